What follows belongs to an exercise in optimizing a design on an open flow for small area and a short achievable clock period; a production flow would make more cautious choices. The RTL was checked by simulation tests, not by an equivalence proof against the original design. Runs are listed by start time; runs that overlapped did not see each other's results, and the first one shown may already differ from the original design. The series may have gaps, and a smaller design here may also do less where the tests do not look. No activity file was given, so power comes from the tool's default toggle rates.

===== flow/config.mk =====
export PLATFORM = sky130hd
export DESIGN_NAME = PC
export DESIGN_NICKNAME = PC
export VERILOG_FILES = /design/flow/design.v
export SDC_FILE = /design/flow/constraint.sdc
export NUM_CORES = 4
export LEC_CHECK = 0
export CAP_MARGIN = 20
export CELL_PAD_IN_SITES_DETAIL_PLACEMENT = 1
export CELL_PAD_IN_SITES_GLOBAL_PLACEMENT = 2
export CORE_MARGIN = 2
export CORE_UTILIZATION = 25
export PLACE_DENSITY = 0.3
export SLEW_MARGIN = 20

===== flow/constraint.sdc =====
create_clock -name core_clock -period 7.0 [get_ports {clk}]
set_input_delay 1.4000 -clock core_clock [delete_from_list [all_inputs] [get_ports {clk}]]
set_output_delay 1.4000 -clock core_clock [all_outputs]
set_load 0.01 [all_outputs]

===== flow/design.v =====
module sign_extend(
	input logic [15:0] Imm,
	output logic [31:0] SignImm
	);
	assign SignImm = {{16{Imm[15]}},Imm};
endmodule
module MUX_RegDst(
	input logic RegDst,
	input logic [4:0] WriteReg,
	input logic [4:0] rt,
	output logic [4:0] RegDst_out
	);
	assign RegDst_out = RegDst ? WriteReg : rt;
endmodule
module MUX_ALUSrc(
	input logic ALUSrc,
	input logic [31:0] SignImm,
	input logic [31:0] RD2,
	output logic [31:0] ALUSrc_out
	);
	assign ALUSrc_out = ALUSrc ? SignImm : RD2;
endmodule
module MUX_MemtoReg(
	input logic MemtoReg,
	input logic [31:0] ALUResult,
	input logic [31:0] RD,  
	output logic [31:0] MemtoReg_out
	);
	assign MemtoReg_out = MemtoReg ? RD : ALUResult;
endmodule
module ALU(
	input logic [31:0] SrcA,
	input logic [31:0] SrcB,
	input logic [2:0] ALUControl,
	output logic [31:0] ALUResult
	);
	logic [31:0] sum, SrcBout;
	assign SrcBout = ALUControl[2] ? ~SrcB : SrcB;
	assign sum = SrcA + SrcBout + ALUControl[2];
	assign ALUResult = sum;
endmodule
module instruction_memory(
	input logic clk,
	input logic rst,
	input logic [31:0] instr_in,  
	output logic [31:0] RD  
);
	always@(posedge clk)
		begin
			if(rst)
				RD <= instr_in;
		end
endmodule
module register_file(
	input logic clk,
	input logic rst,
	input logic WE3,  
	input logic [4:0] A1,A2,A3,  
	input logic [31:0] WD3,  
	output logic [31:0] RD1,  
	output logic [31:0] RD2,  
	output logic [31:0] probe_rf
	);
	reg [31:0] rf[31:0];
	always@(posedge clk or negedge rst)
		begin
			if(!rst)
			begin
				for(int i=0; i<32; i++)
				begin
					rf[i] <= i;
				end
			end
			else
				begin
						if(WE3)
							rf[A3] <= WD3;
				end
		end
	always@(posedge clk)
		begin
			if(rst)
			begin
				RD1 <= rf[A1];
				RD2 <= rf[A2];
			end
		end
		assign probe_rf = rf[A3];
endmodule
module data_memory(
	input logic clk,
	input logic rst,
	input logic [31:0] A,  
	input logic [31:0] WD,  
	input logic WE,  
	output logic [31:0] RD,
	output logic [31:0] probe_dm
	);
	reg [31:0] mem[31:0];
	always@(posedge clk or negedge rst)
		begin
			if(!rst)
			begin
				for(int i=0; i<32; i++)
				begin
					mem[i] <= i;
				end
			end
			else
				begin
					if(WE)
						mem[A[4:0]] <= WD;
				end
		end
		assign RD = mem[A[4:0]];
		assign probe_dm = mem[A[4:0]];
endmodule
module PC(
	input logic clk,
	input logic rst,
	input logic [31:0] instruction,  
	input logic RegWrite, MemWrite,  
	output logic [31:0] probe_register_file,
	output logic [31:0] probe_data_memory
	);
	logic [31:0] instr;
	instruction_memory im(.clk(clk), .rst(rst), .instr_in(instruction), .RD(instr));
	logic [4:0] A1;
	assign A1 = instr[25:21];
	logic [4:0] A2;
	assign A2 = instr[20:16];
	logic [4:0] A3;
	assign A3 = instr[15:11];
	logic RegDst;
	assign RegDst = instr[31];
	logic ALUSrc;
	assign ALUSrc = instr[30];
	logic [2:0] ALUControl;
	assign ALUControl = instr[29:27];
	logic MemtoReg;
	assign MemtoReg = instr[26];
	logic [31:0] SrcB;
	logic [4:0] RegDst_out;
	logic [31:0] MemtoReg_out;
	logic [31:0] SrcA;
	logic [31:0] RD1;
	logic [31:0] RD2;
	logic [31:0] SignImm;
	logic [31:0] ALUResult;
	logic [31:0] ALUSrc_out;
	logic [31:0] RD;
	logic [31:0] WD3;
	sign_extend sign_mux(.Imm(instr[15:0]), .SignImm(SignImm));
	MUX_RegDst regmux (.RegDst(RegDst), .WriteReg(A3), .rt(A2), .RegDst_out(RegDst_out));
	register_file rf (.clk(clk), .rst(rst), .WE3(RegWrite), .A1(A1), .A2(A2), .A3(RegDst_out),
		.WD3(MemtoReg_out), .RD1(RD1), .RD2(RD2), .probe_rf(probe_register_file));
	MUX_ALUSrc alumux(.ALUSrc(ALUSrc), .SignImm(SignImm), .RD2(RD2), .ALUSrc_out(ALUSrc_out));
	ALU arithlu(.SrcA(RD1),.SrcB(ALUSrc_out), .ALUControl(ALUControl), .ALUResult(ALUResult));
	data_memory dm(.clk(clk), .rst(rst), .A(ALUResult), .WD(RD2), .WE(MemWrite),.RD(RD),.probe_dm(probe_data_memory));
	MUX_MemtoReg memmux(.MemtoReg(MemtoReg), .ALUResult(ALUResult), .RD(RD), .MemtoReg_out(MemtoReg_out));
endmodule

===== flow/run.sh =====
#!/bin/bash
# synth_recipe.tcl (not shown) runs the flow's synth.tcl, then flattens the netlist and writes it again
# the make line also repeats each setting of config.mk as NAME=value (left out here)
make -C /OpenROAD-flow-scripts/flow DESIGN_CONFIG=/design/flow/config.mk WORK_HOME=/design/flow/orfs CLKGATE_MAP_FILE= SYNTH_SCRIPT=/design/flow/synth_recipe.tcl finish

==> results of run 1 <==
[area by class of cell]
cell class | count | area (sq um)
Tap cell | 5497 | 6880
Inverter | 6 | 22.5
Clock buffer | 449 | 8780
Antenna cell | 52 | 130
Multi-Input combinational cell | 6625 | 48400
Sequential cell | 2142 | 54300
Fill cell | 45200 | 289000
Clock inverter | 65 | 825
Timing Repair Buffer | 702 | 7290
[worst max-delay path, delay by kind of cell (launching register included)]
kind                       cells  cell delay, ns
AOI/OAI and AO/OA              2            0.65
xor gates and xnor gates       1            0.23
adders and majority gates      1            0.27
buffers and inverters          7            1.66
DFF                            1            0.45
muxes                          3            0.83
and+or+nand+nor                3            0.45
[cell usage in the layout (no fill, tap or decap), types with 41 or more instances in the layout]
| master | instances |
|---|---|
| edfxtp_1 | 94 |
| o22ai_1 | 41 |
| buf_12 | 112 |
| clkbuf_8 | 56 |
| nor2_1 | 220 |
| o21ai_0 | 877 |
| xnor2_1 | 42 |
| a222oi_1 | 117 |
| nand3_1 | 167 |
| nor2_4 | 99 |
| nand4_1 | 216 |
| nor3_1 | 68 |
| mux2_2 | 1079 |
| a22oi_1 | 732 |
| o32a_1 | 51 |
| diode_2 | 52 |
| dfstp_2 | 160 |
| a22o_1 | 434 |
| clkbuf_16 | 310 |
| dfrtp_1 | 1888 |
| a221oi_1 | 461 |
| mux2i_1 | 46 |
| buf_4 | 464 |
| clkdlybuf4s50_1 | 77 |
| clkbuf_1 | 86 |
| nand2_1 | 1114 |
| a21oi_1 | 305 |
[power by group]
group,leakage [uW],switching [uW],internal [uW]
logic,0.0210,18800,10100
clock network,0.00471,6220,9230
registers,0.0272,5720,18100
total,0.0529,30700,37400
[what timing repair did]
item,4_1_cts,5_1_grt
cloned,6,3
setup buffers,31,8
hold buffers,0,0
pin swaps,47,27
resized for setup,122,33
endpoints found under the setup margin,40,18
[metal layers]
metal | part of all wire, % | GRT usage (%) | vias up
met4 | 5.3 | 16.5 | 32
met3 | 7.5 | 8.04 | 1843
met1 | 41 | 43.6 | 52100
met2 | 46 | 55.1 | 5860
met5 | 0.059 | 0.464 | -
li1 | - | - | 37200
[registers in the layout (all words and copies together), names as in the netlist]
register,flops
dm.mem,1024
im.RD,30
rf.RD1,32
rf.RD2,32
rf.rf,1024
[stage by stage]
step	TNS, ns	std cells	util, %	area, sq um
after floorplan	0	9739	-	104000
after global placement	0	14900	27.8	116000
after detailed placement	0	14900	27.8	116000
after CTS	-0.0699	15500	30.3	126000
after global routing	-0.00605	15500	30.4	127000
final	0	15500	30.5	127000
[logic make-up (layout without fill, tap and decap cells)]
group	count (synthesis)	in the layout
flip-flops	2142	2142
other	0	52
AO/OA/AOI/OAI	3271	3271
AND/OR/NAND/NOR	2122	2123
adder cells (fa/ha/maj)	32	32
multiplexers	1139	1139
XOR/XNOR	60	60
buffers and inverters	973	1222
[worst max-delay path by stage]
stage               startpoint                    end  slack [ns]
finish               im.RD[30]  probe_data_memory[31]        0.10
global route         im.RD[30]  probe_data_memory[22]      -0.003
CTS                  im.RD[30]  probe_data_memory[29]       -0.07
detailed placement   im.RD[30]  probe_data_memory[17]        0.22
global placement     im.RD[30]  probe_data_memory[21]        0.21
floorplan            im.RD[30]  probe_data_memory[27]        1.07
==> run_results.csv, run 1 <==
group,metric,value,unit
floorplanning,core_area,416000,sq um
floorplanning,dieArea,422000,sq um
yosys,synth.yosys.seq_area_share,52.1,%
yosys,syn-num-nets,9807,
setup_path,arrival,5.50,ns
sta,finalCriticalPeriod,6.90,ns
sta,drv_slew,0,
yosys,synth.mux.area_fraction,12.3,%
floorplanning,rows,237,
setup_path,endpoint_kind,"output port",
cells_and_area,layout-drive-gt1-share,25.9,%
placement,place_congestion,0.903,
yosys,synth_top_area_cell,"dfrtp_1",
power,finalPower,68200,uW
placement,portBuffers,97,
setup_path,reg2reg_depth,20,
setup_path,slowest_delay,0.49,ns
power,pwr_density_cell,538,nW/um^2
sta,skew,0.0413,ns
grt,grt_pass1_wl,978000,microns
cts,clk_latency,0.96,ns
job,maxCapViolations,0,
setup_path,critPathMostFrequentCell,"buf_4",
floorplanning,start_util,25.1,%
yosys,synth_compound_area_share,22.2,%
yosys,synthArstFlopShare,95.6,%
yosys,yosys.area_share.xor_xnor,0.529,%
grt,gr-total-overflow,0,
routing,via_count,97000,
sta,setup_viol,0,
grt,gr-usage-all-layers,34.4,%
cts,h-tree-depth,5,
power,power_leakage,0.0529,uW
cts,clockRootBuffer,"clkbuf_16",
setup_path,cpMaxStageDelayCell,"clkdlybuf4s50_1",
sta,finalWorstSetupSlack,0.102,ns
setup_path,timing.rr.start,"im.RD[30]",
sta,holdWs,0.289,ns
grt,grt_pass1_vias,96600,
placement,dp_slack,0.225,ns
hold_path,hold_class,"in -> async",
routing,route.detailed.drc,0,
yosys,ys_warn_count,5,
sta,worst_pin_slew,1.35,ns
setup_path,path_cells,"buf_6 -> mux2i_4 -> xnor2_2 -> ha_4 -> a21o_4 -> buf_4 -> or2_2 -> mux2i_2 -> buf_4 -> nor2_2 -> buf_4 -> mux2_2 -> a2111oi_4 -> buf_4 -> nand3_1 -> buf_4 -> clkdlybuf4s50_1",
yosys,syn-cell-area,104000,sq um
yosys,yosys.area.top_type_share,45.3,%
cts,cts.clk_slew.worst_paths,0.06,ns
placement,dp_hpwl,444000,microns
yosys,yosysUniqueCellTypes,82,
floorplanning,die_x,650,microns
setup_path,startpoint_type,"register",
cts,cts.sinks,2142,
sta,hold_viol_final,0,
yosys,yosysMostFrequentCell,"dfrtp_1",
cts,numCtsBuffers,287,
sta,relSlewSlack,10.1,%
routing,firstDrtPassIters,7,
cts,cts_buffer_depth,4,
setup_path,cp_data_required_time,5.60,ns
sta,fmax,145,MHz
cts,cts_tree,"yes",
cells_and_area,area_delta_synth_final,21.5,%
cells_and_area,nets,9832,
yosys,synth_edf_count,94,
setup_path,ff2ff_setup_slack,1.55,ns
sta,fin_crit_sh,98.5,%
floorplanning,ios,100,
status,status,"no timing/DRC/antenna violations",
yosys,synth.avg_cell_area,10.7,sq um
yosys,ys_ff_latch,2142,
yosys,synth-simple-area-share,8.94,%
yosys,synth_top_family_by_area,"compound AO/OA/AOI/OAI gates",
routing,routedWlPerCell,48.1,microns
routing,finalWirelength,747000,microns
yosys,synth_flop_cell,"dfrtp_1",
grt,antenna_found_initial,88,
yosys,synth_fa_ha_area_share,0.391,%
routing,vias_per_cell,6.24,
setup_path,crit_type,"reg -> out",
setup_path,cp_max_fo,12,
yosys,synthCells,9739,
routing,postRouteAntennaNets,0,
setup_path,crit-reg2reg-capture,"rf.rf[8][30]",
yosys,synth_common_cells,"dfrtp_1, nand2_1, mux2_2",
floorplanning,die_h,650,microns
grt,grt_max_degree,170,
power,ir_drop,323,uV
routing,first_iter_violations,12000,
yosys,synth_area_leaders,"dfrtp_1, mux2_2, a22oi_1, o21ai_0, nand2_1",
==> run 2: changes to the inputs <==
==> flow/design.v (replaced) <==
module sign_extend(
	input logic [15:0] Imm,
	output logic [31:0] SignImm
	);
	assign SignImm = {{16{Imm[15]}},Imm};
endmodule
module MUX_RegDst(
	input logic RegDst,
	input logic [4:0] WriteReg,
	input logic [4:0] rt,
	output logic [4:0] RegDst_out
	);
	assign RegDst_out = RegDst ? WriteReg : rt;
endmodule
module MUX_ALUSrc(
	input logic ALUSrc,
	input logic [31:0] SignImm,
	input logic [31:0] RD2,
	output logic [31:0] ALUSrc_out
	);
	assign ALUSrc_out = ALUSrc ? SignImm : RD2;
endmodule
module MUX_MemtoReg(
	input logic MemtoReg,
	input logic [31:0] ALUResult,
	input logic [31:0] RD,  
	output logic [31:0] MemtoReg_out
	);
	assign MemtoReg_out = MemtoReg ? RD : ALUResult;
endmodule
module ALU(
	input logic [31:0] SrcA,
	input logic [31:0] SrcB,
	input logic [2:0] ALUControl,
	output logic [31:0] ALUResult
	);
	logic [31:0] sum, SrcBout;
	assign SrcBout = ALUControl[2] ? ~SrcB : SrcB;
	assign sum = SrcA + SrcBout + ALUControl[2];
	assign ALUResult = sum;
endmodule
module register_file(
	input  logic        clk,
	input  logic        rst,
	input  logic        WE3,             
	input  logic [4:0]  A3,              
	input  logic [31:0] WD3,             
	input  logic [4:0]  A1, A2, A4,      
	output logic [31:0] RD1, RD2, RD4    
	);
	logic [1023:0] rf;
	logic [31:0] valid;
	logic [31:0] wen;    
	always_comb begin
		wen = '0;
		wen[A3] = WE3;
	end
	for (genvar i = 0; i < 32; i++) begin : word
		always @(posedge clk or negedge rst)
			if (!rst)
				valid[i] <= 1'b0;
			else if (wen[i])
				valid[i] <= 1'b1;
		always @(posedge clk)
			if (wen[i])
				rf[i*32 +: 32] <= WD3;
	end
	read_port rp1(.A(A1), .valid(valid), .mem(rf), .RD(RD1));
	read_port rp2(.A(A2), .valid(valid), .mem(rf), .RD(RD2));
	read_port rp4(.A(A4), .valid(valid), .mem(rf), .RD(RD4));
endmodule
module read_port(
	input  logic [4:0]  A,
	input  logic [31:0] valid,
	input  logic [1023:0] mem,
	output logic [31:0] RD
	);
	logic [31:0] sel;
	always_comb begin
		sel = '0;
		sel[A] = 1'b1;
		sel = sel & valid;
		RD = '0;
		for (int i = 0; i < 32; i++)
			RD = RD | ({32{sel[i]}} & mem[i*32 +: 32]);
		if (sel == '0)
			RD[4:0] = A;
	end
endmodule
module data_memory(
	input  logic        clk,
	input  logic        rst,
	input  logic        WE,              
	input  logic [4:0]  WA,              
	input  logic [31:0] WD,              
	input  logic [4:0]  RA,              
	output logic [31:0] RD               
	);
	logic [1023:0] mem;
	logic [31:0] valid;
	logic [31:0] wen;    
	always_comb begin
		wen = '0;
		wen[WA] = WE;
	end
	for (genvar i = 0; i < 32; i++) begin : word
		always @(posedge clk or negedge rst)
			if (!rst)
				valid[i] <= 1'b0;
			else if (wen[i])
				valid[i] <= 1'b1;
		always @(posedge clk)
			if (wen[i])
				mem[i*32 +: 32] <= WD;
	end
	read_port rp(.A(RA), .valid(valid), .mem(mem), .RD(RD));
endmodule
module PC(
	input logic clk,
	input logic rst,
	input logic [31:0] instruction,  
	input logic RegWrite, MemWrite,  
	output logic [31:0] probe_register_file,
	output logic [31:0] probe_data_memory
	);
	logic [4:0] nA1, nA2, nA3;
	logic [31:0] nImm;
	assign nA1 = instruction[25:21];
	assign nA2 = instruction[20:16];
	MUX_RegDst regmux(.RegDst(instruction[31]), .WriteReg(instruction[15:11]), .rt(nA2), .RegDst_out(nA3));
	sign_extend sign_ext(.Imm(instruction[15:0]), .SignImm(nImm));
	logic [31:0] X, Y, ALUr, OP2, prf, pdm;
	logic [4:0]  A3r;
	logic        MemtoRegr;
	logic [31:0] WD;
	MUX_MemtoReg memmux(.MemtoReg(MemtoRegr), .ALUResult(ALUr), .RD(pdm), .MemtoReg_out(WD));
	logic [31:0] nB, nALU;
	MUX_ALUSrc alumux(.ALUSrc(instruction[30]), .SignImm(nImm), .RD2(Y), .ALUSrc_out(nB));
	ALU arithlu(.SrcA(X), .SrcB(nB), .ALUControl(instruction[29:27]), .ALUResult(nALU));
	logic [31:0] rd1, rd2, rd3, rdm;
	register_file rf(.clk(clk), .rst(rst), .WE3(RegWrite), .A3(A3r), .WD3(WD),
		.A1(nA1), .A2(nA2), .A4(nA3), .RD1(rd1), .RD2(rd2), .RD4(rd3));
	data_memory dm(.clk(clk), .rst(rst), .WE(MemWrite), .WA(ALUr[4:0]), .WD(OP2),
		.RA(nALU[4:0]), .RD(rdm));
	always @(posedge clk) begin
		X         <= (RegWrite && A3r == nA1) ? WD : rd1;
		Y         <= (RegWrite && A3r == nA2) ? WD : rd2;
		prf       <= (RegWrite && A3r == nA3) ? WD : rd3;
		pdm       <= (MemWrite && ALUr[4:0] == nALU[4:0]) ? OP2 : rdm;
		ALUr      <= nALU;
		OP2       <= Y;
		A3r       <= nA3;
		MemtoRegr <= instruction[26];
	end
	assign probe_register_file = prf;
	assign probe_data_memory = pdm;
endmodule
==> run_results.csv, run 2 <==
group,metric,value,unit
floorplanning,die_h,626,microns
routing,firstDrtPassIters,9,
hold_path,hold_depth,0,
cells_and_area,final_cell_mix,"edfxtp_1, a22oi_1, buf_4, a221oi_1, a22o_1",
routing,first_iter_violations,10600,
placement,dp_slack,-0.257,ns
status,status,"no timing/DRC/antenna violations",
cts,cts.sinks,2310,
sta,fin_crit_sh,90.0,%
cells_and_area,layout-drive-gt1-share,18.0,%
yosys,syn-cell-area,96600,sq um
grt,grt_pass1_wl,789000,microns
floorplanning,start_util,25.1,%
yosys,synth_top_area_cell,"edfxtp_1",
cts,cts-hold-fix-buffers,0,
routing,vias_per_cell,6.09,
sta,finalWorstSetupSlack,0.697,ns
yosys,ys_ff_latch,2310,
sta,setup_viol,0,
setup_path,slowest_delay,0.66,ns
yosys,ys_warn_count,4,
hold_path,worstHoldStart,"Y[5]",
routing,postRouteAntennaNets,0,
yosys,yosysUniqueCellTypes,85,
placement,portBuffers,97,
cells_and_area,final_common_cell,"edfxtp_1",
cells_and_area,nets,7147,
setup_path,startpoint_type,"input pin",
hold_path,worstHoldEndpoint,"OP2[5]",
setup_path,crit_type,"in -> reg",
power,pwr_density_cell,422,nW/um^2
yosys,synthArstFlopShare,2.77,%
routing,via_count,75600,
setup_path,crit-reg2reg-capture,"pdm[1]",
floorplanning,core_area,385000,sq um
cts,cts_tree,"yes",
cells_and_area,fin_area,118000,sq um
setup_path,cp_max_fo,8,
cts,cts.clk_slew.worst_paths,0.06,ns
cts,h-tree-depth,5,
hold_path,hold_class,"reg -> reg",
sta,drv_slew,0,
yosys,synth.avg_cell_area,14.5,sq um
yosys,synth_common_cells,"edfxtp_1, a22oi_1, clkbuf_1",
cts,clk_latency,0.94,ns
floorplanning,ios,100,
placement,dp_hpwl,399000,microns
placement,place_congestion,0.893,
sta,holdWs,0.354,ns
routing,route.detailed.drc,0,
sta,fmax,159,MHz
floorplanning,die_x,626,microns
yosys,syn-num-nets,6752,
cells_and_area,top_regs,"dm.mem: 1024 flops, rf.rf: 1024 flops",
setup_path,timing.rr.start,"Y[0]",
floorplanning,rows,228,
routing,routedWlPerCell,48.9,microns
yosys,yosys.area.top_type_share,63.7,%
yosys,synth.yosys.seq_area_share,69.4,%
setup_path,ff2ff_setup_slack,1.26,ns
setup_path,reg2reg_depth,17,
sta,relSlewSlack,21.8,%
yosys,synthCells,6671,
setup_path,path_cells,"clkdlybuf4s50_1 -> mux2i_4 -> mux2i_1 -> fa_1 -> ha_1 -> xnor3_1 -> and3_1 -> a22oi_1 -> nor3_1 -> a31oi_1 -> nor2_1 -> nor4_1 -> buf_4 -> nand3_1 -> a2111oi_0 -> buf_4 -> nand3_1 -> o31a_1",
yosys,synth_edf_count,2048,
setup_path,cp_data_required_time,7.78,ns
sta,rsz0062_at_grt,"false",
yosys,synth_flop_cell,"edfxtp_1",
floorplanning,dieArea,391000,sq um
setup_path,arrival,7.08,ns
cells_and_area,area_delta_synth_final,22.3,%
routing,finalWirelength,606000,microns
grt,grt_max_degree,42,
grt,gr-total-overflow,0,
grt,gr-usage-all-layers,30.2,%
sta,finalCriticalPeriod,6.30,ns
power,power_leakage,0.0384,uW
yosys,synth_area_leaders,"edfxtp_1, a22oi_1, a221oi_1, dfxtp_1, a22o_1",
sta,skew,0.0452,ns
cts,numCtsBuffers,296,
cts,clockRootBuffer,"clkbuf_16",
power,ir_drop,205,uV
job,maxCapViolations,0,
cells_and_area,fin_util,30.7,%
cts,cts.repair.resized,0,
grt,grt_pass1_vias,76300,
sta,hold_viol_final,0,
sta,fin_tns_setup,0,ns
setup_path,cpMaxStageDelayCell,"a2111oi_0",
cts,post_cts_buffers,0,
grt,antenna_found_initial,52,
sta,worst_pin_slew,1.16,ns
placement,placed_area,108000,sq um
cts,cts_buffer_depth,4,
setup_path,cp-startpoint,"instruction[0]",
setup_path,endpoint_kind,"register",
yosys,yosysMostFrequentCell,"edfxtp_1",
==> run 2: layout make-up <==
| class | instances | area, sq um |
|---|---|---|
| tap | 5060 | 6330 |
| multi-input combinational | 3727 | 28300 |
| inverter | 70 | 263 |
| antenna | 32 | 80.1 |
| clock inverter | 153 | 1650 |
| clock buffer | 394 | 8220 |
| sequential | 2310 | 67100 |
| fill | 40000 | 267000 |
| timing repair buffer | 661 | 6260 |
==> run 2: worst max-delay path by stage <==
stage                   end  slack, ns  depth (start not counted)
floorplan            pdm[4]       0.90                         18
global placement    pdm[10]      -0.31                         18
detailed placement  pdm[10]      -0.26                         18
CTS                 pdm[10]       0.69                         18
global route         pdm[1]       0.41                         19
finish               pdm[1]       0.70                         18
==> run 2: report_power, final <==
part	switching, uW	internal (uW)	leakage (uW)	total (uW)
clock network	6480	9390	0.00482	15900
logic	10700	4510	0.0125	15200
registers	965	17800	0.0211	18800
total	18200	31700	0.0384	49900
==> run 2: cells by family after synthesis <==
group,count (synthesis),share of synthesized area [%]
buf+inv,634,2.50
flops,2310,69.4
fa+ha+maj,45,0.591
compound gates,2257,18.9
simple gates,1267,6.99
mux,56,0.614
xor+xnor,102,0.997
==> run 2: worst max-delay path: cells and delay by family <==
family / cells / cell delay (ns)
AOI/OAI and AO/OA: 4 / 1.46
xor gates and xnor gates: 1 / 0.49
buffers and inverters: 3 / 0.87
and+or+nand+nor: 6 / 1.46
muxes: 2 / 0.42
adders and majority gates: 2 / 0.95
==> run 2: metrics by stage <==
stage / total power [uW] / cells
2_1_floorplan: 25300 / 6671
3_3_place_gp: 34300 / 11800
3_5_place_dp: 34400 / 11800
4_1_cts: 50300 / 12400
5_1_grt: 51600 / 12400
6_report: 49900 / 12400
==> run 2: layer usage <==
layer / share of wire, % / global-route usage (%)
met1: 39 / 36.8
met2: 48 / 51.3
met3: 6.0 / 4.87
met4: 6.2 / 15.8
met5: 0.013 / 0
==> run 3: changes to the inputs <==
--- a/flow/design.v
+++ b/flow/design.v
@@ -36,6 +36,25 @@
 	);
-	logic [31:0] sum, SrcBout;
-	assign SrcBout = ALUControl[2] ? ~SrcB : SrcB;
-	assign sum = SrcA + SrcBout + ALUControl[2];
-	assign ALUResult = sum;
+	logic [31:0] b, p, g, c;
+	logic [31:0] G [0:5];
+	logic [31:0] P [0:5];
+	assign b = ALUControl[2] ? ~SrcB : SrcB;
+	assign p = SrcA ^ b;
+	assign g = (SrcA & b) | {31'd0, p[0] & ALUControl[2]};
+	always_comb begin
+		G[0] = g;
+		P[0] = p;
+		for (int l = 0; l < 5; l++) begin
+			for (int i = 0; i < 32; i++) begin
+				if (i >= (1 << l)) begin
+					G[l+1][i] = G[l][i] | (P[l][i] & G[l][i - (1 << l)]);
+					P[l+1][i] = P[l][i] & P[l][i - (1 << l)];
+				end else begin
+					G[l+1][i] = G[l][i];
+					P[l+1][i] = P[l][i];
+				end
+			end
+		end
+		c = {G[5][30:0], ALUControl[2]};
+	end
+	assign ALUResult = p ^ c;
 endmodule
@@ -47,4 +66,5 @@
 	input  logic [31:0] WD3,             
-	input  logic [4:0]  A1, A2, A4,      
-	output logic [31:0] RD1, RD2, RD4    
+	input  logic [31:0] S1, S2, S4,      
+	output logic [31:0] RD1, RD2, RD4,   
+	output logic        V1, V2, V4       
 	);
@@ -67,22 +87,20 @@
 	end
-	read_port rp1(.A(A1), .valid(valid), .mem(rf), .RD(RD1));
-	read_port rp2(.A(A2), .valid(valid), .mem(rf), .RD(RD2));
-	read_port rp4(.A(A4), .valid(valid), .mem(rf), .RD(RD4));
+	read_port rp1(.sel(S1), .valid(valid), .mem(rf), .RD(RD1), .V(V1));
+	read_port rp2(.sel(S2), .valid(valid), .mem(rf), .RD(RD2), .V(V2));
+	read_port rp4(.sel(S4), .valid(valid), .mem(rf), .RD(RD4), .V(V4));
 endmodule
 module read_port(
-	input  logic [4:0]  A,
-	input  logic [31:0] valid,
+	input  logic [31:0]   sel,
+	input  logic [31:0]   valid,
 	input  logic [1023:0] mem,
-	output logic [31:0] RD
-	);
-	logic [31:0] sel;
-	always_comb begin
-		sel = '0;
-		sel[A] = 1'b1;
-		sel = sel & valid;
+	output logic [31:0]   RD,
+	output logic          V
+	);
+	logic [31:0] g;
+	always_comb begin
+		g = sel & valid;
+		V = |g;
 		RD = '0;
 		for (int i = 0; i < 32; i++)
-			RD = RD | ({32{sel[i]}} & mem[i*32 +: 32]);
-		if (sel == '0)
-			RD[4:0] = A;
+			RD = RD | ({32{g[i]}} & mem[i*32 +: 32]);
 	end
@@ -95,4 +113,7 @@
 	input  logic [31:0] WD,              
-	input  logic [4:0]  RA,              
-	output logic [31:0] RD               
+	input  logic [3:0]  LO,              
+	input  logic [7:0]  HOT,             
+	output logic [31:0] RD,              
+	output logic        V,               
+	output logic        HIT              
 	);
@@ -115,3 +136,22 @@
 	end
-	read_port rp(.A(RA), .valid(valid), .mem(mem), .RD(RD));
+	logic [31:0] grp [0:7];
+	logic [7:0]  vgrp, wgrp, g;
+	always_comb begin
+		for (int k = 0; k < 8; k++) begin
+			grp[k] = '0;
+			vgrp[k] = 1'b0;
+			wgrp[k] = 1'b0;
+			for (int j = 0; j < 4; j++) begin
+				grp[k]  = grp[k] | ({32{LO[j]}} & mem[(4*k+j)*32 +: 32]);
+				vgrp[k] = vgrp[k] | (LO[j] & valid[4*k+j]);
+				wgrp[k] = wgrp[k] | (LO[j] & wen[4*k+j]);
+			end
+		end
+		g = HOT & vgrp;
+		V = |g;
+		HIT = |(HOT & wgrp);
+		RD = '0;
+		for (int k = 0; k < 8; k++)
+			RD = RD | ({32{g[k]}} & grp[k]);
+	end
 endmodule
@@ -139,12 +179,53 @@
 	ALU arithlu(.SrcA(X), .SrcB(nB), .ALUControl(instruction[29:27]), .ALUResult(nALU));
+	function automatic logic [31:0] dec32(input logic [4:0] a);
+		dec32 = '0;
+		dec32[a] = 1'b1;
+	endfunction
+	logic [31:0] s1, s2, s3;
+	assign s1 = dec32(nA1);
+	assign s2 = dec32(nA2);
+	assign s3 = dec32(instruction[15:11]);    
+	logic [4:0] nb;
+	logic [3:0] lohot;
+	logic       c2;
+	logic [7:0] hot0, hot;
+	assign nb = (instruction[30] ? instruction[4:0] : Y[4:0]) ^ {5{instruction[29]}};
+	always_comb begin
+		lohot = '0;
+		c2 = 1'b0;
+		for (int u = 0; u < 32; u++)
+			if ({X[1:0], nb[1:0], instruction[29]} == u[4:0]) begin
+				lohot[(u[4:3] + u[2:1] + u[0]) % 4] = 1'b1;
+				c2 = (u[4:3] + u[2:1] + u[0]) >= 4;
+			end
+		hot0 = '0;
+		for (int u = 0; u < 64; u++)
+			if ({X[4:2], nb[4:2]} == u[5:0])
+				hot0[(u[5:3] + u[2:0]) % 8] = 1'b1;
+	end
+	assign hot = c2 ? {hot0[6:0], hot0[7]} : hot0;
+	logic [4:0] nAddr;   
+	always_comb begin
+		nAddr = '0;
+		for (int k = 0; k < 8; k++)
+			if (hot[k]) nAddr[4:2] = nAddr[4:2] | k[2:0];
+		for (int j = 0; j < 4; j++)
+			if (lohot[j]) nAddr[1:0] = nAddr[1:0] | j[1:0];
+	end
 	logic [31:0] rd1, rd2, rd3, rdm;
+	logic        v1, v2, v3, vm, hitm;
 	register_file rf(.clk(clk), .rst(rst), .WE3(RegWrite), .A3(A3r), .WD3(WD),
-		.A1(nA1), .A2(nA2), .A4(nA3), .RD1(rd1), .RD2(rd2), .RD4(rd3));
+		.S1(s1), .S2(s2), .S4(s3), .RD1(rd1), .RD2(rd2), .RD4(rd3), .V1(v1), .V2(v2), .V4(v3));
 	data_memory dm(.clk(clk), .rst(rst), .WE(MemWrite), .WA(ALUr[4:0]), .WD(OP2),
-		.RA(nALU[4:0]), .RD(rdm));
+		.LO(lohot), .HOT(hot), .RD(rdm), .V(vm), .HIT(hitm));
+	function automatic logic [31:0] word(input logic [31:0] d, input logic v, input logic [4:0] a);
+		word = {d[31:5], d[4:0] | (a & {5{~v}})};
+	endfunction
+	logic [31:0] nY;
+	assign nY = (RegWrite && A3r == nA2) ? WD : word(rd2, v2, nA2);
 	always @(posedge clk) begin
-		X         <= (RegWrite && A3r == nA1) ? WD : rd1;
-		Y         <= (RegWrite && A3r == nA2) ? WD : rd2;
-		prf       <= (RegWrite && A3r == nA3) ? WD : rd3;
-		pdm       <= (MemWrite && ALUr[4:0] == nALU[4:0]) ? OP2 : rdm;
+		X         <= (RegWrite && A3r == nA1) ? WD : word(rd1, v1, nA1);
+		Y         <= nY;
+		prf       <= instruction[31] ? ((RegWrite && A3r == instruction[15:11]) ? WD : word(rd3, v3, instruction[15:11])) : nY;
+		pdm       <= hitm ? OP2 : word(rdm, vm, nAddr);
 		ALUr      <= nALU;
--- a/flow/config.mk
+++ b/flow/config.mk
@@ -11,4 +11,7 @@
 export CORE_MARGIN = 2
-export CORE_UTILIZATION = 25
-export PLACE_DENSITY = 0.3
+export CORE_UTILIZATION = 30
+export CTS_CLUSTER_DIAMETER = 60
+export CTS_CLUSTER_SIZE = 20
+export PLACE_DENSITY = 0.4
+export SETUP_SLACK_MARGIN = 2.6
 export SLEW_MARGIN = 20
==> run_results.csv, run 3 <==
group,metric,value,unit
status,status,"no timing/DRC/antenna violations",
floorplanning,ios,100,
sta,fin_tns_setup,0,ns
placement,dp_hpwl,365000,microns
yosys,synthArstFlopShare,2.77,%
sta,finalCriticalPeriod,4.49,ns
routing,wl_met1,224000,microns
yosys,ys_ff_latch,2310,
power,p_int,29000,uW
yosys,synth_common_cells,"edfxtp_1, a22oi_1, a221oi_1",
floorplanning,rows,210,
yosys,yosysUniqueCellTypes,93,
sta,drv_slew,0,
power,ir_drop,206,uV
routing,via_count,78200,
placement,portBuffers,97,
yosys,synth_area_leaders,"edfxtp_1, a22oi_1, a221oi_1, dfxtp_1, a22o_1",
routing,route.detailed.drc,0,
setup_path,cp_data_required_time,7.84,ns
cts,clk_latency,0.98,ns
cts,cts_buffer_depth,4,
grt,antenna_found_initial,55,
power,pwr_density_cell,376,nW/um^2
routing,vias_per_cell,6.57,
setup_path,startpoint_type,"input pin",
placement,placed_area,109000,sq um
cells_and_area,fin_cells,11900,
grt,gr-total-overflow,0,
grt,grt_pass1_vias,77400,
floorplanning,core_area,327000,sq um
routing,finalWirelength,580000,microns
routing,top_layer,"met5",
floorplanning,die_x,577,microns
cts,cts_tree,"yes",
yosys,synth.avg_cell_area,14.2,sq um
power,clkPwrFrac,31.7,%
floorplanning,start_util,30.1,%
yosys,synth.yosys.seq_area_share,68.1,%
sta,worst_pin_slew,1.28,ns
routing,routedWlPerCell,48.7,microns
cts,cts.sinks,2310,
sta,relSlewSlack,14.8,%
setup_path,endpoint_kind,"register",
cts,cts.clk_slew.worst_paths,0.08,ns
routing,first_iter_violations,11000,
yosys,ys_warn_count,8,
placement,place_congestion,0.920,
cells_and_area,top_regs,"dm.mem: 1024 flops, rf.rf: 1024 flops",
yosys,synth_edf_count,2048,
cells_and_area,fin_area,120000,sq um
hold_path,hold_class,"reg -> reg",
cells_and_area,final_common_cell,"edfxtp_1",
cts,clockRootBuffer,"clkbuf_16",
yosys,synthCells,6921,
sta,rsz0062_at_grt,"true",
cts,h-tree-depth,4,
grt,gr-usage-all-layers,34.0,%
setup_path,crit_type,"in -> reg",
power,switching_power,16100,uW
setup_path,cp_max_fo,8,
yosys,syn-num-nets,7003,
yosys,synth_flop_cell,"edfxtp_1",
routing,postRouteAntennaNets,0,
power,p_comb_share,26.4,%
placement,placed_cells_incl_taps,11300,
yosys,yosysMostFrequentCell,"edfxtp_1",
cells_and_area,nets,7413,
cells_and_area,final_cell_mix,"edfxtp_1, a22oi_1, a221oi_1, buf_4, a22o_1",
sta,skew,0.0695,ns
power,power_leakage,0.0394,uW
setup_path,arrival,5.34,ns
grt,grt_max_degree,81,
power,swShare,35.7,%
sta,hold_viol_final,0,
routing,route.met3.wl,44800,microns
yosys,yosys.area.top_type_share,62.4,%
cells_and_area,layout-drive-gt1-share,20.0,%
grt,grt_pass1_wl,760000,microns
sta,fmax,223,MHz
cts,numCtsBuffers,245,
yosys,syn-cell-area,98500,sq um
cells_and_area,area_delta_synth_final,21.8,%
routing,wl_met2,277000,microns
yosys,synth_top_area_cell,"edfxtp_1",
routing,firstDrtPassIters,7,
job,maxCapViolations,0,
floorplanning,die_h,577,microns
sta,fin_crit_sh,64.1,%
floorplanning,dieArea,333000,sq um
power,power_frac_seq,41.9,%
sta,setup_viol,0,
==> run 3: cell count changes after synthesis, moves of 76 or more <==
cell      delta
nand4_1     -95
o22ai_1    +120
clkbuf_1   -120
a21oi_1     -76
and3_1      -84
a22oi_1    +280
a222oi_1   -115
nand2_1     +85
==> run 3: worst max-delay path, stage by stage <==
cell and delay (ns):
dlygate4sd2_1 0.49, inv_1 0.16, ha_2 0.28, xor2_1 0.21
nor4_1 0.32, buf_4 0.22, nand2_1 0.09, nor2_4 0.60
buf_4 0.37, a22oi_1 0.13, nand4_1 0.11, a211o_1 0.13
o221ai_1 0.34, a21bo_2 0.44
==> run 3: power groups by stage <==
stage | registers [uW] | logic [uW] | clock network (uW)
2_1_floorplan | 18400 | 6080 | 0
3_3_place_gp | 19100 | 11300 | 0
3_5_place_dp | 19200 | 11400 | 0
4_1_cts | 18900 | 11800 | 14600
5_1_grt | 19000 | 12600 | 15000
6_report | 18900 | 11900 | 14300
==> run 3: logic make-up after synthesis <==
| group | after synthesis | share of synthesized area [%] |
|---|---|---|
| AO/OA/AOI/OAI | 2522 | 20.2 |
| flip-flops | 2310 | 68.1 |
| AND/OR/NAND/NOR | 1233 | 6.44 |
| buffers and inverters | 608 | 2.48 |
| multiplexers | 103 | 1.29 |
| XOR/XNOR | 99 | 0.910 |
| adder cells (fa/ha/maj) | 46 | 0.592 |
==> run 3: repair_timing <==
action	CTS	global route
gates resized for setup	137	72
endpoints found under the setup margin	141	88
gates cloned	5	2
pin swaps	30	21
hold buffers	0	0
setup buffers	81	34
hold endpoints to repair	0	0
==> run 3: layout make-up <==
cell class | instances | area [sq um]
inverter | 87 | 334
clock buffer | 262 | 6390
fill | 33200 | 207000
timing repair buffer | 682 | 7070
sequential | 2310 | 67100
multi-input combinational | 4005 | 31300
antenna | 16 | 40.0
clock inverter | 200 | 2370
tap | 4346 | 5440
==> run 3: routing by layer <==
metal / track usage [%] / vias to the layer above
li1: - / 30200
met2: 56.6 / 4745
met4: 17.0 / 12
met3: 6.94 / 1464
met5: 0 / -
met1: 41.8 / 41800
==> run 3: through the flow <==
stage | hold WS (ns) | total power [uW] | utilization [%] | worst slack, ns
after detailed placement | 0.356 | 30600 | 33.3 | 0.554
after global routing | 0.371 | 46600 | 36.7 | 2.48
final | 0.360 | 45100 | 36.7 | 2.51
after CTS | 0.353 | 45300 | 36.4 | 2.56
after global placement | 0.353 | 30400 | 33.3 | 0.595
after floorplan | 0.330 | 24500 | - | 2.43
==> run 3: worst paths after layout <==
path | from | endpoint | slack [ns] | cells past startpoint
max reg2reg | Y[0] | pdm[18] | 2.89 | 14
min in group asynchronous | rst | rf.valid[10] | 0.40 | 1
max | instruction[12] | prf[17] | 2.51 | 14
min reg2reg | Y[18] | OP2[18] | 0.36 | 0
max in group asynchronous | rst | dm.valid[11] | 5.33 | 2
min | Y[18] | OP2[18] | 0.36 | 0
==> run 4: changes to the inputs <==
--- a/flow/design.v
+++ b/flow/design.v
@@ -187,21 +187,35 @@
 	assign s3 = dec32(instruction[15:11]);    
-	logic [4:0] nb;
+	function automatic logic [11:0] adec(input logic [4:0] x, input logic [4:0] b, input logic cin);
+		logic [3:0] lh;
+		logic       cy;
+		logic [7:0] h0;
+		lh = '0;
+		cy = 1'b0;
+		for (int u = 0; u < 32; u++)
+			if ({x[1:0], b[1:0], cin} == u[4:0]) begin
+				lh[(u[4:3] + u[2:1] + u[0]) % 4] = 1'b1;
+				cy = (u[4:3] + u[2:1] + u[0]) >= 4;
+			end
+		h0 = '0;
+		for (int u = 0; u < 64; u++)
+			if ({x[4:2], b[4:2]} == u[5:0])
+				h0[(u[5:3] + u[2:0]) % 8] = 1'b1;
+		adec = {cy ? {h0[6:0], h0[7]} : h0, lh};
+	endfunction
+	logic [11:0] dRp, dRm, dIp, dIm, dsel;
+	assign dRp = adec(X[4:0], Y[4:0], 1'b0);
+	assign dRm = adec(X[4:0], ~Y[4:0], 1'b1);
+	assign dIp = adec(X[4:0], instruction[4:0], 1'b0);
+	assign dIm = adec(X[4:0], ~instruction[4:0], 1'b1);
+	always_comb
+		case (instruction[30:29])
+			2'b00: dsel = dRp;
+			2'b01: dsel = dRm;
+			2'b10: dsel = dIp;
+			default: dsel = dIm;
+		endcase
 	logic [3:0] lohot;
-	logic       c2;
-	logic [7:0] hot0, hot;
-	assign nb = (instruction[30] ? instruction[4:0] : Y[4:0]) ^ {5{instruction[29]}};
-	always_comb begin
-		lohot = '0;
-		c2 = 1'b0;
-		for (int u = 0; u < 32; u++)
-			if ({X[1:0], nb[1:0], instruction[29]} == u[4:0]) begin
-				lohot[(u[4:3] + u[2:1] + u[0]) % 4] = 1'b1;
-				c2 = (u[4:3] + u[2:1] + u[0]) >= 4;
-			end
-		hot0 = '0;
-		for (int u = 0; u < 64; u++)
-			if ({X[4:2], nb[4:2]} == u[5:0])
-				hot0[(u[5:3] + u[2:0]) % 8] = 1'b1;
-	end
-	assign hot = c2 ? {hot0[6:0], hot0[7]} : hot0;
+	logic [7:0] hot;
+	assign lohot = dsel[3:0];
+	assign hot = dsel[11:4];
 	logic [4:0] nAddr;   
--- a/flow/config.mk
+++ b/flow/config.mk
@@ -11,7 +11,7 @@
 export CORE_MARGIN = 2
-export CORE_UTILIZATION = 30
+export CORE_UTILIZATION = 40
 export CTS_CLUSTER_DIAMETER = 60
 export CTS_CLUSTER_SIZE = 20
-export PLACE_DENSITY = 0.4
-export SETUP_SLACK_MARGIN = 2.6
+export PLACE_DENSITY = 0.5
+export SETUP_SLACK_MARGIN = 3.2
 export SLEW_MARGIN = 20
==> run_results.csv, run 4 <==
group,metric,value,unit
cells_and_area,fin_util,49.4,%
power,p_comb_share,31.4,%
cells_and_area,nets,7958,
sta,holdWs,0.325,ns
grt,antenna_found_initial,50,
sta,rsz0062_at_grt,"true",
setup_path,endpoint_kind,"register",
status,status,"no timing/DRC/antenna violations",
floorplanning,ios,100,
placement,portBuffers,97,
sta,finalCriticalPeriod,4.33,ns
routing,via_count,85700,
cells_and_area,final_common_cell,"edfxtp_1",
yosys,synth.yosys.seq_area_share,67.2,%
yosys,synth.avg_cell_area,13.7,sq um
power,power_leakage,0.0414,uW
yosys,synth_area_leaders,"edfxtp_1, a22oi_1, dfxtp_1, a221oi_1, a222oi_1",
grt,gr-usage-all-layers,43.5,%
floorplanning,die_x,504,microns
placement,dp_hpwl,326000,microns
yosys,syn-num-nets,7380,
power,p_int,28800,uW
routing,vias_per_cell,7.51,
power,pwr_density_cell,373,nW/um^2
sta,fin_crit_sh,61.9,%
floorplanning,core_area,248000,sq um
setup_path,arrival,5.07,ns
grt,busiest_layer,"met2",
routing,route.detailed.drc,0,
cts,clk_latency,0.93,ns
yosys,synthArstFlopShare,2.77,%
cells_and_area,area_delta_synth_final,22.9,%
sta,fmax,231,MHz
routing,routedWlPerCell,50.1,microns
sta,fin_tns_setup,0,ns
grt,grt_max_degree,95,
yosys,synthCells,7302,
cells_and_area,n_fill_cell,24100,
power,ir_drop,268,uV
yosys,yosys.area.top_type_share,61.6,%
floorplanning,rows,183,
cells_and_area,top_regs,"dm.mem: 1024 flops, rf.rf: 1024 flops",
cts,clockRootBuffer,"clkbuf_16",
cells_and_area,fin_cells,11400,
yosys,ys_warn_count,8,
yosys,synth_top_area_cell,"edfxtp_1",
cts,h-tree-depth,4,
grt,grt_pass1_wl,740000,microns
setup_path,reg2reg_depth,12,
sta,relSlewSlack,8.73,%
cts,cts.sinks,2310,
routing,firstDrtPassIters,14,
sta,skew,0.0792,ns
yosys,syn-cell-area,99900,sq um
cts,cts_tree,"yes",
cts,cts_buffer_depth,3,
grt,grtUsageMet2,64.0,%
yosys,ys_ff_latch,2310,
setup_path,ff2ff_setup_slack,3.12,ns
yosys,synth_common_cells,"edfxtp_1, a22oi_1, nand2_1",
routing,finalWirelength,572000,microns
power,swShare,37.1,%
grt,grt_pass1_vias,81200,
floorplanning,dieArea,254000,sq um
hold_path,hold_class,"in -> async",
yosys,synth_edf_count,2048,
cells_and_area,final_cell_mix,"edfxtp_1, a22oi_1, buf_4, nand2_1, a21oi_1",
cts,cts.clk_slew.worst_paths,0.07,ns
sta,hold_viol_final,0,
job,maxCapViolations,0,
placement,place_congestion,0.984,
grt,grt.met3_usage,18.2,%
yosys,yosysMostFrequentCell,"edfxtp_1",
routing,first_iter_violations,16300,
yosys,synth_flop_cell,"edfxtp_1",
placement,placed_cells_incl_taps,10600,
setup_path,crit_type,"in -> reg",
setup_path,startpoint_type,"input pin",
sta,setup_viol,0,
power,switching_power,16900,uW
sta,worst_pin_slew,1.33,ns
routing,postRouteAntennaNets,0,
setup_path,cp_data_required_time,7.74,ns
grt,gr-total-overflow,0,
floorplanning,die_h,504,microns
cts,numCtsBuffers,187,
yosys,yosysUniqueCellTypes,103,
cells_and_area,layout-drive-gt1-share,23.9,%
power,power_frac_seq,42.9,%
grt,use_met1,51.3,%
power,clkPwrFrac,25.7,%
floorplanning,start_util,40.2,%
sta,drv_slew,0,
setup_path,cp_max_fo,5,
[run 4: worst paths after layout]
check	end	from
max in group asynchronous	dm.valid[21]	rst
max	Y[4]	instruction[17]
min	rf.valid[0]	rst
min in group core_clock	OP2[18]	Y[18]
min reg2reg	OP2[18]	Y[18]
max reg2reg	Y[4]	A3r[4]
[run 4: final cells by class]
| type | count | area [sq um] | area share [%] |
|---|---|---|---|
| Sequential cell | 2310 | 67100 | 54.7 |
| Multi-Input combinational cell | 4333 | 33900 | 27.6 |
| Timing Repair Buffer | 985 | 10500 | 8.55 |
| Clock buffer | 211 | 4890 | 3.99 |
| Tap cell | 3330 | 4170 | 3.40 |
| Clock inverter | 141 | 1820 | 1.48 |
| Inverter | 63 | 280 | 0.228 |
| Antenna cell | 31 | 77.6 | 0.0632 |
[run 4: cell families after synthesis]
logic type                 after synthesis  synth area share [%]
adders and majority gates               45                 0.566
buffers and inverters                  672                  2.75
xor gates and xnor gates               104                 0.950
AOI/OAI and AO/OA                     2525                  19.6
and+or+nand+nor                       1535                  7.80
DFF                                   2310                  67.2
muxes                                  111                  1.22
[run 4: power groups by stage]
| stage | registers [uW] | clock network (uW) | logic, uW |
|---|---|---|---|
| finish | 19600 | 11800 | 14400 |
| floorplan | 18900 | 0 | 6650 |
| global placement | 19700 | 0 | 11600 |
| detailed placement | 19800 | 0 | 11800 |
| global route | 19700 | 12300 | 14900 |
| CTS | 19500 | 11800 | 13300 |
[run 4: critical path, cell delays in order]
cell,delay [ns]
buf_12,0.12
buf_8,0.13
o311a_4,0.37
a41o_4,0.30
and3_4,0.28
buf_12,0.17
a222oi_1,0.31
nand2_1,0.12
a221oi_2,0.24
nand4_1,0.64
a211oi_2,0.55
buf_4,0.23
nor2_4,0.04
buf_6,0.15
[run 4: stage by stage]
| stage | instance area (sq um) | setup WS (ns) | total power [uW] |
|---|---|---|---|
| 2_1_floorplan | 101000 | 2.78 | 25500 |
| 3_3_place_gp | 108000 | 0.607 | 31300 |
| 3_5_place_dp | 108000 | 0.629 | 31500 |
| 4_1_cts | 120000 | 3.07 | 44600 |
| 5_1_grt | 123000 | 2.92 | 46900 |
| 6_report | 123000 | 2.67 | 45700 |
[run 4: repair_timing]
item	CTS	global route
hold buffers	0	0
setup endpoints to repair	387	246
gates cloned	22	13
gates resized for setup	515	253
pin swaps	187	216
setup buffers	305	121
[run 4: routing by layer]
| layer | vias to the layer above | wire length, microns | part of all wire (%) |
|---|---|---|---|
| met5 | - | 648 | 0.11 |
| met3 | 2516 | 77300 | 14 |
| met4 | 42 | 51400 | 9.0 |
| li1 | 31600 | - | - |
| met1 | 43700 | 197000 | 34 |
| met2 | 7775 | 245000 | 43 |
==> run 5: changes to the inputs <==
--- a/flow/design.v
+++ b/flow/design.v
@@ -67,2 +67,3 @@
 	input  logic [31:0] S1, S2, S4,      
+	input  logic [4:0]  A1, A2, A4,      
 	output logic [31:0] RD1, RD2, RD4,   
@@ -87,5 +88,5 @@
 	end
-	read_port rp1(.sel(S1), .valid(valid), .mem(rf), .RD(RD1), .V(V1));
-	read_port rp2(.sel(S2), .valid(valid), .mem(rf), .RD(RD2), .V(V2));
-	read_port rp4(.sel(S4), .valid(valid), .mem(rf), .RD(RD4), .V(V4));
+	read_port rp1(.sel(S1), .A(A1), .valid(valid), .mem(rf), .RD(RD1), .V(V1));
+	read_port rp2(.sel(S2), .A(A2), .valid(valid), .mem(rf), .RD(RD2), .V(V2));
+	read_port rp4(.sel(S4), .A(A4), .valid(valid), .mem(rf), .RD(RD4), .V(V4));
 endmodule
@@ -93,2 +94,3 @@
 	input  logic [31:0]   sel,
+	input  logic [4:0]    A,
 	input  logic [31:0]   valid,
@@ -101,3 +103,3 @@
 		g = sel & valid;
-		V = |g;
+		V = valid[A];    
 		RD = '0;
@@ -220,2 +222,21 @@
 	assign hot = dsel[11:4];
+	function automatic logic sum_is(input logic [4:0] x, input logic [4:0] b, input logic cin, input logic [4:0] w);
+		logic [4:0] t;
+		t = x ^ b ^ w;
+		sum_is = (t[0] == cin);
+		for (int i = 0; i < 4; i++)
+			sum_is = sum_is & (t[i+1] == ((x[i] & b[i]) | (x[i] & t[i]) | (b[i] & t[i])));
+	endfunction
+	logic hRp, hRm, hIp, hIm, hitw;
+	assign hRp = sum_is(X[4:0], Y[4:0], 1'b0, ALUr[4:0]);
+	assign hRm = sum_is(X[4:0], ~Y[4:0], 1'b1, ALUr[4:0]);
+	assign hIp = sum_is(X[4:0], instruction[4:0], 1'b0, ALUr[4:0]);
+	assign hIm = sum_is(X[4:0], ~instruction[4:0], 1'b1, ALUr[4:0]);
+	always_comb
+		case (instruction[30:29])
+			2'b00: hitw = MemWrite & hRp;
+			2'b01: hitw = MemWrite & hRm;
+			2'b10: hitw = MemWrite & hIp;
+			default: hitw = MemWrite & hIm;
+		endcase
 	logic [4:0] nAddr;   
@@ -231,3 +252,3 @@
 	register_file rf(.clk(clk), .rst(rst), .WE3(RegWrite), .A3(A3r), .WD3(WD),
-		.S1(s1), .S2(s2), .S4(s3), .RD1(rd1), .RD2(rd2), .RD4(rd3), .V1(v1), .V2(v2), .V4(v3));
+		.S1(s1), .S2(s2), .S4(s3), .A1(nA1), .A2(nA2), .A4(instruction[15:11]), .RD1(rd1), .RD2(rd2), .RD4(rd3), .V1(v1), .V2(v2), .V4(v3));
 	data_memory dm(.clk(clk), .rst(rst), .WE(MemWrite), .WA(ALUr[4:0]), .WD(OP2),
@@ -243,3 +264,3 @@
 		prf       <= instruction[31] ? ((RegWrite && A3r == instruction[15:11]) ? WD : word(rd3, v3, instruction[15:11])) : nY;
-		pdm       <= hitm ? OP2 : word(rdm, vm, nAddr);
+		pdm       <= hitw ? OP2 : word(rdm, vm, nAddr);
 		ALUr      <= nALU;
--- a/flow/config.mk
+++ b/flow/config.mk
@@ -11,6 +11,6 @@
 export CORE_MARGIN = 2
-export CORE_UTILIZATION = 40
+export CORE_UTILIZATION = 30
 export CTS_CLUSTER_DIAMETER = 60
 export CTS_CLUSTER_SIZE = 20
-export PLACE_DENSITY = 0.5
+export PLACE_DENSITY = 0.4
 export SETUP_SLACK_MARGIN = 3.2
==> run_results.csv, run 5 <==
group,metric,value,unit
sta,worst_pin_slew,1.28,ns
sta,setup_viol,0,
grt,grt_max_degree,106,
cts,cts_tree,"yes",
sta,relSlewSlack,14.6,%
grt,gr-usage-all-layers,36.5,%
floorplanning,start_util,30.2,%
setup_path,cp_max_fo,14,
cts,cts.sinks,2310,
grt,antenna_found_initial,61,
setup_path,arrival,4.79,ns
placement,placed_area,112000,sq um
hold_path,hold_class,"in -> async",
sta,skew,0.0835,ns
yosys,syn-cell-area,101000,sq um
routing,routedWlPerCell,51.0,microns
setup_path,crit_type,"in -> reg",
routing,via_count,84100,
setup_path,reg2reg_depth,12,
yosys,synth_area_leaders,"edfxtp_1, a22oi_1, dfxtp_1, a221oi_1, a22o_1",
power,ir_drop,214,uV
yosys,synth_top_area_cell,"edfxtp_1",
setup_path,ff2ff_setup_slack,3.24,ns
yosys,synth.yosys.seq_area_share,66.6,%
routing,finalWirelength,637000,microns
power,power_leakage,0.0415,uW
floorplanning,dieArea,340000,sq um
yosys,synth_edf_count,2048,
cells_and_area,layout-drive-gt1-share,23.2,%
setup_path,cp_data_required_time,7.86,ns
cts,cts.clk_slew.worst_paths,0.07,ns
status,status,"no timing/DRC/antenna violations",
floorplanning,rows,212,
yosys,synth_flop_cell,"edfxtp_1",
yosys,synthArstFlopShare,2.77,%
grt,grt_pass1_wl,826000,microns
sta,fmax,254,MHz
sta,rsz0062_at_grt,"true",
cells_and_area,final_common_cell,"edfxtp_1",
placement,portBuffers,97,
routing,first_iter_violations,13400,
yosys,synth.avg_cell_area,13.8,sq um
power,pwr_density_cell,367,nW/um^2
setup_path,timing.rr.start,"X[1]",
routing,firstDrtPassIters,13,
routing,vias_per_cell,6.73,
cells_and_area,n_fill_cell,33900,
sta,finalCriticalPeriod,3.93,ns
yosys,yosysUniqueCellTypes,91,
floorplanning,die_x,583,microns
sta,fin_tns_setup,0,ns
floorplanning,core_area,334000,sq um
yosys,synthCells,7293,
job,maxCapViolations,0,
cells_and_area,multi_input_area,34200,sq um
yosys,yosys.area.top_type_share,61.1,%
cts,cts-hold-fix-buffers,0,
power,finalPower,45900,uW
cells_and_area,register_area,67100,sq um
cts,numCtsBuffers,236,
yosys,syn-num-nets,7387,
cts,h-tree-depth,4,
grt,gr-total-overflow,0,
cts,clockRootBuffer,"clkbuf_16",
cells_and_area,area_delta_synth_final,24.4,%
sta,holdWs,0.294,ns
cts,clk_latency,1.03,ns
setup_path,endpoint_kind,"register",
placement,dp_hpwl,402000,microns
yosys,ys_ff_latch,2310,
sta,fin_crit_sh,56.1,%
sta,hold_viol_final,0,
routing,route.detailed.drc,0,
cells_and_area,fin_area,125000,sq um
cells_and_area,final_cell_mix,"edfxtp_1, a22oi_1, buf_4, nand2_1, a221oi_1",
setup_path,startpoint_type,"input pin",
floorplanning,ios,100,
placement,place_congestion,0.970,
cells_and_area,nets,7975,
yosys,synth_common_cells,"edfxtp_1, a22oi_1, nand2_1",
cells_and_area,top_regs,"dm.mem: 1024 flops, rf.rf: 1024 flops",
cts,cts_buffer_depth,4,
sta,drv_slew,0,
yosys,ys_warn_count,8,
setup_path,crit-reg2reg-capture,"pdm[2]",
grt,grt_pass1_vias,82100,
routing,postRouteAntennaNets,0,
floorplanning,die_h,583,microns
yosys,yosysMostFrequentCell,"edfxtp_1",
==> run 5: cell types whose count changed after synthesis, moves of 27 or more <==
| cell | before | now |
|---|---|---|
| nor2_1 | 136 | 184 |
| nand3_1 | 222 | 175 |
| a22o_1 | 190 | 234 |
| nand4_1 | 175 | 215 |
| and3_1 | 94 | 56 |
| buf_2 | 81 | 43 |
| o2111a_1 | 1 | 35 |
| or4_1 | 37 | 6 |
| mux4_2 | 0 | 30 |
| nor3_1 | 103 | 75 |
| a222oi_1 | 221 | 194 |
| a22oi_1 | 1202 | 1175 |
==> run 5: cell type report <==
| class | instances | share of cell area (%) |
|---|---|---|
| Sequential cell | 2310 | 53.6 |
| Clock buffer | 266 | 4.90 |
| Antenna cell | 27 | 0.0540 |
| Timing Repair Buffer | 924 | 7.65 |
| Tap cell | 4387 | 4.39 |
| Multi-Input combinational cell | 4331 | 27.4 |
| Clock inverter | 179 | 1.77 |
| Inverter | 78 | 0.260 |
==> run 5: routing by layer <==
layer  vias to the layer above  track usage (%)  routed length, microns
met1                     44200             43.9                  238000
met3                      2054             9.59                   59000
met4                        28             23.5                   50000
met5                         -            0.425                     382
li1                      31800                -                       -
met2                      6042             57.9                  290000
==> run 5: how the worst max path moves through the flow <==
stage	from	to	slack (ns)
4_1_cts	instruction[14]	ALUr[30]	3.07
3_3_place_gp	instruction[21]	X[9]	0.36
6_report	instruction[17]	prf[24]	3.07
2_1_floorplan	instruction[30]	ALUr[30]	2.55
3_5_place_dp	instruction[21]	X[9]	0.81
5_1_grt	instruction[24]	X[6]	3.16
==> run 5: stage by stage <==
step | util (%) | instances | setup slack [ns]
floorplan | - | 7293 | 2.55
global placement | 33.4 | 11700 | 0.356
detailed placement | 33.5 | 11700 | 0.811
CTS | 37.1 | 12400 | 3.07
global route | 37.5 | 12500 | 3.16
finish | 37.5 | 12500 | 3.07
==> run 5: where the power goes <==
part	leakage, uW	switching, uW	total [uW]	internal (uW)
combinational	0.0164	8350	12400	4070
clock	0.00405	6610	13900	7330
sequential	0.0210	1770	19600	17800
==> run 5: cells by family after synthesis <==
kind of cell               count (synthesis)  share of synthesized area, %
AOI/OAI and AO/OA                       2587                          20.1
and+or+nand+nor                         1445                          7.14
muxes                                    117                          1.58
buffers and inverters                    655                          2.53
DFF                                     2310                          66.6
xor gates and xnor gates                 121                          1.11
adders and majority gates                 58                         0.848
==> run 5: repair_timing <==
action,in CTS,in global routing
gates resized for setup,324,138
pin swaps,94,50
cloned,8,0
setup endpoints to repair,248,298
buffers inserted,221,77
==> run 5: worst max-delay path, stage by stage <==
cell and delay [ns]:
buf_4 0.17, inv_6 0.05, ha_4 0.20, xnor2_2 0.18
buf_4 0.23, and3_1 0.26, a21boi_4 0.19, buf_4 0.28
a222oi_1 0.42, nand4_1 0.23, a2111oi_1 0.40, a32oi_1 0.32
mux2_4 0.36
==> run 6: changes to the inputs <==
--- a/flow/config.mk
+++ b/flow/config.mk
@@ -15,3 +15,3 @@
 export PLACE_DENSITY = 0.4
-export SETUP_SLACK_MARGIN = 3.2
+export SETUP_SLACK_MARGIN = 3.5
 export SLEW_MARGIN = 20
==> run_results.csv, run 6 <==
group,metric,value,unit
status,status,"no timing/DRC/antenna violations",
sta,setup_viol,0,
grt,gr-usage-all-layers,36.2,%
setup_path,crit-reg2reg-capture,"pdm[2]",
routing,postRouteAntennaNets,0,
floorplanning,ios,100,
yosys,syn-cell-area,101000,sq um
setup_path,cp_data_required_time,7.94,ns
floorplanning,rows,212,
placement,placed_cells_incl_taps,11700,
grt,busiest_layer,"met2",
setup_path,timing.rr.start,"Y[4]",
yosys,yosys.area.top_type_share,61.1,%
grt,grtUsageMet2,57.3,%
yosys,synth_top_area_cell,"edfxtp_1",
setup_path,path_cells,"buf_6 -> inv_6 -> ha_4 -> nor3b_2 -> nand2_2 -> o32ai_2 -> and3_4 -> buf_4 -> a22oi_1 -> nand2_1 -> nor4_2 -> a21oi_1 -> mux2_4",
sta,finalCriticalPeriod,3.65,ns
setup_path,arrival,4.59,ns
cells_and_area,layout-drive-gt1-share,27.4,%
cts,cts_buffer_depth,4,
yosys,synth_flop_cell,"edfxtp_1",
cells_and_area,nets,8151,
routing,finalWirelength,638000,microns
yosys,synth.avg_cell_area,13.8,sq um
routing,firstDrtPassIters,10,
cts,cts.clk_slew.worst_paths,0.07,ns
sta,rsz0062_at_grt,"true",
routing,route.detailed.drc,0,
grt,grt_pass1_wl,823000,microns
cts,clk_latency,1.04,ns
grt,grt.met3_usage,9.13,%
yosys,synth_edf_count,2048,
cells_and_area,final_cell_mix,"edfxtp_1, a22oi_1, buf_4, nand2_1, clkbuf_16",
power,power_leakage,0.0432,uW
yosys,ys_ff_latch,2310,
power,clkPwrFrac,29.9,%
cells_and_area,top_regs,"dm.mem: 1024 flops, rf.rf: 1024 flops",
grt,grt_pass1_vias,83100,
sta,fmax,274,MHz
setup_path,endpoint,"prf[19]",
cts,clockRootBuffer,"clkbuf_16",
yosys,synth_common_cells,"edfxtp_1, a22oi_1, nand2_1",
grt,gr-total-overflow,0,
yosys,ys_warn_count,8,
floorplanning,start_util,30.2,%
sta,skew,0.0745,ns
cts,cts_tree,"yes",
cts,numCtsBuffers,244,
power,power_frac_seq,41.5,%
setup_path,cp-startpoint,"instruction[12]",
sta,relSlewSlack,22.8,%
cells_and_area,final_common_cell,"edfxtp_1",
setup_path,cp_max_fo,10,
setup_path,slowest_delay,0.51,ns
power,switching_power,17200,uW
routing,via_count,85600,
hold_path,hold_class,"in -> async",
yosys,yosysUniqueCellTypes,91,
power,p_comb_share,28.6,%
floorplanning,dieArea,340000,sq um
setup_path,endpoint_kind,"register",
power,swShare,36.6,%
grt,use_met1,44.1,%
sta,worst_pin_slew,1.14,ns
setup_path,crit_type,"in -> reg",
setup_path,startpoint_type,"input pin",
placement,dp_hpwl,383000,microns
setup_path,ff2ff_setup_slack,3.46,ns
yosys,synthArstFlopShare,2.77,%
placement,place_congestion,0.943,
yosys,synth.yosys.seq_area_share,66.6,%
cells_and_area,fin_cells,12700,
grt,grt_max_degree,110,
floorplanning,core_area,334000,sq um
routing,first_iter_violations,13500,
yosys,synth_area_leaders,"edfxtp_1, a22oi_1, dfxtp_1, a221oi_1, a22o_1",
cells_and_area,area_delta_synth_final,28.7,%
power,ir_drop,238,uV
power,finalPower,47100,uW
yosys,yosysMostFrequentCell,"edfxtp_1",
grt,antenna_found_initial,66,
sta,drv_slew,0,
cts,cts.sinks,2310,
sta,fin_crit_sh,52.2,%
floorplanning,die_x,583,microns
floorplanning,die_h,583,microns
cts,h-tree-depth,4,
job,maxCapViolations,0,
setup_path,cpMaxStageDelayCell,"and3_4",
sta,hold_viol_final,0,
yosys,syn-num-nets,7387,
routing,vias_per_cell,6.74,
power,pwr_density_cell,364,nW/um^2
placement,portBuffers,97,
routing,routedWlPerCell,50.2,microns
power,p_int,29900,uW
yosys,synthCells,7293,
sta,fin_tns_setup,0,ns
setup_path,reg2reg_depth,12,
run 6: cell counts after synthesis:
Identical to the previous run, type by type.
run 6: logic make-up (layout without fill, tap and decap cells):
group                      after synthesis  after routing  synth area share (%)
other                                    0             38                     0
adders and majority gates               58             58                 0.848
xor gates and xnor gates               121            121                  1.11
DFF                                   2310           2310                  66.6
muxes                                  117            117                  1.58
buffers and inverters                  655           1628                  2.53
AOI/OAI and AO/OA                     2587           2587                  20.1
and+or+nand+nor                       1445           1449                  7.14
run 6: metal layers:
metal | wire length (microns) | vias up
met5 | 468 | -
met4 | 48600 | 34
met3 | 59900 | 2166
met2 | 293000 | 6351
met1 | 236000 | 44900
li1 | - | 32200
run 6: worst min-delay path by stage:
stage | from | end | depth (start not counted)
CTS | rst | rf.valid[10] | 1
floorplan | Y[10] | OP2[10] | 0
global route | rst | rf.valid[10] | 1
finish | rst | rf.valid[10] | 1
detailed placement | Y[15] | OP2[15] | 0
global placement | Y[15] | OP2[15] | 0
run 6: critical path, delay by kind of cell:
kind                     cells  cell delay, ns
AND/OR/NAND/NOR              5            1.21
AO/OA/AOI/OAI                3            0.92
buffers and inverters        3            0.58
multiplexers                 1            0.25
adder cells (fa/ha/maj)      1            0.19
run 6: power by group through the flow:
stage	sequential, uW	combinational [uW]	clock (uW)
floorplan	18800	6250	0
global placement	19700	11400	0
detailed placement	19800	11500	0
CTS	19500	12800	14300
global route	19700	14200	14800
finish	19600	13500	14100
run 6: area by class of cell:
class / instances / area, sq um
multi-input combinational: 4332 / 35500
fill: 33700 / 204000
timing repair buffer: 1090 / 12300
clock inverter: 188 / 2220
tap: 4387 / 5490
timing repair inverter: 1 / 5.00
clock buffer: 271 / 6320
sequential: 2310 / 67200
inverter: 78 / 352
antenna: 38 / 95.1
run 6: repair_timing:
| item | CTS | global route |
|---|---|---|
| resized for setup | 562 | 263 |
| cloned | 17 | 13 |
| buffers inserted | 367 | 104 |
| endpoints found under the setup margin | 749 | 306 |
| hold buffers | 0 | 0 |
| pin swaps | 154 | 166 |
run 6: per-stage QoR:
stage	cell area [sq um]	setup WS, ns	util, %	hold WS (ns)
6_report	130000	3.35	38.8	0.313
5_1_grt	129000	3.40	38.8	0.330
4_1_cts	127000	3.30	38.0	0.325
3_5_place_dp	112000	0.696	33.6	0.360
3_3_place_gp	112000	0.709	33.5	0.340
2_1_floorplan	103000	2.55	-	0.330
==> run 7: changes to the inputs <==
--- a/flow/config.mk
+++ b/flow/config.mk
@@ -14,4 +14,4 @@
 export CTS_CLUSTER_SIZE = 20
-export PLACE_DENSITY = 0.4
-export SETUP_SLACK_MARGIN = 3.5
+export PLACE_DENSITY = 0.5
+export SETUP_SLACK_MARGIN = 3.3
 export SLEW_MARGIN = 20
==> run_results.csv, run 7 <==
group,metric,value,unit
grt,grt_max_degree,106,
routing,route.detailed.drc,0,
cells_and_area,top_regs,"dm.mem: 1024 flops, rf.rf: 1024 flops",
placement,placed_area,112000,sq um
cells_and_area,final_common_cell,"edfxtp_1",
cells_and_area,fin_area,126000,sq um
placement,dp_hpwl,370000,microns
placement,place_congestion,0.953,
yosys,synth-simple-area-share,7.14,%
job,maxCapViolations,0,
setup_path,cpLargestDelayFamily,"buffers and inverters",
setup_path,endpoint_kind,"register",
cells_and_area,n_fill_cell,33800,
routing,vias_per_cell,6.75,
sta,skew,0.117,ns
yosys,ys_warn_count,8,
routing,firstDrtPassIters,10,
yosys,synth.avg_cell_area,13.8,sq um
setup_path,crit_type,"in -> reg",
yosys,syn-num-nets,7387,
setup_path,cp_num_buf_inv,7,
yosys,synth.yosys.seq_area_share,66.6,%
grt,antenna_found_initial,50,
yosys,yosysUniqueCellTypes,91,
grt,gr-total-overflow,0,
sta,relSlewSlack,16.0,%
yosys,synth_edf_count,2048,
sta,rsz0062_at_grt,"true",
yosys,synth_common_cells,"edfxtp_1, a22oi_1, nand2_1",
cts,cts.clk_slew.worst_paths,0.08,ns
power,power_leakage,0.0419,uW
yosys,synth_compound_area_share,20.1,%
routing,postRouteAntennaNets,0,
sta,hold_viol_final,0,
cts,cts.sinks,2310,
yosys,synth_top_family_by_area,"compound AO/OA/AOI/OAI gates",
cts,cts-hold-fix-buffers,0,
cells_and_area,nets,8005,
hold_path,hold_class,"reg -> reg",
yosys,synth_fa_ha_area_share,0.848,%
floorplanning,rows,212,
yosys,synth_area_leaders,"edfxtp_1, a22oi_1, dfxtp_1, a221oi_1, a22o_1",
setup_path,cp_data_required_time,7.84,ns
cells_and_area,final_cell_mix,"edfxtp_1, a22oi_1, buf_4, nand2_1, clkbuf_16",
floorplanning,dieArea,340000,sq um
floorplanning,die_x,583,microns
setup_path,startpoint_type,"input pin",
cts,numCtsBuffers,229,
placement,portBuffers,97,
grt,gr-usage-all-layers,35.1,%
power,ir_drop,256,uV
yosys,synth_top_area_cell,"edfxtp_1",
setup_path,slowest_delay,0.44,ns
sta,fin_tns_setup,0,ns
yosys,synth_flop_cell,"edfxtp_1",
cells_and_area,area_delta_synth_final,25.7,%
routing,routedWlPerCell,49.2,microns
sta,fin_crit_sh,54.9,%
setup_path,cp_max_fo,9,
cts,cts_tree,"yes",
setup_path,critPathMostFrequentCell,"buf_4",
floorplanning,ios,100,
cts,cts_buffer_depth,4,
sta,finalCriticalPeriod,3.84,ns
routing,via_count,84600,
yosys,yosys.area.top_type_share,61.1,%
floorplanning,start_util,30.2,%
cells_and_area,layout-drive-gt1-share,24.3,%
yosys,ys_ff_latch,2310,
placement,placed_cells_incl_taps,11700,
sta,worst_pin_slew,1.22,ns
power,pwr_density_cell,362,nW/um^2
yosys,synth.mux.area_fraction,1.58,%
sta,holdWs,0.352,ns
sta,drv_slew,0,
cts,clockRootBuffer,"clkbuf_16",
routing,first_iter_violations,15000,
grt,grt_pass1_wl,801000,microns
setup_path,cpMaxStageDelayCell,"a21boi_4",
sta,fmax,260,MHz
floorplanning,die_h,583,microns
yosys,yosysMostFrequentCell,"edfxtp_1",
cts,h-tree-depth,4,
cells_and_area,fin_cells,12500,
cts,clk_latency,1.00,ns
routing,finalWirelength,616000,microns
yosys,synthArstFlopShare,2.77,%
setup_path,path_cells,"buf_8 -> inv_6 -> ha_4 -> buf_12 -> xor2_4 -> buf_4 -> and3_1 -> buf_4 -> a21boi_4 -> buf_6 -> a221oi_2 -> nand4_1 -> and4b_1 -> o31ai_1 -> buf_4",
floorplanning,core_area,334000,sq um
status,status,"no timing/DRC/antenna violations",
yosys,syn-cell-area,101000,sq um
setup_path,arrival,4.68,ns
sta,setup_viol,0,
grt,grt_pass1_vias,82300,
yosys,synthCells,7293,
yosys,yosys.area_share.xor_xnor,1.11,%
-- run 7: cell counts after synthesis --
No cell type changed its count.
-- run 7: cell families after synthesis --
family | count (synthesis)
AOI/OAI and AO/OA | 2587
adders and majority gates | 58
buffers and inverters | 655
muxes | 117
and+or+nand+nor | 1445
DFF | 2310
xor gates and xnor gates | 121
-- run 7: cell type report --
type                       instances  area [sq um]  area share, %
sequential                      2310         67100           53.1
multi-input combinational       4333         34700           27.4
timing repair buffer             959         10700           8.48
clock buffer                     262          6070           4.80
tap                             4387          5490           4.34
clock inverter                   171          2010           1.59
inverter                          78           332          0.262
antenna                           29          72.6         0.0574
-- run 7: repair_timing --
action,CTS,global route
resized for setup,363,198
gates cloned,15,6
setup endpoints to repair,316,391
pin swaps,94,125
setup buffers,239,128
-- run 7: through the flow --
| step | total power [uW] | util [%] | worst slack (ns) |
|---|---|---|---|
| floorplan | 25000 | - | 2.55 |
| global placement | 31000 | 33.5 | 0.604 |
| detailed placement | 31100 | 33.5 | 0.612 |
| CTS | 45500 | 37.2 | 3.20 |
| global route | 47200 | 37.9 | 3.21 |
| finish | 45800 | 37.9 | 3.16 |
-- run 7: path summary, 6_finish.rpt --
path	cells after the start	to	start	slack (ns)
min in group asynchronous	1	rf.valid[16]	rst	0.39
max	15	prf[5]	instruction[17]	3.16
min	0	OP2[6]	Y[6]	0.35
max in group asynchronous	2	dm.valid[2]	rst	5.47
min reg2reg	0	OP2[6]	Y[6]	0.35
max reg2reg	12	pdm[3]	Y[4]	3.28
-- run 7: per-layer routing --
metal	vias to the layer above	global-route usage, %	routed length, microns
li1	31800	-	-
met1	44100	42.5	227000
met2	6420	54.6	277000
met3	2188	9.43	61100
met4	30	23.6	50800
met5	-	0.553	387
-- run 7: where the power goes --
| part | switching [uW] | total [uW] | internal [uW] | leakage (uW) |
|---|---|---|---|---|
| Clock | 6420 | 13500 | 7080 | 0.00389 |
| Sequential | 1730 | 19500 | 17800 | 0.0210 |
| Combinational | 8480 | 12700 | 4270 | 0.0170 |
| Total | 16600 | 45800 | 29100 | 0.0419 |
==> run 8: changes to the inputs <==
--- a/flow/config.mk
+++ b/flow/config.mk
@@ -11,6 +11,6 @@
 export CORE_MARGIN = 2
-export CORE_UTILIZATION = 30
+export CORE_UTILIZATION = 35
 export CTS_CLUSTER_DIAMETER = 60
 export CTS_CLUSTER_SIZE = 20
-export PLACE_DENSITY = 0.5
+export PLACE_DENSITY = 0.45
 export SETUP_SLACK_MARGIN = 3.3
==> run_results.csv, run 8 <==
group,metric,value,unit
sta,fin_tns_setup,0,ns
grt,antenna_found_initial,56,
sta,setup_viol,0,
power,ir_drop,231,uV
grt,use_met1,48.1,%
cts,clockRootBuffer,"clkbuf_16",
routing,route.detailed.drc,0,
yosys,synthCells,7293,
sta,finalWorstSetupSlack,3.22,ns
cts,cts.sinks,2310,
placement,placed_area,111000,sq um
yosys,yosysMostFrequentCell,"edfxtp_1",
cts,cts.clk_slew.worst_paths,0.08,ns
sta,fmax,264,MHz
yosys,ys_ff_latch,2310,
floorplanning,dieArea,292000,sq um
routing,first_iter_violations,15200,
yosys,synth_common_cells,"edfxtp_1, a22oi_1, nand2_1",
placement,placed_cells_incl_taps,11000,
routing,firstDrtPassIters,10,
setup_path,crit_type,"in -> reg",
cts,clk_latency,0.98,ns
cells_and_area,final_cell_mix,"edfxtp_1, a22oi_1, buf_4, nand2_1, a221oi_1",
yosys,synthArstFlopShare,2.77,%
grt,grt_max_degree,122,
floorplanning,rows,196,
floorplanning,start_util,35.3,%
yosys,yosys.area.top_type_share,61.1,%
cells_and_area,area_delta_synth_final,23.9,%
yosys,ys_warn_count,8,
yosys,synth_top_area_cell,"edfxtp_1",
cells_and_area,final_common_cell,"edfxtp_1",
routing,vias_per_cell,7.19,
cells_and_area,nets,7977,
grt,gr-total-overflow,0,
yosys,synth_area_leaders,"edfxtp_1, a22oi_1, dfxtp_1, a221oi_1, a22o_1",
placement,portBuffers,97,
cells_and_area,fin_util,43.7,%
sta,drv_slew,0,
setup_path,arrival,4.64,ns
yosys,syn-num-nets,7387,
yosys,synth.yosys.seq_area_share,66.6,%
grt,grt_pass1_wl,782000,microns
hold_path,hold_class,"in -> async",
floorplanning,ios,100,
cells_and_area,top_regs,"dm.mem: 1024 flops, rf.rf: 1024 flops",
cts,h-tree-depth,4,
placement,place_congestion,0.966,
sta,skew,0.0970,ns
sta,worst_pin_slew,1.33,ns
cells_and_area,fin_area,125000,sq um
grt,grt.met3_usage,12.0,%
yosys,syn-cell-area,101000,sq um
yosys,synth_edf_count,2048,
cts,numCtsBuffers,213,
job,maxCapViolations,0,
routing,via_count,85300,
routing,finalWirelength,604000,microns
setup_path,endpoint_kind,"register",
power,pwr_density_cell,358,nW/um^2
placement,dp_hpwl,363000,microns
placement,dp_slack,0.776,ns
cts,cts_buffer_depth,4,
setup_path,cp_max_fo,13,
floorplanning,core_area,285000,sq um
sta,rsz0062_at_grt,"true",
status,status,"no timing/DRC/antenna violations",
grt,grt_pass1_vias,81500,
setup_path,startpoint_type,"input pin",
sta,relSlewSlack,8.52,%
yosys,synth.avg_cell_area,13.8,sq um
cts,cts_tree,"yes",
cells_and_area,fin_cells,11900,
floorplanning,die_x,540,microns
sta,finalCriticalPeriod,3.78,ns
yosys,synth_flop_cell,"edfxtp_1",
power,power_leakage,0.0415,uW
routing,postRouteAntennaNets,0,
yosys,yosysUniqueCellTypes,91,
sta,hold_viol_final,0,
sta,fin_crit_sh,54.0,%
setup_path,cp_data_required_time,7.86,ns
cells_and_area,layout-drive-gt1-share,23.6,%
grt,gr-usage-all-layers,39.8,%
routing,routedWlPerCell,50.9,microns
grt,busiest_layer,"met2",
floorplanning,die_h,540,microns
grt,grtUsageMet2,61.6,%
run 8: changes by cell type in the layout (fill, tap and decap cells not counted), moves of 7 or more:
cell / before / now
buf_12: 198 / 167
buf_4: 574 / 594
dfxtp_2: 39 / 26
clkinv_8: 23 / 35
dfxtp_1: 155 / 167
a21oi_2: 14 / 4
clkbuf_16: 240 / 230
clkbuf_1: 18 / 9
clkinv_1: 14 / 5
clkinvlp_4: 24 / 15
a21oi_1: 213 / 220
inv_8: 26 / 19
run 8: path summary, 6_finish.rpt:
path,end,depth (start not counted),start,slack [ns]
worst min register to register,OP2[24],0,Y[24],0.34
worst min-delay path,rf.valid[17],1,rst,0.34
worst max-delay path,prf[26],13,instruction[12],3.22
max in group asynchronous,dm.valid[8],2,rst,5.34
worst max register to register,pdm[2],7,Y[4],3.25
min in group core_clock,OP2[24],0,Y[24],0.34
run 8: power by group:
group	switching (uW)	internal (uW)	total [uW]
clock network	6320	6550	12900
logic	8100	4120	12200
registers	1770	17800	19500
run 8: stage by stage:
step / power (uW) / hold slack, ns
floorplan: 25000 / 0.330
global placement: 30700 / 0.342
finish: 44600 / 0.342
global route: 46000 / 0.353
CTS: 44300 / 0.346
detailed placement: 30800 / 0.349
run 8: kinds of logic (layout without fill, tap and decap cells):
group	after synthesis	count (layout)	share of synthesized area, %
buf+inv	655	1424	2.53
fa+ha+maj	58	58	0.848
mux	117	117	1.58
xor+xnor	121	122	1.11
compound gates	2587	2587	20.1
simple gates	1445	1448	7.14
flops	2310	2310	66.6
other cells	0	31	0
run 8: timing repair:
item | in CTS | in global routing
pin swaps | 95 | 95
hold buffers | 0 | 0
setup endpoints to repair | 302 | 498
buffers inserted | 228 | 140
resized for setup | 361 | 146
endpoints found under the hold margin | 0 | 0
cloned | 12 | 11
run 8: layer usage:
| metal | part of all wire, % | vias up |
|---|---|---|
| met4 | 8.3 | 31 |
| met5 | 0.042 | - |
| met2 | 45 | 6928 |
| li1 | - | 31700 |
| met3 | 11 | 2260 |
| met1 | 36 | 44300 |
run 8: worst max-delay path: stages:
cell and delay (ns):
buf_8 0.17, inv_6 0.09, ha_4 0.20, nor2b_1 0.27, a21oi_4 0.10, o32ai_2 0.45, and3_4 0.71, buf_12 0.28
a22oi_1 0.12, nand4_1 0.14, nor4_2 0.07, a21oi_1 0.34, mux2_2 0.23
run 8: area by class of cell:
| class | instances | area, sq um |
|---|---|---|
| clock buffer | 236 | 5640 |
| fill | 28200 | 161000 |
| sequential | 2310 | 67100 |
| tap | 3762 | 4710 |
| antenna | 31 | 77.6 |
| timing repair buffer | 948 | 10400 |
| multi-input combinational | 4332 | 34500 |
| clock inverter | 162 | 1960 |
| inverter | 78 | 322 |
==> run 9: changes to the inputs <==
--- a/flow/config.mk
+++ b/flow/config.mk
@@ -11,7 +11,7 @@
 export CORE_MARGIN = 2
-export CORE_UTILIZATION = 35
+export CORE_UTILIZATION = 30
 export CTS_CLUSTER_DIAMETER = 60
 export CTS_CLUSTER_SIZE = 20
-export PLACE_DENSITY = 0.45
-export SETUP_SLACK_MARGIN = 3.3
+export PLACE_DENSITY = 0.4
+export SETUP_SLACK_MARGIN = 3.8
 export SLEW_MARGIN = 20
==> run_results.csv, run 9 <==
group,metric,value,unit
yosys,synth_area_leaders,"edfxtp_1, a22oi_1, dfxtp_1, a221oi_1, a22o_1",
power,clkPwrFrac,29.1,%
cells_and_area,final_cell_mix,"edfxtp_1, a22oi_1, buf_4, nand2_1, buf_12",
placement,place_congestion,0.940,
power,ir_drop,232,uV
cts,cts_buffer_depth,4,
floorplanning,start_util,30.2,%
yosys,ys_warn_count,8,
power,finalPower,48500,uW
setup_path,cp_num_buf_inv,4,
routing,routedWlPerCell,51.1,microns
sta,setup_viol,0,
sta,rsz0062_at_grt,"true",
yosys,synth.avg_cell_area,13.8,sq um
yosys,synthCells,7293,
floorplanning,dieArea,340000,sq um
placement,placed_area,112000,sq um
cts,clk_latency,1.01,ns
cells_and_area,final_common_cell,"edfxtp_1",
power,swShare,36.9,%
sta,hold_viol_final,0,
yosys,synth_edf_count,2048,
yosys,synth.yosys.seq_area_share,66.6,%
grt,antenna_found_initial,62,
floorplanning,core_area,334000,sq um
floorplanning,rows,212,
routing,route.met3.wl,65200,microns
status,status,"no timing/DRC/antenna violations",
power,pwr_density_cell,350,nW/um^2
routing,via_count,87600,
routing,firstDrtPassIters,12,
job,maxCapViolations,0,
yosys,ys_ff_latch,2310,
cts,cts.clk_slew.worst_paths,0.07,ns
cts,cts_tree,"yes",
setup_path,endpoint_kind,"register",
cts,cts.sinks,2310,
grt,grt_pass1_vias,85900,
grt,gr-usage-all-layers,38.0,%
grt,gr-total-overflow,0,
cts,h-tree-depth,4,
cts,numCtsBuffers,238,
cells_and_area,fin_area,138000,sq um
sta,fin_tns_setup,0,ns
sta,skew,0.0996,ns
power,p_comb_share,30.4,%
yosys,synth_top_area_cell,"edfxtp_1",
yosys,yosys.area.top_type_share,61.1,%
sta,finalWorstSetupSlack,3.25,ns
routing,finalWirelength,670000,microns
routing,first_iter_violations,14200,
cells_and_area,area_delta_synth_final,37.6,%
floorplanning,die_h,583,microns
setup_path,slowest_delay,0.65,ns
setup_path,cpLargestDelayFamily,"compound AO/OA/AOI/OAI gates",
power,power_leakage,0.0472,uW
routing,wl_met1,242000,microns
sta,fmax,267,MHz
sta,relSlewSlack,21.9,%
routing,vias_per_cell,6.68,
routing,top_layer,"met5",
grt,grt_pass1_wl,859000,microns
cells_and_area,top_regs,"dm.mem: 1024 flops, rf.rf: 1024 flops",
routing,route.detailed.drc,0,
cts,clockRootBuffer,"clkbuf_16",
setup_path,path_cells,"buf_16 -> buf_12 -> inv_4 -> ha_4 -> nor3b_2 -> nand2_2 -> a21oi_4 -> buf_6 -> a221o_1 -> a21oi_1 -> nand4_1 -> nor4_2 -> a21oi_1 -> mux2_4",
setup_path,startpoint_type,"input pin",
yosys,yosysUniqueCellTypes,91,
yosys,syn-cell-area,101000,sq um
power,power_frac_seq,40.5,%
power,p_int,30600,uW
setup_path,cpMaxStageDelayCell,"a21oi_4",
yosys,synthArstFlopShare,2.77,%
setup_path,cp_max_fo,11,
sta,finalCriticalPeriod,3.75,ns
cells_and_area,nets,8579,
routing,wl_met2,306000,microns
yosys,syn-num-nets,7387,
power,switching_power,17900,uW
yosys,yosysMostFrequentCell,"edfxtp_1",
setup_path,crit_type,"in -> reg",
setup_path,critPathMostFrequentCell,"a21oi_1",
yosys,synth_flop_cell,"edfxtp_1",
placement,dp_slack,0.675,ns
sta,fin_crit_sh,53.6,%
cells_and_area,layout-drive-gt1-share,34.7,%
hold_path,hold_class,"in -> async",
placement,portBuffers,97,
placement,dp_hpwl,384000,microns
floorplanning,ios,100,
routing,postRouteAntennaNets,0,
grt,grt_max_degree,137,
sta,worst_pin_slew,1.14,ns
sta,drv_slew,0,
floorplanning,die_x,583,microns
setup_path,cp_data_required_time,7.91,ns
yosys,synth_common_cells,"edfxtp_1, a22oi_1, nand2_1",
setup_path,arrival,4.67,ns
==> run 9: worst register-to-register path: cells and delay by family, from the launching register on <==
kind / cells / cell delay (ns)
DFF: 1 / 0.72
xor gates and xnor gates: 2 / 0.33
muxes: 1 / 0.16
adders and majority gates: 1 / 0.38
AOI/OAI and AO/OA: 8 / 1.82
==> run 9: path summary, 6_finish.rpt <==
path / from / to / slack, ns / cells past startpoint
min in group core_clock: Y[24] / OP2[24] / 0.35 / 0
max in group asynchronous: rst / dm.valid[3] / 5.40 / 2
min reg2reg: Y[24] / OP2[24] / 0.35 / 0
max reg2reg: Y[13] / ALUr[30] / 3.44 / 12
max: instruction[11] / prf[19] / 3.25 / 14
min: rst / rf.valid[23] / 0.34 / 1
==> run 9: power by group through the flow <==
stage	Clock, uW	Combinational (uW)	Sequential [uW]
3_3_place_gp	0	11400	19800
5_1_grt	14700	15400	19800
3_5_place_dp	0	11400	19900
4_1_cts	14300	14000	19600
2_1_floorplan	0	6290	18800
6_report	14100	14700	19600
==> run 9: layout make-up <==
type / instances / area, sq um
sequential: 2310 / 67300
tap: 4387 / 5490
multi-input combinational: 4332 / 37700
timing repair buffer: 1525 / 19100
clock inverter: 192 / 2390
antenna: 34 / 85.1
clock buffer: 254 / 6110
fill: 33200 / 195000
inverter: 78 / 343
==> run 9: cells by family (layout without fill, tap and decap cells) <==
logic type / count (synthesis) / after routing / synth area share [%]
AOI/OAI and AO/OA: 2587 / 2587 / 20.1
xor gates and xnor gates: 121 / 121 / 1.11
adders and majority gates: 58 / 58 / 0.848
buffers and inverters: 655 / 2049 / 2.53
DFF: 2310 / 2310 / 66.6
muxes: 117 / 117 / 1.58
other: 0 / 34 / 0
and+or+nand+nor: 1445 / 1449 / 7.14
==> run 9: per-stage QoR <==
stage / utilization (%) / hold slack [ns] / cells
final: 41.5 / 0.336 / 13100
after global routing: 41.5 / 0.361 / 13100
after CTS: 40.3 / 0.316 / 12900
after detailed placement: 33.6 / 0.345 / 11700
after global placement: 33.5 / 0.349 / 11700
after floorplan: - / 0.330 / 7293
==> run 9: per-layer routing <==
metal | track usage (%) | up-vias
met5 | 0 | -
met4 | 26.1 | 16
met3 | 10.0 | 2213
met2 | 60.2 | 6498
met1 | 45.2 | 45900
li1 | - | 33100
==> run 9: repair_timing <==
item	CTS	global route
pin swaps	478	359
setup buffers	736	157
hold buffers	0	0
gates cloned	42	9
resized for setup	1399	418
setup endpoints to repair	1827	673
hold endpoints to repair	0	0

static timing again, ports no longer ideal:
In the flow no input, the clock included, has a driving cell. The finished layouts below were timed again as built, in two steps.
Step 1: set_driving_cell puts a clkbuf_16 on clk and a buf_2 on each other input, an assumption about the parent block.
Step 2 moves the port delays by t, midway between the first and last clock arrival at a register: inputs arrive t later, outputs are due t later. That takes back most of the time a late clock gives input paths.
a / b / c = ideal ports / drivers / drivers and shift; a / b = the first two.
run | shift t [ns] | setup WS [ns] | latest minus earliest clock arrival (ns)
run 1 | 1.058 | 0.102 / -0.022 / 1.036 | 0.050 / 0.050
run 2 | 1.022 | 0.697 / 0.777 / -0.245 | 0.054 / 0.054
run 3 | 1.042 | 2.510 / 2.587 / 1.546 | 0.077 / 0.077
run 4 | 0.999 | 2.670 / 2.697 / 1.697 | 0.079 / 0.079
run 5 | 1.095 | 3.070 / 3.113 / 2.018 | 0.084 / 0.084
run 6 | 1.093 | 3.347 / 3.283 / 2.190 | 0.084 / 0.084
run 7 | 1.059 | 3.158 / 3.157 / 2.098 | 0.122 / 0.122
run 8 | 1.044 | 3.218 / 3.247 / 2.211 | 0.097 / 0.097
run 9 | 1.098 | 3.248 / 3.263 / 2.166 | 0.114 / 0.115
With both steps, setup timing fails in run 2, where it was met with ideal ports. For run 6, which loses most, drivers alone change the setup slack by -0.064 ns; drivers and shift together by -1.157 ns.
